From an optimization exercise on the open Yosys and OpenROAD flow, aimed at small area; shortcuts taken in it are not production practice.
RTL that was checked went through simulation tests only; none was proved equivalent to the original.
Order is by start time. A run may have started before the one above it ended, and the first run may already hold edits.
Some runs may be left out. An edit can pass the tests and still lose a function that they never use.
No functional check of the RTL was part of run 2.
The clock port is modelled as an ideal driver; clocking choices that lean on that would not hold on a real chip.
Power figures rest on the tool's default switching activity, not on a simulated workload.

[design/flow/design.v]
module Decoder(
  input  [31:0] io_IF_Instr,
  output [2:0]  io_ID_ImmCtrl,
  output [3:0]  io_ID_JumpCtrl,
  output [3:0]  io_EX_A_ALUOP,
  output [2:0]  io_EX_A_ALUSrc1Ctrl,
  output [2:0]  io_EX_A_ALUSrc2Ctrl,
  output        io_EX_A_WordALUEn,
  output [2:0]  io_EX_A_WordALUOP,
  output        io_EX_B_MEMREn,
  output [2:0]  io_EX_B_MEMRCtrl,
  output        io_EX_B_MEMWEn,
  output [2:0]  io_EX_B_MEMWCtrl,
  output        io_EX_C_RegWEn,
  output [1:0]  io_EX_C_RegWSrc,
  output [4:0]  io_EX_C_Rd,
  output        io_EX_D_Rs1REn,
  output        io_EX_D_Rs2REn,
  output [4:0]  io_EX_D_Rs1,
  output [4:0]  io_EX_D_Rs2
);
  wire [6:0] Opcode = io_IF_Instr[6:0];  
  wire [2:0] Funct3 = io_IF_Instr[14:12];  
  wire [6:0] Funct7 = io_IF_Instr[31:25];  
  wire  _T_3 = 3'h0 == Funct3;  
  wire  _T_4 = 3'h1 == Funct3;  
  wire  _T_5 = 3'h4 == Funct3;  
  wire  _T_6 = 3'h5 == Funct3;  
  wire  _T_7 = 3'h6 == Funct3;  
  wire  _T_8 = 3'h7 == Funct3;  
  wire [3:0] _GEN_0 = 3'h7 == Funct3 ? 4'h6 : 4'h0;  
  wire [3:0] _GEN_1 = 3'h6 == Funct3 ? 4'h5 : _GEN_0;  
  wire [3:0] _GEN_2 = 3'h5 == Funct3 ? 4'h4 : _GEN_1;  
  wire [3:0] _GEN_3 = 3'h4 == Funct3 ? 4'h3 : _GEN_2;  
  wire [3:0] _GEN_4 = 3'h1 == Funct3 ? 4'h2 : _GEN_3;  
  wire [3:0] _GEN_5 = 3'h0 == Funct3 ? 4'h1 : _GEN_4;  
  wire  _T_12 = 3'h2 == Funct3;  
  wire  _T_13 = 3'h3 == Funct3;  
  wire [2:0] _GEN_6 = _T_7 ? 3'h6 : 3'h0;  
  wire [2:0] _GEN_7 = _T_6 ? 3'h5 : _GEN_6;  
  wire [2:0] _GEN_8 = _T_5 ? 3'h4 : _GEN_7;  
  wire [2:0] _GEN_9 = 3'h3 == Funct3 ? 3'h7 : _GEN_8;  
  wire [2:0] _GEN_10 = 3'h2 == Funct3 ? 3'h3 : _GEN_9;  
  wire [2:0] _GEN_11 = _T_4 ? 3'h2 : _GEN_10;  
  wire [2:0] _GEN_12 = _T_3 ? 3'h1 : _GEN_11;  
  wire [2:0] _GEN_13 = _T_13 ? 3'h4 : 3'h0;  
  wire [2:0] _GEN_14 = _T_12 ? 3'h3 : _GEN_13;  
  wire [2:0] _GEN_15 = _T_4 ? 3'h2 : _GEN_14;  
  wire [2:0] _GEN_16 = _T_3 ? 3'h1 : _GEN_15;  
  wire [6:0] _T_30 = Funct7 & 7'h7e;  
  wire  _T_31 = 7'h0 == _T_30;  
  wire [3:0] _GEN_17 = 7'h0 == _T_30 ? 4'h7 : 4'h0;  
  wire [3:0] _GEN_18 = 7'h20 == _T_30 ? 4'h9 : 4'h0;  
  wire [3:0] _GEN_19 = _T_31 ? 4'h8 : _GEN_18;  
  wire [3:0] _GEN_20 = _T_6 ? _GEN_19 : 4'h0;  
  wire [3:0] _GEN_21 = _T_4 ? _GEN_17 : _GEN_20;  
  wire [3:0] _GEN_22 = _T_8 ? 4'h6 : _GEN_21;  
  wire [3:0] _GEN_23 = _T_7 ? 4'h5 : _GEN_22;  
  wire [3:0] _GEN_24 = _T_5 ? 4'h4 : _GEN_23;  
  wire [3:0] _GEN_25 = _T_13 ? 4'h3 : _GEN_24;  
  wire [3:0] _GEN_26 = _T_12 ? 4'h2 : _GEN_25;  
  wire [3:0] _GEN_27 = _T_3 ? 4'h0 : _GEN_26;  
  wire [2:0] _GEN_28 = Funct7 == 7'h20 ? 3'h5 : 3'h0;  
  wire [2:0] _GEN_29 = Funct7 == 7'h0 ? 3'h4 : _GEN_28;  
  wire [2:0] _GEN_30 = _T_6 ? _GEN_29 : 3'h0;  
  wire [2:0] _GEN_31 = _T_4 ? 3'h3 : _GEN_30;  
  wire [2:0] _GEN_32 = _T_3 ? 3'h1 : _GEN_31;  
  wire  _T_44 = 7'h0 == Funct7;  
  wire [3:0] _GEN_35 = _T_6 ? 4'h8 : _GEN_1;  
  wire [3:0] _GEN_36 = _T_5 ? 4'h4 : _GEN_35;  
  wire [3:0] _GEN_37 = _T_13 ? 4'h3 : _GEN_36;  
  wire [3:0] _GEN_38 = _T_12 ? 4'h2 : _GEN_37;  
  wire [3:0] _GEN_39 = _T_4 ? 4'h7 : _GEN_38;  
  wire [3:0] _GEN_40 = _T_3 ? 4'h0 : _GEN_39;  
  wire  _T_53 = 7'h20 == Funct7;  
  wire [3:0] _GEN_41 = _T_6 ? 4'h9 : 4'h0;  
  wire [3:0] _GEN_42 = _T_3 ? 4'h1 : _GEN_41;  
  wire [3:0] _GEN_43 = 7'h20 == Funct7 ? _GEN_42 : 4'h0;  
  wire [3:0] _GEN_44 = 7'h0 == Funct7 ? _GEN_40 : _GEN_43;  
  wire [2:0] _GEN_45 = _T_53 ? 3'h2 : 3'h0;  
  wire [2:0] _GEN_46 = _T_44 ? 3'h1 : _GEN_45;  
  wire [2:0] _GEN_47 = _T_44 ? 3'h3 : 3'h0;  
  wire [2:0] _GEN_48 = _T_53 ? 3'h5 : 3'h0;  
  wire [2:0] _GEN_49 = _T_44 ? 3'h4 : _GEN_48;  
  wire [2:0] _GEN_50 = _T_6 ? _GEN_49 : 3'h0;  
  wire [2:0] _GEN_51 = _T_4 ? _GEN_47 : _GEN_50;  
  wire [2:0] _GEN_52 = _T_3 ? _GEN_46 : _GEN_51;  
  wire [2:0] _GEN_53 = 7'h67 == Opcode ? 3'h1 : 3'h0;  
  wire [3:0] _GEN_54 = 7'h67 == Opcode ? 4'h8 : 4'h0;  
  wire [1:0] _GEN_56 = 7'h67 == Opcode ? 2'h2 : 2'h0;  
  wire [2:0] _GEN_57 = 7'h67 == Opcode ? 3'h3 : 3'h0;  
  wire [1:0] _GEN_59 = 7'h67 == Opcode ? 2'h1 : 2'h0;  
  wire [2:0] _GEN_60 = 7'h6f == Opcode ? 3'h5 : _GEN_53;  
  wire [3:0] _GEN_61 = 7'h6f == Opcode ? 4'h7 : _GEN_54;  
  wire [1:0] _GEN_63 = 7'h6f == Opcode ? 2'h2 : _GEN_56;  
  wire [2:0] _GEN_64 = 7'h6f == Opcode ? 3'h3 : _GEN_57;  
  wire  _GEN_65 = 7'h6f == Opcode | 7'h67 == Opcode;  
  wire [1:0] _GEN_66 = 7'h6f == Opcode ? 2'h1 : _GEN_59;  
  wire  _GEN_67 = 7'h6f == Opcode ? 1'h0 : 7'h67 == Opcode;  
  wire [1:0] _GEN_68 = 7'h3b == Opcode ? 2'h3 : _GEN_63;  
  wire [2:0] _GEN_69 = 7'h3b == Opcode ? 3'h2 : _GEN_64;  
  wire  _GEN_70 = 7'h3b == Opcode | _GEN_65;  
  wire [1:0] _GEN_71 = 7'h3b == Opcode ? 2'h1 : _GEN_66;  
  wire  _GEN_72 = 7'h3b == Opcode | _GEN_67;  
  wire [2:0] _GEN_74 = 7'h3b == Opcode ? _GEN_52 : 3'h0;  
  wire [2:0] _GEN_75 = 7'h3b == Opcode ? 3'h0 : _GEN_60;  
  wire [3:0] _GEN_76 = 7'h3b == Opcode ? 4'h0 : _GEN_61;  
  wire [1:0] _GEN_78 = 7'h33 == Opcode ? 2'h3 : _GEN_68;  
  wire [2:0] _GEN_79 = 7'h33 == Opcode ? 3'h2 : _GEN_69;  
  wire  _GEN_80 = 7'h33 == Opcode | _GEN_70;  
  wire [1:0] _GEN_81 = 7'h33 == Opcode ? 2'h1 : _GEN_71;  
  wire  _GEN_82 = 7'h33 == Opcode | _GEN_72;  
  wire  _GEN_83 = 7'h33 == Opcode | 7'h3b == Opcode;  
  wire [3:0] _GEN_84 = 7'h33 == Opcode ? _GEN_44 : 4'h0;  
  wire  _GEN_85 = 7'h33 == Opcode ? 1'h0 : 7'h3b == Opcode;  
  wire [2:0] _GEN_86 = 7'h33 == Opcode ? 3'h0 : _GEN_74;  
  wire [2:0] _GEN_87 = 7'h33 == Opcode ? 3'h0 : _GEN_75;  
  wire [3:0] _GEN_88 = 7'h33 == Opcode ? 4'h0 : _GEN_76;  
  wire [2:0] _GEN_89 = 7'h1b == Opcode ? 3'h1 : _GEN_87;  
  wire [1:0] _GEN_90 = 7'h1b == Opcode ? 2'h3 : _GEN_78;  
  wire [2:0] _GEN_91 = 7'h1b == Opcode ? 3'h1 : _GEN_79;  
  wire  _GEN_92 = 7'h1b == Opcode | _GEN_80;  
  wire [1:0] _GEN_93 = 7'h1b == Opcode ? 2'h1 : _GEN_81;  
  wire  _GEN_94 = 7'h1b == Opcode | _GEN_82;  
  wire [2:0] _GEN_95 = 7'h1b == Opcode ? _GEN_32 : _GEN_86;  
  wire  _GEN_96 = 7'h1b == Opcode ? 1'h0 : _GEN_83;  
  wire [3:0] _GEN_97 = 7'h1b == Opcode ? 4'h0 : _GEN_84;  
  wire  _GEN_98 = 7'h1b == Opcode ? 1'h0 : _GEN_85;  
  wire [3:0] _GEN_99 = 7'h1b == Opcode ? 4'h0 : _GEN_88;  
  wire [2:0] _GEN_100 = 7'h13 == Opcode ? 3'h1 : _GEN_89;  
  wire [1:0] _GEN_101 = 7'h13 == Opcode ? 2'h3 : _GEN_90;  
  wire [2:0] _GEN_102 = 7'h13 == Opcode ? 3'h1 : _GEN_91;  
  wire  _GEN_103 = 7'h13 == Opcode | _GEN_92;  
  wire [1:0] _GEN_104 = 7'h13 == Opcode ? 2'h1 : _GEN_93;  
  wire  _GEN_105 = 7'h13 == Opcode | _GEN_94;  
  wire [3:0] _GEN_106 = 7'h13 == Opcode ? _GEN_27 : _GEN_97;  
  wire [2:0] _GEN_107 = 7'h13 == Opcode ? 3'h0 : _GEN_95;  
  wire  _GEN_108 = 7'h13 == Opcode ? 1'h0 : _GEN_96;  
  wire  _GEN_109 = 7'h13 == Opcode ? 1'h0 : _GEN_98;  
  wire [3:0] _GEN_110 = 7'h13 == Opcode ? 4'h0 : _GEN_99;  
  wire [2:0] _GEN_111 = 7'h23 == Opcode ? 3'h2 : _GEN_100;  
  wire [3:0] _GEN_112 = 7'h23 == Opcode ? 4'h0 : _GEN_106;  
  wire [1:0] _GEN_113 = 7'h23 == Opcode ? 2'h3 : _GEN_101;  
  wire [2:0] _GEN_114 = 7'h23 == Opcode ? 3'h1 : _GEN_102;  
  wire  _GEN_116 = 7'h23 == Opcode | _GEN_105;  
  wire [2:0] _GEN_117 = 7'h23 == Opcode ? _GEN_16 : 3'h0;  
  wire  _GEN_118 = 7'h23 == Opcode ? 1'h0 : _GEN_103;  
  wire [1:0] _GEN_119 = 7'h23 == Opcode ? 2'h0 : _GEN_104;  
  wire [2:0] _GEN_120 = 7'h23 == Opcode ? 3'h0 : _GEN_107;  
  wire  _GEN_121 = 7'h23 == Opcode ? 1'h0 : _GEN_108;  
  wire  _GEN_122 = 7'h23 == Opcode ? 1'h0 : _GEN_109;  
  wire [3:0] _GEN_123 = 7'h23 == Opcode ? 4'h0 : _GEN_110;  
  wire [2:0] _GEN_124 = 7'h3 == Opcode ? 3'h1 : _GEN_111;  
  wire [3:0] _GEN_125 = 7'h3 == Opcode ? 4'h0 : _GEN_112;  
  wire [1:0] _GEN_126 = 7'h3 == Opcode ? 2'h3 : _GEN_113;  
  wire [2:0] _GEN_127 = 7'h3 == Opcode ? 3'h1 : _GEN_114;  
  wire  _GEN_129 = 7'h3 == Opcode | _GEN_118;  
  wire [1:0] _GEN_130 = 7'h3 == Opcode ? 2'h2 : _GEN_119;  
  wire  _GEN_131 = 7'h3 == Opcode | _GEN_116;  
  wire [2:0] _GEN_132 = 7'h3 == Opcode ? _GEN_12 : 3'h0;  
  wire  _GEN_133 = 7'h3 == Opcode ? 1'h0 : 7'h23 == Opcode;  
  wire [2:0] _GEN_134 = 7'h3 == Opcode ? 3'h0 : _GEN_117;  
  wire [2:0] _GEN_135 = 7'h3 == Opcode ? 3'h0 : _GEN_120;  
  wire  _GEN_136 = 7'h3 == Opcode ? 1'h0 : _GEN_121;  
  wire  _GEN_137 = 7'h3 == Opcode ? 1'h0 : _GEN_122;  
  wire [3:0] _GEN_138 = 7'h3 == Opcode ? 4'h0 : _GEN_123;  
  wire [2:0] _GEN_139 = 7'h63 == Opcode ? 3'h3 : _GEN_124;  
  wire  _GEN_140 = 7'h63 == Opcode | _GEN_131;  
  wire  _GEN_141 = 7'h63 == Opcode | _GEN_136;  
  wire [3:0] _GEN_142 = 7'h63 == Opcode ? _GEN_5 : _GEN_138;  
  wire [3:0] _GEN_143 = 7'h63 == Opcode ? 4'h0 : _GEN_125;  
  wire [1:0] _GEN_144 = 7'h63 == Opcode ? 2'h0 : _GEN_126;  
  wire [2:0] _GEN_145 = 7'h63 == Opcode ? 3'h0 : _GEN_127;  
  wire  _GEN_146 = 7'h63 == Opcode ? 1'h0 : 7'h3 == Opcode;  
  wire  _GEN_147 = 7'h63 == Opcode ? 1'h0 : _GEN_129;  
  wire [1:0] _GEN_148 = 7'h63 == Opcode ? 2'h0 : _GEN_130;  
  wire [2:0] _GEN_149 = 7'h63 == Opcode ? 3'h0 : _GEN_132;  
  wire  _GEN_150 = 7'h63 == Opcode ? 1'h0 : _GEN_133;  
  wire [2:0] _GEN_151 = 7'h63 == Opcode ? 3'h0 : _GEN_134;  
  wire [2:0] _GEN_152 = 7'h63 == Opcode ? 3'h0 : _GEN_135;  
  wire  _GEN_153 = 7'h63 == Opcode ? 1'h0 : _GEN_137;  
  wire [2:0] _GEN_154 = 7'h17 == Opcode ? 3'h4 : _GEN_139;  
  wire [3:0] _GEN_155 = 7'h17 == Opcode ? 4'h0 : _GEN_143;  
  wire [1:0] _GEN_156 = 7'h17 == Opcode ? 2'h2 : _GEN_144;  
  wire [2:0] _GEN_157 = 7'h17 == Opcode ? 3'h1 : _GEN_145;  
  wire  _GEN_158 = 7'h17 == Opcode | _GEN_147;  
  wire [1:0] _GEN_159 = 7'h17 == Opcode ? 2'h1 : _GEN_148;  
  wire  _GEN_160 = 7'h17 == Opcode ? 1'h0 : _GEN_140;  
  wire  _GEN_161 = 7'h17 == Opcode ? 1'h0 : _GEN_141;  
  wire [3:0] _GEN_162 = 7'h17 == Opcode ? 4'h0 : _GEN_142;  
  wire  _GEN_163 = 7'h17 == Opcode ? 1'h0 : _GEN_146;  
  wire [2:0] _GEN_164 = 7'h17 == Opcode ? 3'h0 : _GEN_149;  
  wire  _GEN_165 = 7'h17 == Opcode ? 1'h0 : _GEN_150;  
  wire [2:0] _GEN_166 = 7'h17 == Opcode ? 3'h0 : _GEN_151;  
  wire [2:0] _GEN_167 = 7'h17 == Opcode ? 3'h0 : _GEN_152;  
  wire  _GEN_168 = 7'h17 == Opcode ? 1'h0 : _GEN_153;  
  wire [1:0] ALUSrc1Ctrl = 7'h37 == Opcode ? 2'h1 : _GEN_156;  
  assign io_ID_ImmCtrl = 7'h37 == Opcode ? 3'h4 : _GEN_154;  
  assign io_ID_JumpCtrl = 7'h37 == Opcode ? 4'h0 : _GEN_162;  
  assign io_EX_A_ALUOP = 7'h37 == Opcode ? 4'h0 : _GEN_155;  
  assign io_EX_A_ALUSrc1Ctrl = {{1'd0}, ALUSrc1Ctrl};  
  assign io_EX_A_ALUSrc2Ctrl = 7'h37 == Opcode ? 3'h1 : _GEN_157;  
  assign io_EX_A_WordALUEn = 7'h37 == Opcode ? 1'h0 : _GEN_168;  
  assign io_EX_A_WordALUOP = 7'h37 == Opcode ? 3'h0 : _GEN_167;  
  assign io_EX_B_MEMREn = 7'h37 == Opcode ? 1'h0 : _GEN_163;  
  assign io_EX_B_MEMRCtrl = 7'h37 == Opcode ? 3'h0 : _GEN_164;  
  assign io_EX_B_MEMWEn = 7'h37 == Opcode ? 1'h0 : _GEN_165;  
  assign io_EX_B_MEMWCtrl = 7'h37 == Opcode ? 3'h0 : _GEN_166;  
  assign io_EX_C_RegWEn = 7'h37 == Opcode | _GEN_158;  
  assign io_EX_C_RegWSrc = 7'h37 == Opcode ? 2'h1 : _GEN_159;  
  assign io_EX_C_Rd = io_IF_Instr[11:7];  
  assign io_EX_D_Rs1REn = 7'h37 == Opcode ? 1'h0 : _GEN_160;  
  assign io_EX_D_Rs2REn = 7'h37 == Opcode ? 1'h0 : _GEN_161;  
  assign io_EX_D_Rs1 = io_IF_Instr[19:15];  
  assign io_EX_D_Rs2 = io_IF_Instr[24:20];  
endmodule
module RegFile(
  input         clock,
  input         reset,
  input  [4:0]  io_ID_Rs1,
  input  [4:0]  io_ID_Rs2,
  input         io_WB_RegWEn,
  input  [63:0] io_WB_WData,
  input  [4:0]  io_WB_Rd,
  output [63:0] io_EX_RData1,
  output [63:0] io_EX_RData2
);
  reg [63:0] gprFile_1;  
  reg [63:0] gprFile_2;  
  reg [63:0] gprFile_3;  
  reg [63:0] gprFile_4;  
  reg [63:0] gprFile_5;  
  reg [63:0] gprFile_6;  
  reg [63:0] gprFile_7;  
  reg [63:0] gprFile_8;  
  reg [63:0] gprFile_9;  
  reg [63:0] gprFile_10;  
  reg [63:0] gprFile_11;  
  reg [63:0] gprFile_12;  
  reg [63:0] gprFile_13;  
  reg [63:0] gprFile_14;  
  reg [63:0] gprFile_15;  
  reg [63:0] gprFile_16;  
  reg [63:0] gprFile_17;  
  reg [63:0] gprFile_18;  
  reg [63:0] gprFile_19;  
  reg [63:0] gprFile_20;  
  reg [63:0] gprFile_21;  
  reg [63:0] gprFile_22;  
  reg [63:0] gprFile_23;  
  reg [63:0] gprFile_24;  
  reg [63:0] gprFile_25;  
  reg [63:0] gprFile_26;  
  reg [63:0] gprFile_27;  
  reg [63:0] gprFile_28;  
  reg [63:0] gprFile_29;  
  reg [63:0] gprFile_30;  
  reg [63:0] gprFile_31;  
  wire [63:0] _GEN_1 = 5'h1 == io_ID_Rs1 ? gprFile_1 : 64'h0;  
  wire [63:0] _GEN_2 = 5'h2 == io_ID_Rs1 ? gprFile_2 : _GEN_1;  
  wire [63:0] _GEN_3 = 5'h3 == io_ID_Rs1 ? gprFile_3 : _GEN_2;  
  wire [63:0] _GEN_4 = 5'h4 == io_ID_Rs1 ? gprFile_4 : _GEN_3;  
  wire [63:0] _GEN_5 = 5'h5 == io_ID_Rs1 ? gprFile_5 : _GEN_4;  
  wire [63:0] _GEN_6 = 5'h6 == io_ID_Rs1 ? gprFile_6 : _GEN_5;  
  wire [63:0] _GEN_7 = 5'h7 == io_ID_Rs1 ? gprFile_7 : _GEN_6;  
  wire [63:0] _GEN_8 = 5'h8 == io_ID_Rs1 ? gprFile_8 : _GEN_7;  
  wire [63:0] _GEN_9 = 5'h9 == io_ID_Rs1 ? gprFile_9 : _GEN_8;  
  wire [63:0] _GEN_10 = 5'ha == io_ID_Rs1 ? gprFile_10 : _GEN_9;  
  wire [63:0] _GEN_11 = 5'hb == io_ID_Rs1 ? gprFile_11 : _GEN_10;  
  wire [63:0] _GEN_12 = 5'hc == io_ID_Rs1 ? gprFile_12 : _GEN_11;  
  wire [63:0] _GEN_13 = 5'hd == io_ID_Rs1 ? gprFile_13 : _GEN_12;  
  wire [63:0] _GEN_14 = 5'he == io_ID_Rs1 ? gprFile_14 : _GEN_13;  
  wire [63:0] _GEN_15 = 5'hf == io_ID_Rs1 ? gprFile_15 : _GEN_14;  
  wire [63:0] _GEN_16 = 5'h10 == io_ID_Rs1 ? gprFile_16 : _GEN_15;  
  wire [63:0] _GEN_17 = 5'h11 == io_ID_Rs1 ? gprFile_17 : _GEN_16;  
  wire [63:0] _GEN_18 = 5'h12 == io_ID_Rs1 ? gprFile_18 : _GEN_17;  
  wire [63:0] _GEN_19 = 5'h13 == io_ID_Rs1 ? gprFile_19 : _GEN_18;  
  wire [63:0] _GEN_20 = 5'h14 == io_ID_Rs1 ? gprFile_20 : _GEN_19;  
  wire [63:0] _GEN_21 = 5'h15 == io_ID_Rs1 ? gprFile_21 : _GEN_20;  
  wire [63:0] _GEN_22 = 5'h16 == io_ID_Rs1 ? gprFile_22 : _GEN_21;  
  wire [63:0] _GEN_23 = 5'h17 == io_ID_Rs1 ? gprFile_23 : _GEN_22;  
  wire [63:0] _GEN_24 = 5'h18 == io_ID_Rs1 ? gprFile_24 : _GEN_23;  
  wire [63:0] _GEN_25 = 5'h19 == io_ID_Rs1 ? gprFile_25 : _GEN_24;  
  wire [63:0] _GEN_26 = 5'h1a == io_ID_Rs1 ? gprFile_26 : _GEN_25;  
  wire [63:0] _GEN_27 = 5'h1b == io_ID_Rs1 ? gprFile_27 : _GEN_26;  
  wire [63:0] _GEN_28 = 5'h1c == io_ID_Rs1 ? gprFile_28 : _GEN_27;  
  wire [63:0] _GEN_29 = 5'h1d == io_ID_Rs1 ? gprFile_29 : _GEN_28;  
  wire [63:0] _GEN_30 = 5'h1e == io_ID_Rs1 ? gprFile_30 : _GEN_29;  
  wire [63:0] _GEN_31 = 5'h1f == io_ID_Rs1 ? gprFile_31 : _GEN_30;  
  wire [63:0] _GEN_33 = 5'h1 == io_ID_Rs2 ? gprFile_1 : 64'h0;  
  wire [63:0] _GEN_34 = 5'h2 == io_ID_Rs2 ? gprFile_2 : _GEN_33;  
  wire [63:0] _GEN_35 = 5'h3 == io_ID_Rs2 ? gprFile_3 : _GEN_34;  
  wire [63:0] _GEN_36 = 5'h4 == io_ID_Rs2 ? gprFile_4 : _GEN_35;  
  wire [63:0] _GEN_37 = 5'h5 == io_ID_Rs2 ? gprFile_5 : _GEN_36;  
  wire [63:0] _GEN_38 = 5'h6 == io_ID_Rs2 ? gprFile_6 : _GEN_37;  
  wire [63:0] _GEN_39 = 5'h7 == io_ID_Rs2 ? gprFile_7 : _GEN_38;  
  wire [63:0] _GEN_40 = 5'h8 == io_ID_Rs2 ? gprFile_8 : _GEN_39;  
  wire [63:0] _GEN_41 = 5'h9 == io_ID_Rs2 ? gprFile_9 : _GEN_40;  
  wire [63:0] _GEN_42 = 5'ha == io_ID_Rs2 ? gprFile_10 : _GEN_41;  
  wire [63:0] _GEN_43 = 5'hb == io_ID_Rs2 ? gprFile_11 : _GEN_42;  
  wire [63:0] _GEN_44 = 5'hc == io_ID_Rs2 ? gprFile_12 : _GEN_43;  
  wire [63:0] _GEN_45 = 5'hd == io_ID_Rs2 ? gprFile_13 : _GEN_44;  
  wire [63:0] _GEN_46 = 5'he == io_ID_Rs2 ? gprFile_14 : _GEN_45;  
  wire [63:0] _GEN_47 = 5'hf == io_ID_Rs2 ? gprFile_15 : _GEN_46;  
  wire [63:0] _GEN_48 = 5'h10 == io_ID_Rs2 ? gprFile_16 : _GEN_47;  
  wire [63:0] _GEN_49 = 5'h11 == io_ID_Rs2 ? gprFile_17 : _GEN_48;  
  wire [63:0] _GEN_50 = 5'h12 == io_ID_Rs2 ? gprFile_18 : _GEN_49;  
  wire [63:0] _GEN_51 = 5'h13 == io_ID_Rs2 ? gprFile_19 : _GEN_50;  
  wire [63:0] _GEN_52 = 5'h14 == io_ID_Rs2 ? gprFile_20 : _GEN_51;  
  wire [63:0] _GEN_53 = 5'h15 == io_ID_Rs2 ? gprFile_21 : _GEN_52;  
  wire [63:0] _GEN_54 = 5'h16 == io_ID_Rs2 ? gprFile_22 : _GEN_53;  
  wire [63:0] _GEN_55 = 5'h17 == io_ID_Rs2 ? gprFile_23 : _GEN_54;  
  wire [63:0] _GEN_56 = 5'h18 == io_ID_Rs2 ? gprFile_24 : _GEN_55;  
  wire [63:0] _GEN_57 = 5'h19 == io_ID_Rs2 ? gprFile_25 : _GEN_56;  
  wire [63:0] _GEN_58 = 5'h1a == io_ID_Rs2 ? gprFile_26 : _GEN_57;  
  wire [63:0] _GEN_59 = 5'h1b == io_ID_Rs2 ? gprFile_27 : _GEN_58;  
  wire [63:0] _GEN_60 = 5'h1c == io_ID_Rs2 ? gprFile_28 : _GEN_59;  
  wire [63:0] _GEN_61 = 5'h1d == io_ID_Rs2 ? gprFile_29 : _GEN_60;  
  wire [63:0] _GEN_62 = 5'h1e == io_ID_Rs2 ? gprFile_30 : _GEN_61;  
  wire [63:0] _GEN_63 = 5'h1f == io_ID_Rs2 ? gprFile_31 : _GEN_62;  
  wire  _T_2 = io_WB_Rd != 5'h0;  
  assign io_EX_RData1 = io_ID_Rs1 == io_WB_Rd & io_WB_RegWEn & io_WB_Rd != 5'h0 ? io_WB_WData : _GEN_31;  
  assign io_EX_RData2 = io_ID_Rs2 == io_WB_Rd & io_WB_RegWEn & _T_2 ? io_WB_WData : _GEN_63;  
  always @(posedge clock) begin
    if (reset) begin  
      gprFile_1 <= 64'h0;  
    end else if (io_WB_RegWEn) begin  
      if (5'h1 == io_WB_Rd) begin  
        gprFile_1 <= io_WB_WData;  
      end
    end
    if (reset) begin  
      gprFile_2 <= 64'h0;  
    end else if (io_WB_RegWEn) begin  
      if (5'h2 == io_WB_Rd) begin  
        gprFile_2 <= io_WB_WData;  
      end
    end
    if (reset) begin  
      gprFile_3 <= 64'h0;  
    end else if (io_WB_RegWEn) begin  
      if (5'h3 == io_WB_Rd) begin  
        gprFile_3 <= io_WB_WData;  
      end
    end
    if (reset) begin  
      gprFile_4 <= 64'h0;  
    end else if (io_WB_RegWEn) begin  
      if (5'h4 == io_WB_Rd) begin  
        gprFile_4 <= io_WB_WData;  
      end
    end
    if (reset) begin  
      gprFile_5 <= 64'h0;  
    end else if (io_WB_RegWEn) begin  
      if (5'h5 == io_WB_Rd) begin  
        gprFile_5 <= io_WB_WData;  
      end
    end
    if (reset) begin  
      gprFile_6 <= 64'h0;  
    end else if (io_WB_RegWEn) begin  
      if (5'h6 == io_WB_Rd) begin  
        gprFile_6 <= io_WB_WData;  
      end
    end
    if (reset) begin  
      gprFile_7 <= 64'h0;  
    end else if (io_WB_RegWEn) begin  
      if (5'h7 == io_WB_Rd) begin  
        gprFile_7 <= io_WB_WData;  
      end
    end
    if (reset) begin  
      gprFile_8 <= 64'h0;  
    end else if (io_WB_RegWEn) begin  
      if (5'h8 == io_WB_Rd) begin  
        gprFile_8 <= io_WB_WData;  
      end
    end
    if (reset) begin  
      gprFile_9 <= 64'h0;  
    end else if (io_WB_RegWEn) begin  
      if (5'h9 == io_WB_Rd) begin  
        gprFile_9 <= io_WB_WData;  
      end
    end
    if (reset) begin  
      gprFile_10 <= 64'h0;  
    end else if (io_WB_RegWEn) begin  
      if (5'ha == io_WB_Rd) begin  
        gprFile_10 <= io_WB_WData;  
      end
    end
    if (reset) begin  
      gprFile_11 <= 64'h0;  
    end else if (io_WB_RegWEn) begin  
      if (5'hb == io_WB_Rd) begin  
        gprFile_11 <= io_WB_WData;  
      end
    end
    if (reset) begin  
      gprFile_12 <= 64'h0;  
    end else if (io_WB_RegWEn) begin  
      if (5'hc == io_WB_Rd) begin  
        gprFile_12 <= io_WB_WData;  
      end
    end
    if (reset) begin  
      gprFile_13 <= 64'h0;  
    end else if (io_WB_RegWEn) begin  
      if (5'hd == io_WB_Rd) begin  
        gprFile_13 <= io_WB_WData;  
      end
    end
    if (reset) begin  
      gprFile_14 <= 64'h0;  
    end else if (io_WB_RegWEn) begin  
      if (5'he == io_WB_Rd) begin  
        gprFile_14 <= io_WB_WData;  
      end
    end
    if (reset) begin  
      gprFile_15 <= 64'h0;  
    end else if (io_WB_RegWEn) begin  
      if (5'hf == io_WB_Rd) begin  
        gprFile_15 <= io_WB_WData;  
      end
    end
    if (reset) begin  
      gprFile_16 <= 64'h0;  
    end else if (io_WB_RegWEn) begin  
      if (5'h10 == io_WB_Rd) begin  
        gprFile_16 <= io_WB_WData;  
      end
    end
    if (reset) begin  
      gprFile_17 <= 64'h0;  
    end else if (io_WB_RegWEn) begin  
      if (5'h11 == io_WB_Rd) begin  
        gprFile_17 <= io_WB_WData;  
      end
    end
    if (reset) begin  
      gprFile_18 <= 64'h0;  
    end else if (io_WB_RegWEn) begin  
      if (5'h12 == io_WB_Rd) begin  
        gprFile_18 <= io_WB_WData;  
      end
    end
    if (reset) begin  
      gprFile_19 <= 64'h0;  
    end else if (io_WB_RegWEn) begin  
      if (5'h13 == io_WB_Rd) begin  
        gprFile_19 <= io_WB_WData;  
      end
    end
    if (reset) begin  
      gprFile_20 <= 64'h0;  
    end else if (io_WB_RegWEn) begin  
      if (5'h14 == io_WB_Rd) begin  
        gprFile_20 <= io_WB_WData;  
      end
    end
    if (reset) begin  
      gprFile_21 <= 64'h0;  
    end else if (io_WB_RegWEn) begin  
      if (5'h15 == io_WB_Rd) begin  
        gprFile_21 <= io_WB_WData;  
      end
    end
    if (reset) begin  
      gprFile_22 <= 64'h0;  
    end else if (io_WB_RegWEn) begin  
      if (5'h16 == io_WB_Rd) begin  
        gprFile_22 <= io_WB_WData;  
      end
    end
    if (reset) begin  
      gprFile_23 <= 64'h0;  
    end else if (io_WB_RegWEn) begin  
      if (5'h17 == io_WB_Rd) begin  
        gprFile_23 <= io_WB_WData;  
      end
    end
    if (reset) begin  
      gprFile_24 <= 64'h0;  
    end else if (io_WB_RegWEn) begin  
      if (5'h18 == io_WB_Rd) begin  
        gprFile_24 <= io_WB_WData;  
      end
    end
    if (reset) begin  
      gprFile_25 <= 64'h0;  
    end else if (io_WB_RegWEn) begin  
      if (5'h19 == io_WB_Rd) begin  
        gprFile_25 <= io_WB_WData;  
      end
    end
    if (reset) begin  
      gprFile_26 <= 64'h0;  
    end else if (io_WB_RegWEn) begin  
      if (5'h1a == io_WB_Rd) begin  
        gprFile_26 <= io_WB_WData;  
      end
    end
    if (reset) begin  
      gprFile_27 <= 64'h0;  
    end else if (io_WB_RegWEn) begin  
      if (5'h1b == io_WB_Rd) begin  
        gprFile_27 <= io_WB_WData;  
      end
    end
    if (reset) begin  
      gprFile_28 <= 64'h0;  
    end else if (io_WB_RegWEn) begin  
      if (5'h1c == io_WB_Rd) begin  
        gprFile_28 <= io_WB_WData;  
      end
    end
    if (reset) begin  
      gprFile_29 <= 64'h0;  
    end else if (io_WB_RegWEn) begin  
      if (5'h1d == io_WB_Rd) begin  
        gprFile_29 <= io_WB_WData;  
      end
    end
    if (reset) begin  
      gprFile_30 <= 64'h0;  
    end else if (io_WB_RegWEn) begin  
      if (5'h1e == io_WB_Rd) begin  
        gprFile_30 <= io_WB_WData;  
      end
    end
    if (reset) begin  
      gprFile_31 <= 64'h0;  
    end else if (io_WB_RegWEn) begin  
      if (5'h1f == io_WB_Rd) begin  
        gprFile_31 <= io_WB_WData;  
      end
    end
  end
endmodule
module ImmSext(
  input  [24:0] io_i31To7,
  input  [2:0]  io_immCtrl,
  output [63:0] io_imm64
);
  wire [51:0] _out_T_2 = io_i31To7[24] ? 52'hfffffffffffff : 52'h0;  
  wire [63:0] _out_T_4 = {_out_T_2,io_i31To7[24:13]};  
  wire [63:0] _out_T_10 = {_out_T_2,io_i31To7[24:18],io_i31To7[4:0]};  
  wire [50:0] _out_T_13 = io_i31To7[24] ? 51'h7ffffffffffff : 51'h0;  
  wire [63:0] _out_T_18 = {_out_T_13,io_i31To7[24],io_i31To7[0],io_i31To7[23:18],io_i31To7[4:1],1'h0};  
  wire [31:0] _out_T_21 = io_i31To7[24] ? 32'hffffffff : 32'h0;  
  wire [63:0] _out_T_23 = {_out_T_21,io_i31To7[24:5],12'h0};  
  wire [42:0] _out_T_26 = io_i31To7[24] ? 43'h7ffffffffff : 43'h0;  
  wire [63:0] _out_T_31 = {_out_T_26,io_i31To7[24],io_i31To7[12:5],io_i31To7[13],io_i31To7[23:14],1'h0};  
  wire [63:0] _out_T_34 = {59'h0,io_i31To7[12:8]};  
  wire [63:0] _GEN_0 = 3'h6 == io_immCtrl ? _out_T_34 : 64'h0;  
  wire [63:0] _GEN_1 = 3'h5 == io_immCtrl ? _out_T_31 : _GEN_0;  
  wire [63:0] _GEN_2 = 3'h4 == io_immCtrl ? _out_T_23 : _GEN_1;  
  wire [63:0] _GEN_3 = 3'h3 == io_immCtrl ? _out_T_18 : _GEN_2;  
  wire [63:0] _GEN_4 = 3'h2 == io_immCtrl ? _out_T_10 : _GEN_3;  
  assign io_imm64 = 3'h1 == io_immCtrl ? _out_T_4 : _GEN_4;  
endmodule
module Transfer(
  input  [3:0]  io_ID_A_JumpCtrl,
  input  [31:0] io_ID_B_PC,
  input  [63:0] io_ID_B_Imm,
  input  [63:0] io_ID_B_Rs1Data,
  input  [63:0] io_ID_B_Rs2Data,
  output        io_PC_JumpEn,
  output [31:0] io_PC_PC
);
  wire [31:0] Rs1Data32 = io_ID_B_Rs1Data[31:0];  
  wire [63:0] _GEN_28 = {{32'd0}, io_ID_B_PC};  
  wire [63:0] _PCADDImm_T_1 = _GEN_28 + io_ID_B_Imm;  
  wire [63:0] _GEN_29 = {{32'd0}, Rs1Data32};  
  wire [63:0] _Rs1ADDImm_T_1 = _GEN_29 + io_ID_B_Imm;  
  wire [63:0] _Rs1ADDImm_T_2 = _Rs1ADDImm_T_1 & 64'hfffffffe;  
  wire [31:0] PCADD4 = io_ID_B_PC + 32'h4;  
  wire  _T_1 = io_ID_B_Rs1Data == io_ID_B_Rs2Data;  
  wire [31:0] PCADDImm = _PCADDImm_T_1[31:0];
  wire [31:0] _GEN_1 = io_ID_B_Rs1Data == io_ID_B_Rs2Data ? PCADDImm : PCADD4;  
  wire  _T_3 = io_ID_B_Rs1Data != io_ID_B_Rs2Data;  
  wire [31:0] _GEN_3 = io_ID_B_Rs1Data != io_ID_B_Rs2Data ? PCADDImm : PCADD4;  
  wire  _T_7 = $signed(io_ID_B_Rs1Data) < $signed(io_ID_B_Rs2Data);  
  wire [31:0] _GEN_5 = $signed(io_ID_B_Rs1Data) < $signed(io_ID_B_Rs2Data) ? PCADDImm : PCADD4;  
  wire  _T_11 = $signed(io_ID_B_Rs1Data) >= $signed(io_ID_B_Rs2Data);  
  wire [31:0] _GEN_7 = $signed(io_ID_B_Rs1Data) >= $signed(io_ID_B_Rs2Data) ? PCADDImm : PCADD4;  
  wire  _T_13 = io_ID_B_Rs1Data < io_ID_B_Rs2Data;  
  wire [31:0] _GEN_9 = io_ID_B_Rs1Data < io_ID_B_Rs2Data ? PCADDImm : PCADD4;  
  wire  _T_15 = io_ID_B_Rs1Data >= io_ID_B_Rs2Data;  
  wire [31:0] _GEN_11 = io_ID_B_Rs1Data >= io_ID_B_Rs2Data ? PCADDImm : PCADD4;  
  wire [31:0] Rs1ADDImm = _Rs1ADDImm_T_2[31:0];
  wire [31:0] _GEN_13 = 4'h8 == io_ID_A_JumpCtrl ? Rs1ADDImm : PCADD4;  
  wire  _GEN_14 = 4'h7 == io_ID_A_JumpCtrl | 4'h8 == io_ID_A_JumpCtrl;  
  wire [31:0] _GEN_15 = 4'h7 == io_ID_A_JumpCtrl ? PCADDImm : _GEN_13;  
  wire  _GEN_16 = 4'h6 == io_ID_A_JumpCtrl ? _T_15 : _GEN_14;  
  wire [31:0] _GEN_17 = 4'h6 == io_ID_A_JumpCtrl ? _GEN_11 : _GEN_15;  
  wire  _GEN_18 = 4'h5 == io_ID_A_JumpCtrl ? _T_13 : _GEN_16;  
  wire [31:0] _GEN_19 = 4'h5 == io_ID_A_JumpCtrl ? _GEN_9 : _GEN_17;  
  wire  _GEN_20 = 4'h4 == io_ID_A_JumpCtrl ? _T_11 : _GEN_18;  
  wire [31:0] _GEN_21 = 4'h4 == io_ID_A_JumpCtrl ? _GEN_7 : _GEN_19;  
  wire  _GEN_22 = 4'h3 == io_ID_A_JumpCtrl ? _T_7 : _GEN_20;  
  wire [31:0] _GEN_23 = 4'h3 == io_ID_A_JumpCtrl ? _GEN_5 : _GEN_21;  
  wire  _GEN_24 = 4'h2 == io_ID_A_JumpCtrl ? _T_3 : _GEN_22;  
  wire [31:0] _GEN_25 = 4'h2 == io_ID_A_JumpCtrl ? _GEN_3 : _GEN_23;  
  assign io_PC_JumpEn = 4'h1 == io_ID_A_JumpCtrl ? _T_1 : _GEN_24;  
  assign io_PC_PC = 4'h1 == io_ID_A_JumpCtrl ? _GEN_1 : _GEN_25;  
endmodule
module IDStage(
  input         clock,
  input         reset,
  input  [31:0] io_IF_Instr,
  input  [31:0] io_IF_PC,
  output [3:0]  io_EX_A_ALUOP,
  output [2:0]  io_EX_A_ALUSrc1Ctrl,
  output [2:0]  io_EX_A_ALUSrc2Ctrl,
  output        io_EX_A_WordALUEn,
  output [2:0]  io_EX_A_WordALUOP,
  output        io_EX_B_MEMREn,
  output [2:0]  io_EX_B_MEMRCtrl,
  output        io_EX_B_MEMWEn,
  output [2:0]  io_EX_B_MEMWCtrl,
  output        io_EX_C_RegWEn,
  output [1:0]  io_EX_C_RegWSrc,
  output [4:0]  io_EX_C_Rd,
  output        io_EX_D_Rs1REn,
  output        io_EX_D_Rs2REn,
  output [4:0]  io_EX_D_Rs1,
  output [4:0]  io_EX_D_Rs2,
  output [31:0] io_EX_E_PC,
  output [63:0] io_EX_E_Imm,
  output [63:0] io_EX_E_RData1,
  output [63:0] io_EX_E_RData2,
  input         io_WB_RegWEn,
  input  [63:0] io_WB_WData,
  input  [4:0]  io_WB_Rd,
  output [31:0] io_PC_PC,
  output        io_HAZARD_JumpEn,
  input  [1:0]  io_DATAPATH_Rs1Ctrl,
  input  [1:0]  io_DATAPATH_Rs2Ctrl,
  input  [63:0] io_DATAPATH_MEMData,
  input  [63:0] io_DATAPATH_WBData
);
  wire [31:0] Decoder_io_IF_Instr;  
  wire [2:0] Decoder_io_ID_ImmCtrl;  
  wire [3:0] Decoder_io_ID_JumpCtrl;  
  wire [3:0] Decoder_io_EX_A_ALUOP;  
  wire [2:0] Decoder_io_EX_A_ALUSrc1Ctrl;  
  wire [2:0] Decoder_io_EX_A_ALUSrc2Ctrl;  
  wire  Decoder_io_EX_A_WordALUEn;  
  wire [2:0] Decoder_io_EX_A_WordALUOP;  
  wire  Decoder_io_EX_B_MEMREn;  
  wire [2:0] Decoder_io_EX_B_MEMRCtrl;  
  wire  Decoder_io_EX_B_MEMWEn;  
  wire [2:0] Decoder_io_EX_B_MEMWCtrl;  
  wire  Decoder_io_EX_C_RegWEn;  
  wire [1:0] Decoder_io_EX_C_RegWSrc;  
  wire [4:0] Decoder_io_EX_C_Rd;  
  wire  Decoder_io_EX_D_Rs1REn;  
  wire  Decoder_io_EX_D_Rs2REn;  
  wire [4:0] Decoder_io_EX_D_Rs1;  
  wire [4:0] Decoder_io_EX_D_Rs2;  
  wire  RegFile_clock;  
  wire  RegFile_reset;  
  wire [4:0] RegFile_io_ID_Rs1;  
  wire [4:0] RegFile_io_ID_Rs2;  
  wire  RegFile_io_WB_RegWEn;  
  wire [63:0] RegFile_io_WB_WData;  
  wire [4:0] RegFile_io_WB_Rd;  
  wire [63:0] RegFile_io_EX_RData1;  
  wire [63:0] RegFile_io_EX_RData2;  
  wire [24:0] ImmSext_io_i31To7;  
  wire [2:0] ImmSext_io_immCtrl;  
  wire [63:0] ImmSext_io_imm64;  
  wire [3:0] Transfer_io_ID_A_JumpCtrl;  
  wire [31:0] Transfer_io_ID_B_PC;  
  wire [63:0] Transfer_io_ID_B_Imm;  
  wire [63:0] Transfer_io_ID_B_Rs1Data;  
  wire [63:0] Transfer_io_ID_B_Rs2Data;  
  wire  Transfer_io_PC_JumpEn;  
  wire [31:0] Transfer_io_PC_PC;  
  wire [63:0] _GEN_0 = io_DATAPATH_Rs1Ctrl == 2'h2 ? io_DATAPATH_WBData : RegFile_io_EX_RData1;  
  wire [63:0] _GEN_2 = io_DATAPATH_Rs2Ctrl == 2'h2 ? io_DATAPATH_WBData : RegFile_io_EX_RData2;  
  Decoder Decoder (  
    .io_IF_Instr(Decoder_io_IF_Instr),
    .io_ID_ImmCtrl(Decoder_io_ID_ImmCtrl),
    .io_ID_JumpCtrl(Decoder_io_ID_JumpCtrl),
    .io_EX_A_ALUOP(Decoder_io_EX_A_ALUOP),
    .io_EX_A_ALUSrc1Ctrl(Decoder_io_EX_A_ALUSrc1Ctrl),
    .io_EX_A_ALUSrc2Ctrl(Decoder_io_EX_A_ALUSrc2Ctrl),
    .io_EX_A_WordALUEn(Decoder_io_EX_A_WordALUEn),
    .io_EX_A_WordALUOP(Decoder_io_EX_A_WordALUOP),
    .io_EX_B_MEMREn(Decoder_io_EX_B_MEMREn),
    .io_EX_B_MEMRCtrl(Decoder_io_EX_B_MEMRCtrl),
    .io_EX_B_MEMWEn(Decoder_io_EX_B_MEMWEn),
    .io_EX_B_MEMWCtrl(Decoder_io_EX_B_MEMWCtrl),
    .io_EX_C_RegWEn(Decoder_io_EX_C_RegWEn),
    .io_EX_C_RegWSrc(Decoder_io_EX_C_RegWSrc),
    .io_EX_C_Rd(Decoder_io_EX_C_Rd),
    .io_EX_D_Rs1REn(Decoder_io_EX_D_Rs1REn),
    .io_EX_D_Rs2REn(Decoder_io_EX_D_Rs2REn),
    .io_EX_D_Rs1(Decoder_io_EX_D_Rs1),
    .io_EX_D_Rs2(Decoder_io_EX_D_Rs2)
  );
  RegFile RegFile (  
    .clock(RegFile_clock),
    .reset(RegFile_reset),
    .io_ID_Rs1(RegFile_io_ID_Rs1),
    .io_ID_Rs2(RegFile_io_ID_Rs2),
    .io_WB_RegWEn(RegFile_io_WB_RegWEn),
    .io_WB_WData(RegFile_io_WB_WData),
    .io_WB_Rd(RegFile_io_WB_Rd),
    .io_EX_RData1(RegFile_io_EX_RData1),
    .io_EX_RData2(RegFile_io_EX_RData2)
  );
  ImmSext ImmSext (  
    .io_i31To7(ImmSext_io_i31To7),
    .io_immCtrl(ImmSext_io_immCtrl),
    .io_imm64(ImmSext_io_imm64)
  );
  Transfer Transfer (  
    .io_ID_A_JumpCtrl(Transfer_io_ID_A_JumpCtrl),
    .io_ID_B_PC(Transfer_io_ID_B_PC),
    .io_ID_B_Imm(Transfer_io_ID_B_Imm),
    .io_ID_B_Rs1Data(Transfer_io_ID_B_Rs1Data),
    .io_ID_B_Rs2Data(Transfer_io_ID_B_Rs2Data),
    .io_PC_JumpEn(Transfer_io_PC_JumpEn),
    .io_PC_PC(Transfer_io_PC_PC)
  );
  assign io_EX_A_ALUOP = Decoder_io_EX_A_ALUOP;  
  assign io_EX_A_ALUSrc1Ctrl = Decoder_io_EX_A_ALUSrc1Ctrl;  
  assign io_EX_A_ALUSrc2Ctrl = Decoder_io_EX_A_ALUSrc2Ctrl;  
  assign io_EX_A_WordALUEn = Decoder_io_EX_A_WordALUEn;  
  assign io_EX_A_WordALUOP = Decoder_io_EX_A_WordALUOP;  
  assign io_EX_B_MEMREn = Decoder_io_EX_B_MEMREn;  
  assign io_EX_B_MEMRCtrl = Decoder_io_EX_B_MEMRCtrl;  
  assign io_EX_B_MEMWEn = Decoder_io_EX_B_MEMWEn;  
  assign io_EX_B_MEMWCtrl = Decoder_io_EX_B_MEMWCtrl;  
  assign io_EX_C_RegWEn = Decoder_io_EX_C_RegWEn;  
  assign io_EX_C_RegWSrc = Decoder_io_EX_C_RegWSrc;  
  assign io_EX_C_Rd = Decoder_io_EX_C_Rd;  
  assign io_EX_D_Rs1REn = Decoder_io_EX_D_Rs1REn;  
  assign io_EX_D_Rs2REn = Decoder_io_EX_D_Rs2REn;  
  assign io_EX_D_Rs1 = Decoder_io_EX_D_Rs1;  
  assign io_EX_D_Rs2 = Decoder_io_EX_D_Rs2;  
  assign io_EX_E_PC = io_IF_PC;  
  assign io_EX_E_Imm = ImmSext_io_imm64;  
  assign io_EX_E_RData1 = io_DATAPATH_Rs1Ctrl == 2'h1 ? io_DATAPATH_MEMData : _GEN_0;  
  assign io_EX_E_RData2 = io_DATAPATH_Rs2Ctrl == 2'h1 ? io_DATAPATH_MEMData : _GEN_2;  
  assign io_PC_PC = Transfer_io_PC_PC;  
  assign io_HAZARD_JumpEn = Transfer_io_PC_JumpEn;  
  assign Decoder_io_IF_Instr = io_IF_Instr;  
  assign RegFile_clock = clock;
  assign RegFile_reset = reset;
  assign RegFile_io_ID_Rs1 = io_IF_Instr[19:15];  
  assign RegFile_io_ID_Rs2 = io_IF_Instr[24:20];  
  assign RegFile_io_WB_RegWEn = io_WB_RegWEn;  
  assign RegFile_io_WB_WData = io_WB_WData;  
  assign RegFile_io_WB_Rd = io_WB_Rd;  
  assign ImmSext_io_i31To7 = io_IF_Instr[31:7];  
  assign ImmSext_io_immCtrl = Decoder_io_ID_ImmCtrl;  
  assign Transfer_io_ID_A_JumpCtrl = Decoder_io_ID_JumpCtrl;  
  assign Transfer_io_ID_B_PC = io_IF_PC;  
  assign Transfer_io_ID_B_Imm = ImmSext_io_imm64;  
  assign Transfer_io_ID_B_Rs1Data = io_DATAPATH_Rs1Ctrl == 2'h1 ? io_DATAPATH_MEMData : _GEN_0;  
  assign Transfer_io_ID_B_Rs2Data = io_DATAPATH_Rs2Ctrl == 2'h1 ? io_DATAPATH_MEMData : _GEN_2;  
endmodule
[design/flow/run.sh]
#!/bin/bash
# synth_recipe.tcl (not shown) runs the flow's synth.tcl, then flattens the netlist and writes it again
# the make line also repeats each setting of config.mk as NAME=value (left out here)
make -C /OpenROAD-flow-scripts/flow DESIGN_CONFIG=/design/flow/config.mk WORK_HOME=/design/flow/orfs CLKGATE_MAP_FILE= SYNTH_SCRIPT=/design/flow/synth_recipe.tcl finish
[design/flow/config.mk]
export PLATFORM = sky130hd
export DESIGN_NAME = IDStage
export DESIGN_NICKNAME = IDStage
export VERILOG_FILES = /design/flow/design.v
export SDC_FILE = /design/flow/constraint.sdc
export NUM_CORES = 8
export LEC_CHECK = 0
export CAP_MARGIN = 20
export CORE_MARGIN = 2
export CORE_UTILIZATION = 30
export SETUP_SLACK_MARGIN = 1.0
export SLEW_MARGIN = 20
[design/flow/constraint.sdc]
create_clock -name core_clock -period 12.5 [get_ports {clock}]
set_input_delay 2.5000 -clock core_clock [delete_from_list [all_inputs] [get_ports {clock}]]
set_output_delay 2.5000 -clock core_clock [all_outputs]
set_load 0.01 [all_outputs]
==> results of run 1 <==
-- worst max-delay path: cells and delay by family --
| family | cells | cell delay [ps] |
|---|---|---|
| AOI/OAI and AO/OA | 9 | 2060 |
| adders and majority gates | 1 | 350 |
| buffers and inverters | 15 | 2450 |
| muxes | 1 | 160 |
| and+or+nand+nor | 10 | 1650 |
-- cell usage in the layout (no fill, tap or decap), types with 42 or more instances in the layout --
| master | synthesis | layout |
|---|---|---|
| inv_1 | 79 | 76 |
| clkdlybuf4s50_1 | 0 | 511 |
| a21oi_1 | 2390 | 2342 |
| a211oi_1 | 111 | 91 |
| clkbuf_8 | 0 | 55 |
| nor3_1 | 150 | 119 |
| dfxtp_1 | 1984 | 1984 |
| nand2_1 | 4599 | 4557 |
| a21oi_2 | 2 | 46 |
| nor2_1 | 491 | 403 |
| a221oi_1 | 121 | 106 |
| a22oi_1 | 1338 | 1308 |
| mux2i_1 | 203 | 193 |
| nand3_1 | 202 | 192 |
| nor2_4 | 0 | 82 |
| a21o_1 | 50 | 50 |
| clkbuf_1 | 1263 | 42 |
| clkbuf_16 | 0 | 232 |
| a22o_1 | 96 | 96 |
| and2_1 | 57 | 53 |
| o22ai_1 | 89 | 80 |
| and3_1 | 54 | 53 |
| o21ai_0 | 281 | 226 |
| xnor2_1 | 59 | 53 |
| a31oi_1 | 99 | 83 |
| buf_6 | 1 | 129 |
| buf_4 | 82 | 1287 |
| diode_2 | 0 | 117 |
| a222oi_1 | 120 | 120 |
| buf_12 | 0 | 237 |
| ha_1 | 126 | 114 |
| nand4_1 | 176 | 176 |
-- layer usage --
layer,track usage,vias up
li1,-,55100
met1,0.548,67500
met2,0.636,15100
met3,0.220,5000
met4,0.428,60
met5,0.000661,-
-- where the power goes --
part	leakage (nW)	switching (W)	internal, W
Clock	3.73	0.00308	0.00410
Sequential	16.0	0.0000516	0.00637
Combinational	29.5	0.00175	0.000901
-- worst paths after layout --
| kind | from | to | slack (ps) | cells after the start |
|---|---|---|---|---|
| worst max-delay path | io_IF_Instr[16] | io_PC_PC[12] | 720 | 36 |
| worst min-delay path | RegFile.gprFile_12[50] | RegFile.gprFile_12[50] | 470 | 2 |
| worst max register to register | RegFile.gprFile_22[8] | RegFile.gprFile_22[8] | 11440 | 2 |
| worst min register to register | RegFile.gprFile_12[50] | RegFile.gprFile_12[50] | 470 | 2 |
-- cell type report --
class	instances	area (sq um)
Inverter	80	303
Sequential cell	1984	39700
Multi-Input combinational cell	11400	63800
Tap cell	4751	5940
Clock buffer	320	6490
Fill cell	37000	215000
Antenna cell	117	293
Clock inverter	73	1070
Timing Repair Buffer	2246	22500
-- kinds of logic (layout without fill, tap and decap cells) --
logic type,Yosys count,in the layout,synth area share
buf+inv,1628,2719,0.0613
fa+ha+maj,128,128,0.0151
simple gates,5966,5966,0.228
compound gates,4976,4976,0.293
xor+xnor,97,97,0.00795
flops,1984,1984,0.372
other cells,1,119,0.0000351
mux,242,242,0.0233
-- timing repair --
item	4_1_cts	5_1_grt
setup endpoints to repair	33	33
cloned	13	7
gates resized for setup	433	355
pin swaps	111	155
buffers inserted	145	101
-- stage by stage --
step	power, W	setup WS (ps)	cells
finish	0.0163	721	21000
global route	0.0164	703	20900
detailed placement	0.00882	-1260	20200
floorplan	0.00746	1640	15000
CTS	0.0159	789	20800
global placement	0.00883	-1850	20200
==> reports/qor.csv, run 1 <==
metric,value,unit
power_leakage,49.3,nW
synth_area_leaders,"dfxtp_1 37%, nand2_1 16%, a21oi_1 11%",
setup_tns,0,ps
setup_viol,0,
die_h,601,um
power.density,116,mW/mm^2
row_count,219,
ant_nets,0,
min_path_type,reg -> reg,
clk_latency,920,ps
numPortBuffers,564,
tightestPinTransition,1410,ps
via_per_inst,6.81,
synth_seq_cells,1984,
yosysTopAreaCell,dfxtp_1,
grt_pass1_wl,1170000,um
max_stage_delay,660,ps
seq_area_frac_synth,0.372,
cap_violations,0,
drt_iter0_markers,30700,
dr_total_vias,143000,
coreArea,0.355,sq mm
drive_above_1_share,0.163,
rsz0062_at_grt,true,
status,finished clean,
synth_top_area_share,0.372,
drt-total-wl,903000,um
clockRootBuffer,clkbuf_16,
numCtsBuffers,220,
cts.sinks,1984,
ys.flop_type,dfxtp_1,
postSynthAreaPerCell,7.11,sq um
cp.arrival,9280,ps
start_util,0.301,
die-area,0.361,sq mm
peakVddDrop,0.129,mV
finalHoldViolCount,0,
netlist_instances,15000,
cts-hold-fix-buffers,0,
grt_max_degree,205,
gp_congestion,1.11,
route.detailed.drc,0,
dp_hpwl,584000,um
drt-pass1-iter-count,13,
antenna_found_initial,130,
final_core_util,0.395,
cts_tree,done,
crit_required,10000,ps
cts_max_level,4,
drv_slew,0,
fmax,0.0849,GHz
areaGrowthSynthToFinish,31.2,%
synth_most_common_cell,nand2_1,
synth_edf_count,0,
end_kind,output port,
cp-start-kind,input port,
async_flop_share,0,
wire_per_inst,43.0,um
critical_path_class,in -> out,
grt_pass1_vias,125000,
yosysWarningCount,1,
syn_area,0.107,sq mm
layout.nets,16300,
gr-total-overflow,0,
fin_crit_sh,0.942,
synthTopCellsByCount,"4599 x nand2_1, 2390 x a21oi_1, 1984 x dfxtp_1, 1338 x a22oi_1, 1263 x clkbuf_1",
highest_layer,met5,
dpl-instance-area,0.126,sq mm
wl_met2,341000,um
io_pins,567,
cp_slowest_cell,o211ai_1,
wl_met3,151000,um
holdWs,470,ps
track_usage,0.472,
finClkSkew,0,ps
clk_path_buf_depth,4,
wl_met1,304000,um
clk_pin_slew_worst_paths,60,ps
path_max_fanout,8,
fin_area,0.140,sq mm
min_period,11780,ps
crit_top_cell,buf_4,
fp.dieW,601,um
ys_types,93,
max_slew_margin,0.0624,
==> run 2, diff against run 1 <==
==> design/flow/design.v (replaced) <==
module IDStage(
  input         clock,
  input         reset,
  input  [31:0] io_IF_Instr,
  input  [31:0] io_IF_PC,
  output [3:0]  io_EX_A_ALUOP,
  output [2:0]  io_EX_A_ALUSrc1Ctrl,
  output [2:0]  io_EX_A_ALUSrc2Ctrl,
  output        io_EX_A_WordALUEn,
  output [2:0]  io_EX_A_WordALUOP,
  output        io_EX_B_MEMREn,
  output [2:0]  io_EX_B_MEMRCtrl,
  output        io_EX_B_MEMWEn,
  output [2:0]  io_EX_B_MEMWCtrl,
  output        io_EX_C_RegWEn,
  output [1:0]  io_EX_C_RegWSrc,
  output [4:0]  io_EX_C_Rd,
  output        io_EX_D_Rs1REn,
  output        io_EX_D_Rs2REn,
  output [4:0]  io_EX_D_Rs1,
  output [4:0]  io_EX_D_Rs2,
  output [31:0] io_EX_E_PC,
  output [63:0] io_EX_E_Imm,
  output [63:0] io_EX_E_RData1,
  output [63:0] io_EX_E_RData2,
  input         io_WB_RegWEn,
  input  [63:0] io_WB_WData,
  input  [4:0]  io_WB_Rd,
  output [31:0] io_PC_PC,
  output        io_HAZARD_JumpEn,
  input  [1:0]  io_DATAPATH_Rs1Ctrl,
  input  [1:0]  io_DATAPATH_Rs2Ctrl,
  input  [63:0] io_DATAPATH_MEMData,
  input  [63:0] io_DATAPATH_WBData
);
  wire [31:0] ins = io_IF_Instr;
  wire [6:0] op = ins[6:0];
  wire [2:0] f3 = ins[14:12];
  wire [6:0] f7 = ins[31:25];
  wire [4:0] rs1 = ins[19:15];
  wire [4:0] rs2 = ins[24:20];
  wire isLUI   = op == 7'h37;
  wire isAUIPC = op == 7'h17;
  wire isBR    = op == 7'h63;
  wire isLD    = op == 7'h03;
  wire isST    = op == 7'h23;
  wire isOPI   = op == 7'h13;
  wire isOPIW  = op == 7'h1b;
  wire isOP    = op == 7'h33;
  wire isOPW   = op == 7'h3b;
  wire isJAL   = op == 7'h6f;
  wire isJALR  = op == 7'h67;
  reg [3:0] aluop;
  reg [2:0] wop;
  reg [2:0] mrctl;
  reg [2:0] mwctl;
  wire f7z  = f7 == 7'h00;
  wire f7s  = f7 == 7'h20;
  wire f7hz = f7[6:1] == 6'h00;
  wire f7hs = f7[6:1] == 6'h10;
  always @* begin
    aluop = 4'h0;
    if (isOPI) begin
      case (f3)
        3'd1: aluop = f7hz ? 4'h7 : 4'h0;
        3'd2: aluop = 4'h2;
        3'd3: aluop = 4'h3;
        3'd4: aluop = 4'h4;
        3'd5: aluop = f7hz ? 4'h8 : (f7hs ? 4'h9 : 4'h0);
        3'd6: aluop = 4'h5;
        3'd7: aluop = 4'h6;
        default: aluop = 4'h0;
      endcase
    end else if (isOP) begin
      if (f7z) begin
        case (f3)
          3'd1: aluop = 4'h7;
          3'd2: aluop = 4'h2;
          3'd3: aluop = 4'h3;
          3'd4: aluop = 4'h4;
          3'd5: aluop = 4'h8;
          3'd6: aluop = 4'h5;
          3'd7: aluop = 4'h6;
          default: aluop = 4'h0;
        endcase
      end else if (f7s) begin
        case (f3)
          3'd0: aluop = 4'h1;
          3'd5: aluop = 4'h9;
          default: aluop = 4'h0;
        endcase
      end
    end
  end
  always @* begin
    wop = 3'h0;
    if (isOPIW) begin
      case (f3)
        3'd0: wop = 3'h1;
        3'd1: wop = 3'h3;
        3'd5: wop = f7z ? 3'h4 : (f7s ? 3'h5 : 3'h0);
        default: wop = 3'h0;
      endcase
    end else if (isOPW) begin
      case (f3)
        3'd0: wop = f7z ? 3'h1 : (f7s ? 3'h2 : 3'h0);
        3'd1: wop = f7z ? 3'h3 : 3'h0;
        3'd5: wop = f7z ? 3'h4 : (f7s ? 3'h5 : 3'h0);
        default: wop = 3'h0;
      endcase
    end
  end
  always @* begin
    case (f3)
      3'd0: mrctl = 3'h1;
      3'd1: mrctl = 3'h2;
      3'd2: mrctl = 3'h3;
      3'd3: mrctl = 3'h7;
      3'd4: mrctl = 3'h4;
      3'd5: mrctl = 3'h5;
      3'd6: mrctl = 3'h6;
      default: mrctl = 3'h0;
    endcase
    if (!isLD) mrctl = 3'h0;
  end
  always @* begin
    case (f3)
      3'd0: mwctl = 3'h1;
      3'd1: mwctl = 3'h2;
      3'd2: mwctl = 3'h3;
      3'd3: mwctl = 3'h4;
      default: mwctl = 3'h0;
    endcase
    if (!isST) mwctl = 3'h0;
  end
  wire isALUI = isLD | isST | isOPI | isOPIW;        
  wire isALUR = isOP | isOPW;                        
  wire isJ    = isJAL | isJALR;
  assign io_EX_A_ALUOP       = aluop;
  assign io_EX_A_ALUSrc1Ctrl = {1'b0, isALUI | isALUR | isAUIPC | isJ, isALUI | isALUR | isLUI};
  assign io_EX_A_ALUSrc2Ctrl = {1'b0, isALUR | isJ, isALUI | isLUI | isAUIPC | isJ};
  assign io_EX_A_WordALUEn   = isOPW;
  assign io_EX_A_WordALUOP   = wop;
  assign io_EX_B_MEMREn      = isLD;
  assign io_EX_B_MEMRCtrl    = mrctl;
  assign io_EX_B_MEMWEn      = isST;
  assign io_EX_B_MEMWCtrl    = mwctl;
  assign io_EX_C_RegWEn      = isLUI | isAUIPC | isLD | isOPI | isOPIW | isALUR | isJ;
  assign io_EX_C_RegWSrc     = {isLD, isLUI | isAUIPC | isOPI | isOPIW | isALUR | isJ};
  assign io_EX_C_Rd          = ins[11:7];
  assign io_EX_D_Rs1REn      = isBR | isLD | isST | isOPI | isOPIW | isALUR | isJALR;
  assign io_EX_D_Rs2REn      = isBR | isALUR;
  assign io_EX_D_Rs1         = rs1;
  assign io_EX_D_Rs2         = rs2;
  assign io_EX_E_PC          = io_IF_PC;
  wire isI = isLD | isOPI | isOPIW | isJALR;
  wire isU = isLUI | isAUIPC;
  wire immv = isI | isST | isBR | isU | isJAL;
  wire sgn = ins[31] & immv;
  wire [63:0] imm;
  assign imm[63:32] = {32{sgn}};
  assign imm[31:20] = isU ? ins[31:20] : {12{sgn}};
  assign imm[19:12] = (isU | isJAL) ? ins[19:12] : {8{sgn}};
  assign imm[11]    = isBR ? ins[7] : (isJAL ? ins[20] : ((isI | isST) & ins[31]));
  assign imm[10:5]  = (isI | isST | isBR | isJAL) ? ins[30:25] : 6'h0;
  assign imm[4:1]   = (isI | isJAL) ? ins[24:21] : ((isST | isBR) ? ins[11:8] : 4'h0);
  assign imm[0]     = isI ? ins[20] : (isST ? ins[7] : 1'b0);
  assign io_EX_E_Imm = imm;
  wire [4:0] wrd = io_WB_Rd;
  reg [31:1] valid;
  wire [31:1] we;
  wire [63:0] rq [0:31];
  assign rq[0] = 64'h0;
  genvar i;
  generate
    for (i = 1; i < 32; i = i + 1) begin : gr
      reg [63:0] q;
      assign we[i] = io_WB_RegWEn & (wrd == i);
      always @(posedge clock)
        if (we[i]) q <= io_WB_WData;
      always @(posedge clock)
        if (reset) valid[i] <= 1'b0;
        else if (we[i]) valid[i] <= 1'b1;
      assign rq[i] = q;
    end
  endgenerate
  wire wnz = io_WB_RegWEn & (wrd != 5'h0);
  wire byp1 = wnz & (wrd == rs1);
  wire byp2 = wnz & (wrd == rs2);
  wire rf1 = io_DATAPATH_Rs1Ctrl[0] == io_DATAPATH_Rs1Ctrl[1];
  wire rf2 = io_DATAPATH_Rs2Ctrl[0] == io_DATAPATH_Rs2Ctrl[1];
  wire s1m = io_DATAPATH_Rs1Ctrl == 2'd1;
  wire s1w = io_DATAPATH_Rs1Ctrl == 2'd2;
  wire s2m = io_DATAPATH_Rs2Ctrl == 2'd1;
  wire s2w = io_DATAPATH_Rs2Ctrl == 2'd2;
  wire s1b = rf1 & byp1;
  wire s2b = rf2 & byp2;
  wire rr1 = rf1 & ~byp1;
  wire rr2 = rf2 & ~byp2;
  reg [63:0] rd1, rd2;
  integer k;
  always @* begin
    rd1 = ({64{s1m}} & io_DATAPATH_MEMData) | ({64{s1w}} & io_DATAPATH_WBData) |
          ({64{s1b}} & io_WB_WData);
    rd2 = ({64{s2m}} & io_DATAPATH_MEMData) | ({64{s2w}} & io_DATAPATH_WBData) |
          ({64{s2b}} & io_WB_WData);
    for (k = 1; k < 32; k = k + 1) begin
      rd1 = rd1 | ({64{rr1 & valid[k] & (rs1 == k)}} & rq[k]);
      rd2 = rd2 | ({64{rr2 & valid[k] & (rs2 == k)}} & rq[k]);
    end
  end
  assign io_EX_E_RData1 = rd1;
  assign io_EX_E_RData2 = rd2;
  wire eq  = rd1 == rd2;
  wire ltu = rd1 < rd2;
  wire lt  = ltu ^ rd1[63] ^ rd2[63];
  reg cond;
  always @* begin
    case (f3)
      3'd0: cond = eq;
      3'd1: cond = ~eq;
      3'd4: cond = lt;
      3'd5: cond = ~lt;
      3'd6: cond = ltu;
      3'd7: cond = ~ltu;
      default: cond = 1'b0;
    endcase
  end
  wire taken = isJ | (isBR & cond);
  wire [31:0] base = isJALR ? rd1[31:0] : io_IF_PC;
  wire [31:0] tgt = base + imm[31:0];
  wire [31:0] pc4 = io_IF_PC + 32'd4;
  assign io_HAZARD_JumpEn = taken;
  assign io_PC_PC = taken ? {tgt[31:1], tgt[0] & ~isJALR} : pc4;
endmodule
==> run 2 against run 1 <==
Net effect:
- still clean
- non-clock buffer count is 572 lower
- register-to-register slack worse by 40 ps
- sequential share of layout area is 22 points higher
- clock power is 7.1% lower
- flip-flop and latch count is 31 higher
- highest routed layer unchanged
==> reports/qor.csv, run 2 <==
metric,value,unit,change
status,finished clean,,unchanged
grt_max_degree,66,,was 205
ant_nets,0,,unchanged
die-area,0.310,sq mm,was 0.361 sq mm
grt_pass1_vias,80500,,was 125000
r2r-start,valid[22],,was RegFile.gprFile_22[8]
path_max_fanout,7,,was 8
fmax,0.0856,GHz,was 0.0849 GHz
synth_edf_count,1984,,was 0
cp_slowest_cell,a222oi_1,,was o211ai_1
yosysWarningCount,1,,unchanged
grt_pass1_wl,766000,um,was 1170000 um
max_stage_delay,990,ps,was 660 ps
layout.nets,8244,,was 16300
largest_reg_flops,1984,,
clk_pin_slew_worst_paths,60,ps,about the same
holdWs,568,ps,was 470 ps
gr-total-overflow,0,,unchanged
postSynthAreaPerCell,14.0,sq um,was 7.11 sq um
fin_crit_sh,0.935,,was 0.942
synth_seq_cells,2015,,was 1984
cts.sinks,2015,,was 1984
min_path_type,reg -> reg,,unchanged
dp_slack,-1090,ps,was -1260 ps
drive_above_1_share,0.224,,was 0.163
final_core_util,0.394,,was 0.395
gr-usage-met2,0.521,,was 0.636
seq_area_frac_synth,0.656,,was 0.372
end_kind,output port,,unchanged
layout_commonest_cell,edfxtp_1,,was nand2_1
async_flop_share,0,,unchanged
dp_hpwl,365000,um,was 584000 um
crit_top_cell,buf_6,,was buf_4
finClkSkew,0,ps,unchanged
clk_path_buf_depth,3,,was 4
cp.arrival,9190,ps,was 9280 ps
grt_use_met3,0.159,,was 0.220
clk_latency,870,ps,was 920 ps
nFillCells,28500,,was 37000
tightestPinTransition,1370,ps,was 1410 ps
synth_most_common_cell,edfxtp_1,,was nand2_1
busiest_layer,met2,,unchanged
synth_top_area_share,0.649,,was 0.372
totalPowerFinal,0.0154,W,was 0.0163 W
ys_types,87,,was 93
min_period,11690,ps,was 11780 ps
finalHoldViolCount,0,,unchanged
numCtsBuffers,212,,was 220
start_util,0.301,,about the same
setup_ws,813,ps,was 721 ps
drt-pass1-iter-count,15,,was 13
hp-start,valid[29],,was RegFile.gprFile_12[50]
power_leakage,40.2,nW,was 49.3 nW
syn_area,0.0918,sq mm,was 0.107 sq mm
placedCellCount,11500,,was 20200
numPortBuffers,564,,unchanged
cts_tree,done,,unchanged
areaGrowthSynthToFinish,31.0,%,was 31.2%
setup_viol,0,,unchanged
multiInputGateArea,0.0302,sq mm,was 0.0638 sq mm
yosysTopAreaCell,edfxtp_1,,was dfxtp_1
dr_total_vias,87100,,was 143000
io_pins,567,,unchanged
route.detailed.drc,0,,unchanged
setup.worst_path.start,io_WB_Rd[3],,was io_IF_Instr[16]
antenna_found_initial,68,,was 130
wire_per_inst,49.4,um,was 43.0 um
power.density,128,mW/mm^2,was 116 mW/mm^2
drt_iter0_markers,21700,,was 30700
coreArea,0.305,sq mm,was 0.355 sq mm
row_count,203,,was 219
regMostFlops,gr.q,,
reg_top3,"gr.q: 1984 flops, valid: 31 flops",,
gp_congestion,1.00,,was 1.11
fp.dieW,557,um,was 601 um
final_cell_mix,"1984 x edfxtp_1, 809 x buf_4, 755 x a22oi_1, 507 x a22o_1, 504 x clkdlybuf4s50_1",,"was 4557 x nand2_1, 2342 x a21oi_1, 1984 x dfxtp_1, 1308 x a22oi_1, 1287 x buf_4"
synth_area_leaders,"edfxtp_1 65%, a22oi_1 6.2%, a22o_1 4.8%",,"was dfxtp_1 37%, nand2_1 16%, a21oi_1 11%"
cap_violations,0,,unchanged
max_slew_margin,0.0880,,was 0.0624
register_area,0.0602,sq mm,was 0.0397 sq mm
die_h,557,um,was 601 um
track_usage,0.369,,was 0.472
ys.flop_type,edfxtp_1,,was dfxtp_1
layout.cells.non_filler,12200,,was 21000
drt-total-wl,602000,um,was 903000 um
cp-start-kind,input port,,unchanged
drv_slew,0,,unchanged
cts_max_level,4,,unchanged
crit_required,10000,ps,about the same
rsz0062_at_grt,false,,was true
critical_path_class,in -> out,,unchanged
synthTopCellsByCount,"1984 x edfxtp_1, 757 x a22oi_1, 507 x a22o_1, 476 x a221oi_1, 299 x nand2_1",,"was 4599 x nand2_1, 2390 x a21oi_1, 1984 x dfxtp_1, 1338 x a22oi_1, 1263 x clkbuf_1"
peakVddDrop,0.170,mV,was 0.129 mV
netlist_instances,6572,,was 15000
clockRootBuffer,clkbuf_16,,unchanged
grtUsageMet1,0.448,,was 0.548
via_per_inst,7.14,,was 6.81
==> run 2: cell count changes in the layout (fill, tap and decap cells not counted), sizes merged, moves of 236 or more <==
| cell | change |
|---|---|
| dfxtp | -1953 |
| a22o | +411 |
| o21ai | -236 |
| a22oi | -581 |
| buf | -561 |
| a221oi | +357 |
| edfxtp | +1984 |
| a21oi | -2320 |
| nand2 | -4300 |
==> run 2: cell families after synthesis <==
| group | Yosys count | synth area share |
|---|---|---|
| AO/OA/AOI/OAI | 2225 | 0.199 |
| XOR/XNOR | 67 | 0.00639 |
| adder cells (fa/ha/maj) | 101 | 0.0138 |
| buffers and inverters | 632 | 0.0337 |
| flip-flops | 2015 | 0.656 |
| multiplexers | 66 | 0.00811 |
| other | 1 | 0.0000408 |
| AND/OR/NAND/NOR | 1465 | 0.0835 |
==> run 2: layout make-up <==
type / instances / area share
Sequential cell: 2015 / 0.500
Multi-Input combinational cell: 3932 / 0.251
Timing Repair Buffer: 1674 / 0.144
Clock buffer: 244 / 0.0453
Tap cell: 4100 / 0.0427
Clock inverter: 154 / 0.0143
Inverter: 40 / 0.00132
Antenna cell: 46 / 0.000957
==> run 2: power by group <==
part / switching, W / total [W] / internal [W]
Combinational: 0.000767 / 0.00120 / 0.000434
Clock: 0.00297 / 0.00668 / 0.00371
Sequential: 0.0000528 / 0.00756 / 0.00750
Total: 0.00379 / 0.0154 / 0.0116
==> run 2: metal layers <==
metal	wire length, um	vias up
met5	466	-
met4	56400	48
met3	105000	2872
met2	240000	10600
met1	201000	42900
li1	-	30700
==> run 2: final timing paths <==
kind	to	slack, ps	cells past startpoint
worst max register to register	valid[22]	11400	2
worst min-delay path	valid[29]	570	2
worst max-delay path	io_PC_PC[24]	810	29
worst min register to register	valid[29]	570	2
==> run 2: timing repair <==
action | 4_1_cts | 5_1_grt
resized for setup | 257 | 203
pin swaps | 102 | 113
endpoints found under the setup margin | 33 | 33
hold buffers | 0 | 0
buffers inserted | 158 | 109
gates cloned | 10 | 12
==> run 2: per-stage QoR <==
stage	setup TNS (ps)	instance area [sq um]
2_1_floorplan	0	91800
3_3_place_gp	-35340	109000
3_5_place_dp	-33370	109000
4_1_cts	0	118000
5_1_grt	0	120000
6_report	0	120000
==> run 2: worst max-delay path, delay by kind of cell <==
family | cells | cell delay (ps)
buf+inv | 13 | 2350
simple gates | 8 | 2260
compound gates | 5 | 1450
mux | 2 | 450
fa+ha+maj | 1 | 140
==> run 3, diff against run 2 <==
--- a/design/flow/design.v
+++ b/design/flow/design.v
@@ -168,6 +168,5 @@
   assign io_EX_E_Imm = imm;
   wire [4:0] wrd = io_WB_Rd;
-  reg [31:1] valid;
-  wire [31:1] we;
+  wire [63:0] wdz = io_WB_WData & {64{~reset}};
   wire [63:0] rq [0:31];
   assign rq[0] = 64'h0;
@@ -176,10 +175,6 @@
     for (i = 1; i < 32; i = i + 1) begin : gr
       reg [63:0] q;
-      assign we[i] = io_WB_RegWEn & (wrd == i);
       always @(posedge clock)
-        if (we[i]) q <= io_WB_WData;
-      always @(posedge clock)
-        if (reset) valid[i] <= 1'b0;
-        else if (we[i]) valid[i] <= 1'b1;
+        if (reset | (io_WB_RegWEn & (wrd == i))) q <= wdz;
       assign rq[i] = q;
     end
@@ -206,25 +201,41 @@
           ({64{s2b}} & io_WB_WData);
     for (k = 1; k < 32; k = k + 1) begin
-      rd1 = rd1 | ({64{rr1 & valid[k] & (rs1 == k)}} & rq[k]);
-      rd2 = rd2 | ({64{rr2 & valid[k] & (rs2 == k)}} & rq[k]);
+      rd1 = rd1 | ({64{rr1 & (rs1 == k)}} & rq[k]);
+      rd2 = rd2 | ({64{rr2 & (rs2 == k)}} & rq[k]);
     end
   end
   assign io_EX_E_RData1 = rd1;
   assign io_EX_E_RData2 = rd2;
-  wire eq  = rd1 == rd2;
-  wire ltu = rd1 < rd2;
-  wire lt  = ltu ^ rd1[63] ^ rd2[63];
-  reg cond;
-  always @* begin
-    case (f3)
-      3'd0: cond = eq;
-      3'd1: cond = ~eq;
-      3'd4: cond = lt;
-      3'd5: cond = ~lt;
-      3'd6: cond = ltu;
-      3'd7: cond = ~ltu;
-      default: cond = 1'b0;
-    endcase
-  end
+  wire [63:0] ce = ~(rd1 ^ rd2);
+  wire [63:0] cl = ~rd1 & rd2;
+  wire [15:0] e1, l1;
+  generate
+    for (i = 0; i < 16; i = i + 1) begin : cmp1
+      if (i < 15) begin : full
+        assign e1[i] = &ce[4*i+3:4*i];
+        assign l1[i] = cl[4*i+3] | (ce[4*i+3] & cl[4*i+2]) | (ce[4*i+3] & ce[4*i+2] & cl[4*i+1]) |
+                       (ce[4*i+3] & ce[4*i+2] & ce[4*i+1] & cl[4*i]);
+      end else begin : top
+        assign e1[i] = &ce[62:60];
+        assign l1[i] = cl[62] | (ce[62] & cl[61]) | (ce[62] & ce[61] & cl[60]);
+      end
+    end
+  endgenerate
+  wire [3:0] e2, l2;
+  generate
+    for (i = 0; i < 4; i = i + 1) begin : cmp2
+      assign e2[i] = &e1[4*i+3:4*i];
+      assign l2[i] = l1[4*i+3] | (e1[4*i+3] & l1[4*i+2]) | (e1[4*i+3] & e1[4*i+2] & l1[4*i+1]) |
+                     (e1[4*i+3] & e1[4*i+2] & e1[4*i+1] & l1[4*i]);
+    end
+  endgenerate
+  wire e3 = &e2;
+  wire l3 = l2[3] | (e2[3] & l2[2]) | (e2[3] & e2[2] & l2[1]) | (e2[3] & e2[2] & e2[1] & l2[0]);
+  wire eq  = ce[63] & e3;
+  wire ltu = cl[63] | (ce[63] & l3);
+  wire lt  = (rd1[63] & ~rd2[63]) | (ce[63] & l3);
+  wire f3ok = f3[2] | ~f3[1];
+  wire cmp = f3[2] ? (f3[1] ? ltu : lt) : eq;
+  wire cond = f3ok & (cmp ^ f3[0]);
   wire taken = isJ | (isBR & cond);
   wire [31:0] base = isJALR ? rd1[31:0] : io_IF_PC;
==> design/flow/flow/run.sh (new file) <==
#!/bin/bash
# Standard ORFS layout, except that the port buffers are the smallest buffer cell.
set -euo pipefail
bash standard.sh BUFFER_PORTS_ARGS="-buffer_cell sky130_fd_sc_hd__buf_1" finish > standard_flow.log 2>&1
==> design/flow/standard.sh (new file) <==
#!/bin/bash
# synth_recipe.tcl (not shown) runs the flow's synth.tcl, then flattens the netlist and writes it again
# the make line also repeats each setting of config.mk as NAME=value (left out here)
make -C /OpenROAD-flow-scripts/flow DESIGN_CONFIG=/design/flow/config.mk WORK_HOME=/design/flow/orfs CLKGATE_MAP_FILE= SYNTH_SCRIPT=/design/flow/synth_recipe.tcl "${@:-finish}"
--- a/design/flow/config.mk
+++ b/design/flow/config.mk
@@ -8,5 +8,8 @@
 export CAP_MARGIN = 20
 export CORE_MARGIN = 2
-export CORE_UTILIZATION = 30
-export SETUP_SLACK_MARGIN = 1.0
+export CORE_UTILIZATION = 40
+export CTS_CLUSTER_DIAMETER = 100
+export CTS_CLUSTER_SIZE = 20
+export PLACE_DENSITY = 0.8
+export SETUP_SLACK_MARGIN = 0.5
 export SLEW_MARGIN = 20
removed: design/flow/run.sh
==> run 3 against run 2 <==
Net effect:
- hold slack improved by 1600 ps
- largest cell class unchanged
- clock power fell by 43%
- global-route usage rose by 6.7 points
- setup slack got worse by 510 ps
- design area fell by 14%
- non-clock buffer count fell by 523
- synthesized area fell by 1.0%
- still clean on timing, DRC and antenna
- critical endpoint is now io_PC_PC[7]
- power fell by 7.7%
- routed wire length fell by 12%
- synthesized cell count fell by 0.26%
==> reports/qor.csv, run 3 <==
metric,value,unit,change
status,finished clean,,unchanged
synthMuxAreaShare,0.00940,,was 0.00811
ys_types,82,,was 87
die_h,481,um,was 557 um
synth_top_family_by_area,compound AO/OA/AOI/OAI gates,,unchanged
final_cell_mix,"1984 x edfxtp_1, 1012 x a22oi_1, 556 x buf_1, 493 x buf_4, 397 x a22o_1",,"was 1984 x edfxtp_1, 809 x buf_4, 755 x a22oi_1, 507 x a22o_1, 504 x clkdlybuf4s50_1"
synth_compound_area_frac,0.206,,was 0.199
syn_area,0.0909,sq mm,was 0.0918 sq mm
ant_nets,0,,unchanged
synth_fa_ha_area_frac,0.0141,,was 0.0138
regMostFlops,gr.q,,unchanged
clk_path_buf_depth,3,,unchanged
yosys.area_share.simple,0.0757,,was 0.0835
cts_max_level,3,,was 4
dpl-instance-area,0.100,sq mm,was 0.109 sq mm
yosysWarningCount,1,,unchanged
power.density,137,mW/mm^2,was 128 mW/mm^2
yosysTopAreaCell,edfxtp_1,,unchanged
grt_max_degree,65,,was 66
crit_required,10000,ps,about the same
cp-start-kind,input port,,unchanged
clk_pin_slew_worst_paths,90,ps,was 60 ps
critical_path_class,in -> out,,unchanged
start_util,0.403,,was 0.301
path_max_fanout,14,,was 7
track_usage,0.436,,was 0.369
synth_area_leaders,"edfxtp_1 66%, a22oi_1 8.4%, a22o_1 3.8%",,"was edfxtp_1 65%, a22oi_1 6.2%, a22o_1 4.8%"
peakVddDrop,0.122,mV,was 0.170 mV
reg_top3,gr.q: 1984 flops,,"was gr.q: 1984 flops, valid: 31 flops"
dr_total_vias,84600,,was 87100
layout.nets,7606,,was 8244
fin_area,0.104,sq mm,was 0.120 sq mm
netlist_instances,6555,,was 6572
busiest_layer,met2,,unchanged
postSynthAreaPerCell,13.9,sq um,was 14.0 sq um
numCtsBuffers,110,,was 212
drt-pass1-iter-count,15,,unchanged
grt_pass1_wl,683000,um,was 766000 um
cts_tree,done,,unchanged
end_kind,output port,,unchanged
power_leakage,34.2,nW,was 40.2 nW
cts.sinks,1984,,was 2015
async_flop_share,0,,unchanged
synth_top_area_share,0.656,,was 0.649
max_slew_margin,0.129,,was 0.0880
rsz0062_at_grt,false,,unchanged
fmax,0.0820,GHz,was 0.0856 GHz
drive_above_1_share,0.129,,was 0.224
dp_hpwl,320000,um,was 365000 um
register_area,0.0596,sq mm,was 0.0602 sq mm
ys.flop_type,edfxtp_1,,unchanged
cap_violations,0,,unchanged
grt_pass1_vias,77600,,was 80500
setup_viol,0,,unchanged
cts-hold-fix-buffers,0,,unchanged
min_path_type,in -> reg,,was reg -> reg
nFillCells,19800,,was 28500
numPortBuffers,564,,unchanged
synth_xor_area_frac,0.00598,,was 0.00639
gr-total-overflow,0,,unchanged
synth_edf_count,1984,,unchanged
fp.dieW,481,um,was 557 um
holdWs,2200,ps,was 568 ps
drt_iter0_markers,22500,,was 21700
route.detailed.drc,0,,unchanged
gp_congestion,1.03,,was 1.00
synthTopCellsByCount,"1984 x edfxtp_1, 1012 x a22oi_1, 397 x a22o_1, 376 x a221oi_1, 325 x nand2_1",,"was 1984 x edfxtp_1, 757 x a22oi_1, 507 x a22o_1, 476 x a221oi_1, 299 x nand2_1"
finalHoldViolCount,0,,unchanged
tightestPinTransition,1310,ps,was 1370 ps
fin_crit_sh,0.976,,was 0.935
via_per_inst,8.22,,was 7.14
antenna_found_initial,55,,was 68
areaGrowthSynthToFinish,14.2,%,was 31.0%
synth_most_common_cell,edfxtp_1,,unchanged
final_core_util,0.461,,was 0.394
multiInputGateArea,0.0294,sq mm,was 0.0302 sq mm
clockRootBuffer,clkbuf_16,,unchanged
row_count,174,,was 203
grt_use_met3,0.249,,was 0.159
gr-usage-met2,0.592,,was 0.521
synth_seq_cells,1984,,was 2015
largest_reg_flops,1984,,unchanged
cp.arrival,9700,ps,was 9190 ps
io_pins,567,,unchanged
seq_area_frac_synth,0.656,,about the same
wire_per_inst,51.3,um,was 49.4 um
layout_commonest_cell,edfxtp_1,,unchanged
die-area,0.231,sq mm,was 0.310 sq mm
min_period,12200,ps,was 11690 ps
coreArea,0.225,sq mm,was 0.305 sq mm
grtUsageMet1,0.495,,was 0.448
drt-total-wl,528000,um,was 602000 um
drv_slew,0,,unchanged
## run 3: worst max-delay path, stage by stage
cell and delay, ps:
clkbuf_2 270, buf_4 340, nor2_1 540, nand2_1 290, a211oi_4 910, buf_4 580
nand2_1 130, nand3_1 120, a221o_1 140, nor4_1 60, nand3_1 290, inv_1 90
ha_1 310, nand4_1 140, nor4_1 80, buf_4 190, a221oi_4 450, a21oi_2 150
o31ai_4 600, buf_4 220, mux2_2 360, nor2_4 140, buf_12 160, inv_2 130
o21ai_0 250, buf_1 190
## run 3: kinds of logic (layout without fill, tap and decap cells)
family          after synthesis  in the layout
other cells                   1             55
xor+xnor                     62             62
fa+ha+maj                   102            102
buf+inv                     678           1364
flops                      1984           1984
mux                          80             80
compound gates             2337           2337
simple gates               1311           1315
## run 3: per-layer routing
layer | wire length (um) | share of wire
met1 | 158000 | 0.30
met5 | 657 | 0.0012
met3 | 107000 | 0.20
met4 | 59500 | 0.11
met2 | 203000 | 0.38
## run 3: timing repair
item,CTS,global route
setup endpoints to repair,33,33
cloned,0,4
hold endpoints to repair,0,0
pin swaps,3,27
buffers inserted,2,43
resized for setup,12,36
## run 3: path summary, 6_finish.rpt
| check | startpoint | end | slack, ps | cells after the start |
|---|---|---|---|---|
| worst max-delay path | io_IF_Instr[17] | io_PC_PC[7] | 300 | 26 |
| worst min-delay path | io_WB_WData[15] | gr[19].q[15] | 2200 | 2 |
## run 3: final cells by class
cell class,count,area share
flip-flops and latches,1984,0.574
multi-input cells,3898,0.283
repair buffers,1151,0.0739
well taps,2992,0.0361
clock buffers,113,0.0270
inverters,91,0.00329
diodes,53,0.00128
clock inverters,9,0.000856
## run 3: power by group
part           switching [W]  internal [W]
Clock                0.00224       0.00160
Combinational        0.00159      0.000496
Sequential          0.000359       0.00797
## run 3: through the flow
step           total power [W]  instances  setup TNS, ps  setup slack (ps)
2_1_floorplan          0.00912       6556              0              1700
3_3_place_gp            0.0103      10100         -19830              -895
3_5_place_dp            0.0103      10100          -4170              -440
4_1_cts                 0.0139      10200              0               522
5_1_grt                 0.0143      10200              0               496
6_report                0.0142      10300              0               300
==> run 4, diff against run 3 <==
--- a/design/flow/design.v
+++ b/design/flow/design.v
@@ -193,16 +193,35 @@
   wire rr1 = rf1 & ~byp1;
   wire rr2 = rf2 & ~byp2;
-  reg [63:0] rd1, rd2;
-  integer k;
-  always @* begin
-    rd1 = ({64{s1m}} & io_DATAPATH_MEMData) | ({64{s1w}} & io_DATAPATH_WBData) |
-          ({64{s1b}} & io_WB_WData);
-    rd2 = ({64{s2m}} & io_DATAPATH_MEMData) | ({64{s2w}} & io_DATAPATH_WBData) |
-          ({64{s2b}} & io_WB_WData);
-    for (k = 1; k < 32; k = k + 1) begin
-      rd1 = rd1 | ({64{rr1 & (rs1 == k)}} & rq[k]);
-      rd2 = rd2 | ({64{rr2 & (rs2 == k)}} & rq[k]);
-    end
-  end
+  wire [33:0] sel1, sel2;
+  wire [63:0] src [0:33];
+  generate
+    for (i = 1; i < 32; i = i + 1) begin : gs
+      assign sel1[i-1] = rr1 & (rs1 == i);
+      assign sel2[i-1] = rr2 & (rs2 == i);
+      assign src[i-1] = rq[i];
+    end
+  endgenerate
+  assign sel1[33:31] = {s1b, s1w, s1m};
+  assign sel2[33:31] = {s2b, s2w, s2m};
+  assign src[31] = io_DATAPATH_MEMData;
+  assign src[32] = io_DATAPATH_WBData;
+  assign src[33] = io_WB_WData;
+  wire [63:0] rd1, rd2;
+  genvar b, g;
+  generate
+    for (b = 0; b < 64; b = b + 1) begin : gb
+      wire [11:0] n1, n2;
+      for (g = 0; g < 11; g = g + 1) begin : gg
+        IDStage_aoi222 u1 (.a1(sel1[3*g]), .a2(src[3*g][b]), .b1(sel1[3*g+1]), .b2(src[3*g+1][b]),
+                           .c1(sel1[3*g+2]), .c2(src[3*g+2][b]), .y(n1[g]));
+        IDStage_aoi222 u2 (.a1(sel2[3*g]), .a2(src[3*g][b]), .b1(sel2[3*g+1]), .b2(src[3*g+1][b]),
+                           .c1(sel2[3*g+2]), .c2(src[3*g+2][b]), .y(n2[g]));
+      end
+      assign n1[11] = ~(sel1[33] & src[33][b]);
+      assign n2[11] = ~(sel2[33] & src[33][b]);
+      assign rd1[b] = ~&n1;
+      assign rd2[b] = ~&n2;
+    end
+  endgenerate
   assign io_EX_E_RData1 = rd1;
   assign io_EX_E_RData2 = rd2;
@@ -245,2 +264,8 @@
   assign io_PC_PC = taken ? {tgt[31:1], tgt[0] & ~isJALR} : pc4;
 endmodule
+module IDStage_aoi222(
+  input  a1, a2, b1, b2, c1, c2,
+  output y
+);
+  assign y = ~((a1 & a2) | (b1 & b2) | (c1 & c2));
+endmodule
--- a/design/flow/config.mk
+++ b/design/flow/config.mk
@@ -11,5 +11,6 @@
 export CTS_CLUSTER_DIAMETER = 100
 export CTS_CLUSTER_SIZE = 20
-export PLACE_DENSITY = 0.8
+export PLACE_DENSITY = 0.65
 export SETUP_SLACK_MARGIN = 0.5
 export SLEW_MARGIN = 20
+export SYNTH_HIERARCHICAL = 1
==> run 4 against run 3 <==
Net effect:
- count of clock-buffer cells in the layout fell by 1
- cell count fell by 13%
- die area fell by 6.7%
- flip-flop and latch count did not move
- first-iteration DRC count fell by 1.8%
- maximum frequency barely moved
- largest power group unchanged
- largest cell class unchanged
- clock power fell by 2%
- critical path type unchanged
- synthesized area fell by 6.7%
- combinational power fell by 14%
- via count fell by 16%
- routed wire length fell by 23%
- hold slack got worse by 53 ps
==> reports/qor.csv, run 4 <==
metric,value,unit,change
cts_tree,done,,unchanged
status,finished clean,,unchanged
numPortBuffers,564,,unchanged
power_leakage,31.9,nW,was 34.2 nW
synthTopCellsByCount,"1984 x edfxtp_1, 1408 x a222oi_1, 267 x nand4_1, 181 x nand3_1, 158 x nor2_1",,"was 1984 x edfxtp_1, 1012 x a22oi_1, 397 x a22o_1, 376 x a221oi_1, 325 x nand2_1"
setup_tns,0,ps,unchanged
largest_reg_flops,1984,,unchanged
track_usage,0.356,,was 0.436
drt-total-wl,405000,um,was 528000 um
die-area,0.216,sq mm,was 0.231 sq mm
end_kind,output port,,unchanged
layout.nets,6485,,was 7606
switching_share,0.273,,was 0.294
cap_violations,0,,unchanged
cp_slowest_cell,a222oi_1,,was a211oi_4
synth_compound_area_frac,0.202,,was 0.206
cts-hold-fix-buffers,0,,unchanged
areaGrowthSynthToFinish,15.9,%,was 14.2%
p_seq_frac,0.598,,was 0.584
regMostFlops,gr.q,,unchanged
setup_ws,296,ps,was 300 ps
synth_edf_count,1984,,unchanged
fp.dieW,464,um,was 481 um
row_count,168,,was 174
cts_max_level,3,,unchanged
synth_top_family_by_area,compound AO/OA/AOI/OAI gates,,unchanged
postSynthAreaPerCell,16.7,sq um,was 13.9 sq um
synth_seq_cells,1984,,unchanged
clkPwrFrac,0.272,,was 0.269
power.density,141,mW/mm^2,was 137 mW/mm^2
wire_per_inst,45.3,um,was 51.3 um
grt_pass1_vias,65100,,was 77600
fin_crit_sh,0.976,,about the same
async_flop_share,0,,unchanged
synth_area_leaders,"edfxtp_1 70%, a222oi_1 17%, nand4_1 2.0%",,"was edfxtp_1 66%, a22oi_1 8.4%, a22o_1 3.8%"
path_max_fanout,10,,was 14
netlist_instances,5062,,was 6555
gr-total-overflow,0,,unchanged
rsz0062_at_grt,false,,unchanged
clk_path_buf_depth,3,,unchanged
grt_pass1_wl,538000,um,was 683000 um
gp_congestion,1.04,,was 1.03
layout_commonest_cell,edfxtp_1,,unchanged
setup_viol,0,,unchanged
dp_hpwl,258000,um,was 320000 um
layout.cells.non_filler,8955,,was 10300
seq_area_frac_synth,0.703,,was 0.656
drt-pass1-iter-count,17,,was 15
cts.sinks,1984,,unchanged
reg_top3,gr.q: 1984 flops,,unchanged
fmax,0.0819,GHz,was 0.0820 GHz
synth_most_common_cell,edfxtp_1,,unchanged
synthMuxAreaShare,0.00406,,was 0.00940
crit_top_cell,buf_4,,unchanged
placedCellCount,8628,,was 10100
antenna_found_initial,51,,was 55
ys_types,67,,was 82
final_cell_mix,"1984 x edfxtp_1, 1408 x a222oi_1, 554 x buf_1, 414 x buf_4, 267 x nand4_1",,"was 1984 x edfxtp_1, 1012 x a22oi_1, 556 x buf_1, 493 x buf_4, 397 x a22o_1"
clockRootBuffer,clkbuf_16,,unchanged
io_pins,567,,unchanged
crit_required,10000,ps,about the same
drive_above_1_share,0.138,,was 0.129
ys.flop_type,edfxtp_1,,unchanged
synth_fa_ha_area_frac,0.0151,,was 0.0141
clk_pin_slew_worst_paths,80,ps,was 90 ps
coreArea,0.210,sq mm,was 0.225 sq mm
dp_slack,-542,ps,was -440 ps
peakVddDrop,0.125,mV,was 0.122 mV
combPwrFrac,0.130,,was 0.146
totalPowerFinal,0.0138,W,was 0.0142 W
cp-start-kind,input port,,unchanged
drt_iter0_markers,22100,,was 22500
synth_top_area_share,0.703,,was 0.656
min_period,12200,ps,about the same
syn_area,0.0848,sq mm,was 0.0909 sq mm
finalHoldViolCount,0,,unchanged
min_path_type,in -> reg,,unchanged
tightestPinTransition,1270,ps,was 1310 ps
drv_slew,0,,unchanged
grt_max_degree,65,,unchanged
ant_nets,0,,unchanged
die_h,464,um,was 481 um
p_sw,0.00377,W,was 0.00419 W
max_stage_delay,830,ps,was 910 ps
critical_path_class,in -> out,,unchanged
yosysWarningCount,7,,was 1
yosys.area_share.simple,0.0546,,was 0.0757
yosysTopAreaCell,edfxtp_1,,unchanged
start_util,0.403,,about the same
numCtsBuffers,110,,unchanged
max_slew_margin,0.156,,was 0.129
via_per_inst,7.91,,was 8.22
synth_xor_area_frac,0.00703,,was 0.00598
cp.arrival,9700,ps,about the same
p_int,0.0100,W,was 0.0101 W
route.detailed.drc,0,,unchanged
dr_total_vias,70900,,was 84600
==> run 4: final timing paths <==
kind	startpoint	to	cells past startpoint
hold / removal	io_WB_WData[55]	gr[31].q[55]	2
setup / recovery	io_WB_Rd[4]	io_PC_PC[1]	30
==> run 4: power groups by stage <==
stage	registers [W]	clock network (W)	logic, W
after global routing	0.00831	0.00396	0.00182
after detailed placement	0.00838	0	0.00164
after floorplan	0.00833	0	0.000747
after CTS	0.00824	0.00373	0.00168
final	0.00826	0.00376	0.00179
after global placement	0.00835	0	0.00163
==> run 4: critical path: cells and delay by family <==
family / cells / cell delay [ps]
and+or+nand+nor: 11 / 2580
AOI/OAI and AO/OA: 5 / 1850
buffers and inverters: 10 / 1760
muxes: 1 / 340
adders and majority gates: 1 / 310
xor gates and xnor gates: 2 / 280
==> run 4: metrics by stage <==
step	hold WS, ps	util	cell area [sq um]
global placement	2950	0.443	93200
global route	2160	0.467	98200
finish	2150	0.467	98300
CTS	2110	0.462	97200
detailed placement	2960	0.444	93200
floorplan	3040	-	84800
==> run 4: cell type report <==
cell class,instances,area [sq um]
repair buffers,1050,6460
inverters,88,330
well taps,2805,3510
clock inverters,9,129
flip-flops and latches,1984,59600
multi-input cells,2881,25400
fillers,18100,112000
diodes,26,65.1
clock buffers,112,2800
==> run 4: cell families (layout without fill, tap and decap cells) <==
kind of cell / Yosys count / after routing
mux: 33 / 33
buf+inv: 236 / 1259
other cells: 1 / 28
xor+xnor: 68 / 68
compound gates: 1770 / 1770
fa+ha+maj: 102 / 102
simple gates: 868 / 906
flops: 1984 / 1984
==> run 4: what timing repair did <==
item                       4_1_cts  5_1_grt
cloned                          33       10
pin swaps                       66       77
buffers inserted                70       66
gates resized for setup         38       81
setup endpoints to repair       33       33
==> run 4: per-module statistics from Yosys (local to each module, per instance) <==
module / flip-flops and latches / copies in the design / cells / area (sq um)
IDStage: 1984 / 1 / 3654 / 70700
IDStage_aoi222: 0 / 1408 / 1 / 10.0
==> run 4: layer usage <==
layer  vias to the layer above  track usage  routed length [um]
met5                         -      0.00423                 805
met2                      7938        0.529              173000
met3                      1454        0.161               75300
met1                     34900        0.437              130000
li1                      26500            -                   -
met4                        56        0.179               26100
==> run 5, diff against run 4 <==
--- a/design/flow/design.v
+++ b/design/flow/design.v
@@ -171,10 +171,12 @@
   wire [63:0] rq [0:31];
   assign rq[0] = 64'h0;
+  wire [31:1] we;                
   genvar i;
   generate
     for (i = 1; i < 32; i = i + 1) begin : gr
       reg [63:0] q;
+      assign we[i] = io_WB_RegWEn & (wrd == i);
       always @(posedge clock)
-        if (reset | (io_WB_RegWEn & (wrd == i))) q <= wdz;
+        if (reset | we[i]) q <= wdz;
       assign rq[i] = q;
     end
@@ -191,12 +193,10 @@
   wire s1b = rf1 & byp1;
   wire s2b = rf2 & byp2;
-  wire rr1 = rf1 & ~byp1;
-  wire rr2 = rf2 & ~byp2;
   wire [33:0] sel1, sel2;
   wire [63:0] src [0:33];
   generate
     for (i = 1; i < 32; i = i + 1) begin : gs
-      assign sel1[i-1] = rr1 & (rs1 == i);
-      assign sel2[i-1] = rr2 & (rs2 == i);
+      assign sel1[i-1] = rf1 & ~we[i] & (rs1 == i);
+      assign sel2[i-1] = rf2 & ~we[i] & (rs2 == i);
       assign src[i-1] = rq[i];
     end
==> run 5 against run 4 <==
Net effect:
- critical path type unchanged
- non-clock buffer count decreased by 56
- still clean on timing, DRC and antenna
- via count fell by 1.2%
- power fell by 0.20%
- sequential power about the same
==> reports/qor.csv, run 5 <==
metric,value,unit,change
status,finished clean,,unchanged
power_leakage,31.7,nW,was 31.9 nW
largest_reg_flops,1984,,unchanged
finalHoldViolCount,0,,unchanged
synthTopCellsByCount,"1984 x edfxtp_1, 1408 x a222oi_1, 280 x nand4_1, 166 x nand3_1, 110 x nor2_1",,"was 1984 x edfxtp_1, 1408 x a222oi_1, 267 x nand4_1, 181 x nand3_1, 158 x nor2_1"
synth_top_area_share,0.702,,was 0.703
row_count,169,,was 168
min_period,12100,ps,was 12200 ps
setup_viol,0,,unchanged
layout.cells.non_filler,8895,,was 8955
clk_pin_slew_worst_paths,80,ps,about the same
holdPathStages,2,,unchanged
cp_slowest_cell,a221oi_1,,was a222oi_1
ys_types,74,,was 67
io_pins,567,,unchanged
layout.nets,6425,,was 6485
numCtsBuffers,111,,was 110
rsz0062_at_grt,true,,was false
tightestPinTransition,1230,ps,was 1270 ps
die-area,0.216,sq mm,about the same
synth_seq_cells,1984,,unchanged
cap_violations,0,,unchanged
drt_iter0_markers,19900,,was 22100
seq_area_frac_synth,0.702,,was 0.703
yosysWarningCount,7,,unchanged
antenna_found_initial,54,,was 51
gp_congestion,1.03,,was 1.04
dp_hpwl,257000,um,was 258000 um
min_path_type,in -> reg,,unchanged
dpl-instance-area,0.0942,sq mm,was 0.0932 sq mm
cts.sinks,1984,,unchanged
grt_pass1_wl,531000,um,was 538000 um
placedCellCount,8734,,was 8628
synth_most_common_cell,edfxtp_1,,unchanged
setup_ws,400,ps,was 296 ps
cts_tree,done,,unchanged
path_cells,buf_1 -> buf_4 -> nand4b_1 -> nor3_4 -> buf_4 -> buf_4 -> a222oi_1 -> nand3_1 -> a2111o_1 -> ha_1 -> a21oi_1 -> o21ai_1 -> a221oi_1 -> nor2_1 -> nor4_4 -> a2111oi_1 -> a41o_2 -> nor2_8 -> buf_12 -> mux2i_1 -> buf_1,,
dp_slack,-700,ps,was -542 ps
fp.dieW,465,um,was 464 um
synth_edf_count,1984,,unchanged
start_util,0.402,,was 0.403
layout_commonest_cell,edfxtp_1,,unchanged
max_stage_delay,620,ps,was 830 ps
reg_top3,gr.q: 1984 flops,,unchanged
crit_required,10000,ps,about the same
synth_area_leaders,"edfxtp_1 70%, a222oi_1 17%, nand4_1 2.1%",,"was edfxtp_1 70%, a222oi_1 17%, nand4_1 2.0%"
final_cell_mix,"1984 x edfxtp_1, 1408 x a222oi_1, 559 x buf_1, 385 x buf_4, 280 x nand4_1",,"was 1984 x edfxtp_1, 1408 x a222oi_1, 554 x buf_1, 414 x buf_4, 267 x nand4_1"
grt_max_degree,65,,unchanged
cts_max_level,3,,unchanged
yosysTopAreaCell,edfxtp_1,,unchanged
critical_path_class,in -> out,,unchanged
coreArea,0.211,sq mm,was 0.210 sq mm
fin_area,0.0977,sq mm,was 0.0983 sq mm
end_kind,output port,,unchanged
gr-total-overflow,0,,unchanged
via_per_inst,7.87,,was 7.91
crit_top_cell,buf_4,,unchanged
fin_crit_sh,0.968,,was 0.976
clockRootBuffer,clkbuf_16,,unchanged
track_usage,0.349,,was 0.356
drv_slew,0,,unchanged
cp.arrival,9600,ps,was 9700 ps
regMostFlops,gr.q,,unchanged
ant_nets,0,,unchanged
totalPowerFinal,0.0138,W,about the same
route.detailed.drc,0,,unchanged
holdWs,2160,ps,was 2150 ps
clk_path_buf_depth,3,,unchanged
cp-start-kind,input port,,unchanged
drive_above_1_share,0.119,,was 0.138
postSynthAreaPerCell,16.7,sq um,about the same
areaGrowthSynthToFinish,15.0,%,was 15.9%
crit_buf_inv,6,,was 10
wire_per_inst,44.3,um,was 45.3 um
grt_pass1_vias,65900,,was 65100
power.density,141,mW/mm^2,about the same
max_slew_margin,0.180,,was 0.156
hp-start,io_WB_WData[8],,was io_WB_WData[55]
async_flop_share,0,,unchanged
numPortBuffers,564,,unchanged
netlist_instances,5094,,was 5062
path_max_fanout,18,,was 10
peakVddDrop,0.125,mV,about the same
dr_total_vias,70000,,was 70900
hold_path_end,gr[26].q[8],,was gr[31].q[55]
ys.flop_type,edfxtp_1,,unchanged
drt-pass1-iter-count,17,,unchanged
die_h,465,um,was 464 um
drt-total-wl,394000,um,was 405000 um
cts-hold-fix-buffers,0,,unchanged
crit_cells,21,,was 30
fmax,0.0826,GHz,was 0.0819 GHz
syn_area,0.0849,sq mm,was 0.0848 sq mm
critical_path.top_delay_family,compound AO/OA/AOI/OAI gates,,was simple AND/OR/NAND/NOR gates
run 5: worst max path at each step:
| stage | from | endpoint | slack [ps] |
|---|---|---|---|
| 5_1_grt | io_DATAPATH_Rs1Ctrl[0] | io_PC_PC[20] | 500 |
| 3_3_place_gp | io_IF_Instr[16] | io_PC_PC[0] | -970 |
| 6_report | io_IF_Instr[23] | io_PC_PC[28] | 400 |
| 4_1_cts | io_WB_Rd[0] | io_PC_PC[31] | 510 |
| 2_1_floorplan | io_WB_Rd[2] | io_PC_PC[15] | 510 |
| 3_5_place_dp | io_IF_Instr[16] | io_PC_PC[0] | -700 |
run 5: cells by family (layout without fill, tap and decap cells):
family | Yosys count | after routing | share of synthesized area
buffers and inverters | 233 | 1204 | 0.0142
AO/OA/AOI/OAI | 1783 | 1783 | 0.201
other | 1 | 10 | 0.0000442
flip-flops | 1984 | 1984 | 0.702
adder cells (fa/ha/maj) | 102 | 102 | 0.0151
multiplexers | 26 | 26 | 0.00311
XOR/XNOR | 68 | 68 | 0.00701
AND/OR/NAND/NOR | 897 | 897 | 0.0582
run 5: where the power goes:
part / internal (W) / switching, W
clock: 0.00164 / 0.00216
sequential: 0.00796 / 0.000289
combinational: 0.000452 / 0.00128
run 5: stage by stage:
stage / setup TNS (ps) / util
final: 0 / 0.462
after floorplan: 0 / -
after CTS: 0 / 0.461
after global placement: -23390 / 0.445
after global routing: 0 / 0.462
after detailed placement: -15340 / 0.445
run 5: cell type report:
type	instances	area [sq um]
fill	18400	114000
sequential	1984	59600
multi-input combinational	2878	25400
timing repair buffer	994	5830
tap	2821	3530
clock buffer	112	2800
inverter	86	325
clock inverter	12	220
antenna	8	20.0
run 5: per-layer routing:
metal / vias up / share of wire / global-route usage
li1: 26500 / - / -
met2: 7543 / 0.43 / 0.532
met3: 1417 / 0.18 / 0.129
met5: - / 0.00082 / 0.000668
met1: 34500 / 0.32 / 0.430
met4: 50 / 0.069 / 0.190
run 5: per-module statistics from Yosys, one instance, submodules excluded:
module	cells	cell area, sq um
IDStage	3686	70800
IDStage_aoi222	1	10.0
run 5: repair_timing:
item	in CTS	in global routing
setup endpoints to repair	33	32
gates resized for setup	29	32
gates cloned	0	0
setup buffers	20	9
pin swaps	17	8
==> run 6, diff against run 5 <==
--- a/design/flow/design.v
+++ b/design/flow/design.v
@@ -226,32 +226,7 @@
   assign io_EX_E_RData1 = rd1;
   assign io_EX_E_RData2 = rd2;
-  wire [63:0] ce = ~(rd1 ^ rd2);
-  wire [63:0] cl = ~rd1 & rd2;
-  wire [15:0] e1, l1;
-  generate
-    for (i = 0; i < 16; i = i + 1) begin : cmp1
-      if (i < 15) begin : full
-        assign e1[i] = &ce[4*i+3:4*i];
-        assign l1[i] = cl[4*i+3] | (ce[4*i+3] & cl[4*i+2]) | (ce[4*i+3] & ce[4*i+2] & cl[4*i+1]) |
-                       (ce[4*i+3] & ce[4*i+2] & ce[4*i+1] & cl[4*i]);
-      end else begin : top
-        assign e1[i] = &ce[62:60];
-        assign l1[i] = cl[62] | (ce[62] & cl[61]) | (ce[62] & ce[61] & cl[60]);
-      end
-    end
-  endgenerate
-  wire [3:0] e2, l2;
-  generate
-    for (i = 0; i < 4; i = i + 1) begin : cmp2
-      assign e2[i] = &e1[4*i+3:4*i];
-      assign l2[i] = l1[4*i+3] | (e1[4*i+3] & l1[4*i+2]) | (e1[4*i+3] & e1[4*i+2] & l1[4*i+1]) |
-                     (e1[4*i+3] & e1[4*i+2] & e1[4*i+1] & l1[4*i]);
-    end
-  endgenerate
-  wire e3 = &e2;
-  wire l3 = l2[3] | (e2[3] & l2[2]) | (e2[3] & e2[2] & l2[1]) | (e2[3] & e2[2] & e2[1] & l2[0]);
-  wire eq  = ce[63] & e3;
-  wire ltu = cl[63] | (ce[63] & l3);
-  wire lt  = (rd1[63] & ~rd2[63]) | (ce[63] & l3);
+  wire eq  = rd1 == rd2;
+  wire ltu = rd1 < rd2;
+  wire lt  = ltu ^ rd1[63] ^ rd2[63];
   wire f3ok = f3[2] | ~f3[1];
   wire cmp = f3[2] ? (f3[1] ? ltu : lt) : eq;
@@ -259,5 +234,24 @@
   wire taken = isJ | (isBR & cond);
   wire [31:0] base = isJALR ? rd1[31:0] : io_IF_PC;
-  wire [31:0] tgt = base + imm[31:0];
+  reg [31:0] cg, cp, tgt;
+  integer l, n, d;
+  always @* begin
+    cg = base & imm[31:0];
+    cp = base ^ imm[31:0];
+    for (l = 1; l <= 5; l = l + 1)
+      for (n = 0; n < 32; n = n + 1)
+        if ((n + 1) % (1 << l) == 0) begin
+          d = n - (1 << (l - 1));
+          cg[n] = cg[n] | (cp[n] & cg[d]);
+          cp[n] = cp[n] & cp[d];
+        end
+    for (l = 4; l >= 1; l = l - 1)
+      for (n = 0; n < 32; n = n + 1)
+        if ((n + 1) % (1 << l) == (1 << (l - 1)) && n >= (1 << l)) begin
+          d = n - (1 << (l - 1));
+          cg[n] = cg[n] | (cp[n] & cg[d]);
+        end
+    tgt = (base ^ imm[31:0]) ^ {cg[30:0], 1'b0};
+  end
   wire [31:0] pc4 = io_IF_PC + 32'd4;
   assign io_HAZARD_JumpEn = taken;
--- a/design/flow/config.mk
+++ b/design/flow/config.mk
@@ -10,6 +10,6 @@
 export CORE_UTILIZATION = 40
 export CTS_CLUSTER_DIAMETER = 100
-export CTS_CLUSTER_SIZE = 20
-export PLACE_DENSITY = 0.65
+export CTS_CLUSTER_SIZE = 24
+export PLACE_DENSITY = 0.72
 export SETUP_SLACK_MARGIN = 0.5
 export SLEW_MARGIN = 20
==> run 6 against run 5 <==
Net effect:
- still clean on timing, DRC and antenna
- die area fell by 0.40%
- routed wire length down 3.9%
- first-iteration DRC count is 6.0% higher
- utilization fell by 0.27 points
- hold slack worse by 15 ps
- count of clock-buffer cells in the layout down 17
- synthesized area decreased by 0.40%
- combinational power decreased by 2%
- via count is 0.25% lower
- design area is 1.4% lower
- sequential power is essentially flat
- largest power group unchanged
- highest routed layer unchanged
==> reports/qor.csv, run 6 <==
metric,value,unit,change
status,finished clean,,unchanged
layout_commonest_cell,edfxtp_1,,unchanged
drive_above_1_share,0.109,,was 0.119
clockRootBuffer,clkbuf_16,,unchanged
critical_path_class,in -> out,,unchanged
route.detailed.drc,0,,unchanged
gr-usage-met2,0.504,,was 0.532
grtUsageMet1,0.404,,was 0.430
min_period,12120,ps,was 12100 ps
drt-total-wl,379000,um,was 394000 um
row_count,168,,was 169
power_leakage,31.0,nW,was 31.7 nW
reg_top3,gr.q: 1984 flops,,unchanged
dpl-instance-area,0.0935,sq mm,was 0.0942 sq mm
totalPowerFinal,0.0134,W,was 0.0138 W
numCtsBuffers,94,,was 111
max_stage_delay,1030,ps,was 620 ps
drt_iter0_markers,21100,,was 19900
start_util,0.403,,was 0.402
gr-total-overflow,0,,unchanged
die_h,464,um,was 465 um
path_cells,buf_1 -> nand2_1 -> nor3_4 -> buf_4 -> buf_4 -> a222oi_1 -> nand3_1 -> a2111oi_1 -> buf_4 -> ha_1 -> nand4_1 -> nor2_1 -> buf_4 -> nand2_1 -> o2bb2ai_2 -> buf_4 -> and4b_1 -> a32o_1 -> o21a_1 -> o31a_2 -> inv_4 -> mux2_1 -> buf_1,,was buf_1 -> buf_4 -> nand4b_1 -> nor3_4 -> buf_4 -> buf_4 -> a222oi_1 -> nand3_1 -> a2111o_1 -> ha_1 -> a21oi_1 -> o21ai_1 -> a221oi_1 -> nor2_1 -> nor4_4 -> a2111oi_1 -> a41o_2 -> nor2_8 -> buf_12 -> mux2i_1 -> buf_1
path_max_fanout,15,,was 18
cts_tree,done,,unchanged
synth_edf_count,1984,,unchanged
netlist_instances,4994,,was 5094
coreArea,0.210,sq mm,was 0.211 sq mm
synth_most_common_cell,edfxtp_1,,unchanged
layout.nets,6259,,was 6425
rsz0062_at_grt,true,,unchanged
crit_top_cell,buf_4,,unchanged
largest_reg_flops,1984,,unchanged
dp_hpwl,243000,um,was 257000 um
via_per_inst,8.01,,was 7.87
busiest_layer,met2,,unchanged
grt_use_met3,0.125,,was 0.129
register_area,0.0596,sq mm,unchanged
cp-start-kind,input port,,unchanged
antenna_found_initial,33,,was 54
wire_per_inst,43.5,um,was 44.3 um
track_usage,0.336,,was 0.349
cp_slowest_cell,nor3_4,,was a221oi_1
io_pins,567,,unchanged
seq_area_frac_synth,0.705,,was 0.702
nFillCells,18200,,was 18400
yosysWarningCount,7,,unchanged
syn_area,0.0846,sq mm,was 0.0849 sq mm
min_path_type,in -> reg,,unchanged
cap_violations,0,,unchanged
clk_path_buf_depth,3,,unchanged
postSynthAreaPerCell,16.9,sq um,was 16.7 sq um
max_slew_margin,0.0804,,was 0.180
cts_max_level,3,,unchanged
async_flop_share,0,,unchanged
critical_path.top_delay_family,simple AND/OR/NAND/NOR gates,,was compound AO/OA/AOI/OAI gates
setup_viol,0,,unchanged
drt-pass1-iter-count,17,,unchanged
dr_total_vias,69800,,was 70000
numPortBuffers,564,,unchanged
synth_area_leaders,"edfxtp_1 70%, a222oi_1 17%, nand4_1 2.0%",,"was edfxtp_1 70%, a222oi_1 17%, nand4_1 2.1%"
gp_congestion,0.994,,was 1.03
synth_seq_cells,1984,,unchanged
fin_crit_sh,0.970,,was 0.968
grt_max_degree,65,,unchanged
final_cell_mix,"1984 x edfxtp_1, 1408 x a222oi_1, 563 x buf_1, 309 x buf_4, 275 x nand4_1",,"was 1984 x edfxtp_1, 1408 x a222oi_1, 559 x buf_1, 385 x buf_4, 280 x nand4_1"
fmax,0.0825,GHz,was 0.0826 GHz
synthTopCellsByCount,"1984 x edfxtp_1, 1408 x a222oi_1, 275 x nand4_1, 165 x nand3_1, 103 x inv_1",,"was 1984 x edfxtp_1, 1408 x a222oi_1, 280 x nand4_1, 166 x nand3_1, 110 x nor2_1"
fin_area,0.0963,sq mm,was 0.0977 sq mm
die-area,0.215,sq mm,was 0.216 sq mm
power.density,139,mW/mm^2,was 141 mW/mm^2
ant_nets,0,,unchanged
areaGrowthSynthToFinish,13.9,%,was 15.0%
synth_top_area_share,0.705,,was 0.702
crit_buf_inv,8,,was 6
yosysTopAreaCell,edfxtp_1,,unchanged
grt_pass1_wl,514000,um,was 531000 um
finalHoldViolCount,0,,unchanged
ys_types,70,,was 74
regMostFlops,gr.q,,unchanged
peakVddDrop,0.119,mV,was 0.125 mV
fp.dieW,464,um,was 465 um
grt_pass1_vias,65300,,was 65900
multiInputGateArea,0.0248,sq mm,was 0.0254 sq mm
end_kind,output port,,unchanged
ys.flop_type,edfxtp_1,,unchanged
drv_slew,0,,unchanged
cp.arrival,9620,ps,was 9600 ps
cts.sinks,1984,,unchanged
tightestPinTransition,1380,ps,was 1230 ps
crit_required,10000,ps,about the same
clk_pin_slew_worst_paths,100,ps,was 80 ps
## run 6: area by class of cell
type | instances | share of cell area
diodes | 27 | 0.000701
inverters | 105 | 0.00412
clock inverters | 9 | 0.00165
flip-flops and latches | 1984 | 0.619
clock buffers | 95 | 0.0247
multi-input cells | 2767 | 0.257
repair buffers | 925 | 0.0566
well taps | 2805 | 0.0364
## run 6: per-module statistics from Yosys (local to each module, per instance)
module          flops+latches  cell area, sq um
IDStage_aoi222              0              10.0
IDStage                  1984             70500
## run 6: per-layer routing
metal | vias to the layer above | part of all wire
met5 | - | 0.00065
met4 | 21 | 0.086
met3 | 1660 | 0.18
met2 | 8211 | 0.43
met1 | 34000 | 0.31
li1 | 25900 | -
## run 6: path summary, 6_finish.rpt
check | startpoint | to | slack [ps] | cells past startpoint
min | io_WB_WData[5] | gr[31].q[5] | 2140 | 2
max | io_IF_Instr[22] | io_PC_PC[0] | 380 | 23
## run 6: repair_timing
| item | CTS | global route |
|---|---|---|
| hold endpoints to repair | 0 | 0 |
| setup endpoints to repair | 32 | 33 |
| hold buffers | 0 | 0 |
| buffers inserted | 3 | 7 |
| resized for setup | 4 | 17 |
| pin swaps | 2 | 6 |
## run 6: where the power goes
group | internal, W | switching (W) | total (W)
sequential | 0.00796 | 0.000291 | 0.00825
clock | 0.00139 | 0.00211 | 0.00350
combinational | 0.000432 | 0.00126 | 0.00169
## run 6: per-stage QoR
stage / cells / hold WS, ps / setup TNS [ps] / utilization / worst slack (ps)
after floorplan: 4995 / 3040 / 0 / - / 1380
after global placement: 8572 / 2920 / -7690 / 0.445 / -318
after detailed placement: 8575 / 2920 / 0 / 0.446 / 343
after CTS: 8682 / 2120 / 0 / 0.458 / 528
after global routing: 8695 / 2140 / 0 / 0.459 / 420
final: 8717 / 2140 / 0 / 0.459 / 380
## run 6: cells by family after synthesis
logic type,after synthesis,synth area share
AO/OA/AOI/OAI,1696,0.195
XOR/XNOR,54,0.00559
adder cells (fa/ha/maj),114,0.0183
buffers and inverters,244,0.0149
flip-flops,1984,0.705
multiplexers,59,0.00784
other,1,0.0000443
AND/OR/NAND/NOR,842,0.0543
==> run 7, diff against run 6 <==
==> design/flow/flow/run.sh (replaced) <==
#!/bin/bash
# Standard ORFS layout with two changes: the port buffers are the smallest buffer cell, and
# before clock tree synthesis each large buffer tree left by placement is replaced by a single
# buffer (flow/rebuf_hook.tcl).
set -euo pipefail
export RB_MINBUFS=2 RB_MINSINKS=40 RB_BUF=buf_8
bash standard.sh BUFFER_PORTS_ARGS="-buffer_cell sky130_fd_sc_hd__buf_1" \
  PRE_CTS_TCL="$PWD/flow/rebuf_hook.tcl" finish > standard_flow.log 2>&1
==> design/flow/flow/rebuf_hook.tcl (new file) <==
# Re-buffer large fanout nets: a buffer tree rooted at a logic gate that reaches many sinks is
# replaced by one buffer placed at the sinks' centroid, and the root gate is set to its
# smallest drive strength. Later stages legalize the placement and repair timing.
proc rb_isbuf {inst} { return [regexp {__buf_[0-9]+$} [[$inst getMaster] getName]] }
set rb_block [ord::get_db_block]
set rb_trees {}
foreach net [$rb_block getNets] {
  set drv ""; set dpin ""
  foreach it [$net getITerms] { if {[$it isOutputSignal]} { set drv [$it getInst]; set dpin [[$it getMTerm] getName] } }
  if {$drv == "" || [rb_isbuf $drv]} continue
  set bufs {}; set sinks 0; set frontier [list $net]
  while {[llength $frontier]} {
    set n [lindex $frontier 0]; set frontier [lrange $frontier 1 end]
    foreach it [$n getITerms] {
      if {[$it isOutputSignal]} continue
      set inst [$it getInst]
      if {[rb_isbuf $inst] && ![regexp {^(input|output)} [$inst getName]]} {
        lappend bufs [$inst getName]
        foreach o [$inst getITerms] { if {[$o isOutputSignal]} { lappend frontier [$o getNet] } }
      } else { incr sinks }
    }
  }
  if {[llength $bufs] >= $::env(RB_MINBUFS) && $sinks >= $::env(RB_MINSINKS)} { lappend rb_trees [list $dpin [$drv getName] $bufs $sinks] }
}
set rb_all {}
foreach t $rb_trees { lappend rb_all {*}[lindex $t 2] }
puts "rebuffer: [llength $rb_trees] trees, [llength $rb_all] buffers"
if {[llength $rb_all]} {
  set rb_keep {}
  foreach inst [$rb_block getInsts] { if {[rb_isbuf $inst] && [lsearch -exact $rb_all [$inst getName]] < 0} { lappend rb_keep [$inst getName] } }
  if {[llength $rb_keep]} { set_dont_touch [get_cells $rb_keep] }
  remove_buffers [get_cells $rb_all]
  if {[llength $rb_keep]} { unset_dont_touch [get_cells $rb_keep] }
  foreach t $rb_trees {
    set drv [$rb_block findInst [lindex $t 1]]
    set net [[$drv findITerm [lindex $t 0]] getNet]
    set xs 0; set ys 0; set k 0
    foreach it [$net getITerms] { if {[$it isInputSignal]} { set b [[$it getInst] getBBox]; set xs [expr {$xs + [$b xMin]}]; set ys [expr {$ys + [$b yMin]}]; incr k } }
    insert_buffer -net [get_nets [$net getName]] -buffer_cell sky130_fd_sc_hd__$::env(RB_BUF) -location [list [expr {$xs/$k/1000.0}] [expr {$ys/$k/1000.0}]]
    set m [[$drv getMaster] getName]
    if {[regsub {_[0-9]+$} $m {_1} m1] && $m1 ne $m && [llength [get_lib_cells -quiet $m1]]} { replace_cell [get_cells [lindex $t 1]] [get_lib_cells $m1] }
  }
}
==> run 7 against run 6 <==
Net effect:
- still clean
- sequential power barely moved
- hold slack worse by 9.7 ps
- synthesized cell count stayed put
- sequential share of layout area is 1.0 points higher
- critical path depth decreased by 1
- setup slack got worse by 120 ps
- die area did not move
- power is 0.14% higher
- critical path type unchanged
- largest cell class unchanged
- largest power group unchanged
==> reports/qor.csv, run 7 <==
metric,value,unit,change
status,finished clean,,unchanged
final_core_util,0.452,,was 0.459
numPortBuffers,564,,unchanged
gp_congestion,0.994,,unchanged
crit_required,10000,ps,about the same
antenna_found_initial,33,,unchanged
layout.cells.non_filler,8553,,was 8717
crit_buf_inv,7,,was 8
async_flop_share,0,,unchanged
holdWs,2130,ps,was 2140 ps
reg_top3,gr.q: 1984 flops,,unchanged
grt_max_degree,69,,was 65
max_stage_delay,670,ps,was 1030 ps
power_leakage,30.2,nW,was 31.0 nW
track_usage,0.341,,was 0.336
largest_reg_flops,1984,,unchanged
drt-pass1-iter-count,32,,was 17
cts_tree,done,,unchanged
start_util,0.403,,unchanged
cts.sinks,1984,,unchanged
power.density,142,mW/mm^2,was 139 mW/mm^2
fmax,0.0817,GHz,was 0.0825 GHz
drive_above_1_share,0.0849,,was 0.109
drv_slew,0,,unchanged
grt_pass1_wl,520000,um,was 514000 um
die-area,0.215,sq mm,unchanged
coreArea,0.210,sq mm,unchanged
setup_viol,0,,unchanged
grt_pass1_vias,65200,,was 65300
netlist_instances,4994,,unchanged
ys.flop_type,edfxtp_1,,unchanged
gr-total-overflow,0,,unchanged
synth_seq_cells,1984,,unchanged
postSynthAreaPerCell,16.9,sq um,unchanged
layout_commonest_cell,edfxtp_1,,unchanged
dp_slack,343,ps,unchanged
path_cells,buf_1 -> nand2b_1 -> buf_4 -> nor3_2 -> buf_8 -> a222oi_1 -> nand4_1 -> a2111o_1 -> inv_1 -> ha_1 -> nand4_1 -> nor2_2 -> nand2_1 -> o2bb2ai_2 -> buf_4 -> and4b_1 -> a32o_1 -> o21a_1 -> o31a_2 -> inv_4 -> mux2_1 -> buf_1,,was buf_1 -> nand2_1 -> nor3_4 -> buf_4 -> buf_4 -> a222oi_1 -> nand3_1 -> a2111oi_1 -> buf_4 -> ha_1 -> nand4_1 -> nor2_1 -> buf_4 -> nand2_1 -> o2bb2ai_2 -> buf_4 -> and4b_1 -> a32o_1 -> o21a_1 -> o31a_2 -> inv_4 -> mux2_1 -> buf_1
synthMuxAreaShare,0.00784,,unchanged
yosys.area_share.simple,0.0543,,unchanged
route.detailed.drc,0,,unchanged
cp_slowest_cell,buf_8,,was nor3_4
synth_area_leaders,"edfxtp_1 70%, a222oi_1 17%, nand4_1 2.0%",,unchanged
critical_path_class,in -> out,,unchanged
peakVddDrop,0.114,mV,was 0.119 mV
max_slew_margin,0.137,,was 0.0804
synth_fa_ha_area_frac,0.0183,,unchanged
clk_pin_slew_worst_paths,100,ps,about the same
drt-total-wl,384000,um,was 379000 um
setup_ws,262,ps,was 380 ps
min_period,12240,ps,was 12120 ps
final_cell_mix,"1984 x edfxtp_1, 1408 x a222oi_1, 562 x buf_1, 275 x nand4_1, 164 x nand3_1",,"was 1984 x edfxtp_1, 1408 x a222oi_1, 563 x buf_1, 309 x buf_4, 275 x nand4_1"
io_pins,567,,unchanged
min_path_type,in -> reg,,unchanged
drt_iter0_markers,23400,,was 21100
row_count,168,,unchanged
synth_compound_area_frac,0.195,,unchanged
multiInputGateArea,0.0244,sq mm,was 0.0248 sq mm
finalHoldViolCount,0,,unchanged
wire_per_inst,44.9,um,was 43.5 um
tightestPinTransition,1290,ps,was 1380 ps
post_cts_buffers,0,,was 3
synth_top_family_by_area,compound AO/OA/AOI/OAI gates,,unchanged
yosysWarningCount,7,,unchanged
cp.arrival,9740,ps,was 9620 ps
critical_path.top_delay_family,simple AND/OR/NAND/NOR gates,,unchanged
fp.dieW,464,um,unchanged
via_per_inst,8.11,,was 8.01
yosysTopAreaCell,edfxtp_1,,unchanged
syn_area,0.0846,sq mm,unchanged
areaGrowthSynthToFinish,12.1,%,was 13.9%
path_max_fanout,64,,was 15
setup_tns,0,ps,unchanged
register_area,0.0596,sq mm,unchanged
dr_total_vias,69300,,was 69800
regMostFlops,gr.q,,unchanged
nFillCells,18200,,about the same
ant_nets,0,,unchanged
placedCellCount,8575,,unchanged
rsz0062_at_grt,true,,unchanged
synth_edf_count,1984,,unchanged
synthTopCellsByCount,"1984 x edfxtp_1, 1408 x a222oi_1, 275 x nand4_1, 165 x nand3_1, 103 x inv_1",,unchanged
layout.nets,6113,,was 6259
numCtsBuffers,94,,unchanged
die_h,464,um,unchanged
synth_most_common_cell,edfxtp_1,,unchanged
end_kind,output port,,unchanged
ys_types,70,,unchanged
synth_top_area_share,0.705,,unchanged
cap_violations,0,,unchanged
seq_area_frac_synth,0.705,,unchanged
fin_crit_sh,0.979,,was 0.970
cp-start-kind,input port,,unchanged
dp_hpwl,243000,um,unchanged
synth_xor_area_frac,0.00559,,unchanged
[run 7: cell count changes in the layout (fill, tap and decap cells not counted), sizes merged]
cell	change
diode	-18
buf	-147
clkbuf	+1
[run 7: power breakdown]
group	total (W)	switching [W]	internal [W]
combinational	0.00168	0.00126	0.000422
clock	0.00352	0.00213	0.00139
sequential	0.00825	0.000296	0.00796
[run 7: kinds of logic after synthesis]
logic type | Yosys count
flip-flops | 1984
other | 1
buffers and inverters | 244
adder cells (fa/ha/maj) | 114
AND/OR/NAND/NOR | 842
AO/OA/AOI/OAI | 1696
XOR/XNOR | 54
multiplexers | 59
[run 7: routing by layer]
| layer | vias up | global-route usage | wire, um |
|---|---|---|---|
| li1 | 25600 | - | - |
| met1 | 33700 | 0.398 | 116000 |
| met2 | 8202 | 0.506 | 162000 |
| met3 | 1789 | 0.154 | 71800 |
| met4 | 34 | 0.217 | 33800 |
| met5 | - | 0.0267 | 703 |
[run 7: final timing paths]
check	from	to	cells after the start
worst max-delay path	io_IF_Instr[22]	io_PC_PC[0]	22
worst min-delay path	io_WB_WData[5]	gr[31].q[5]	2
[run 7: metrics by stage]
step	total power (W)	cell area [sq um]
6_report	0.0135	94800
5_1_grt	0.0137	94800
4_1_cts	0.0133	94500
3_5_place_dp	0.00997	93500
3_3_place_gp	0.00989	93400
2_1_floorplan	0.00901	84900
[run 7: Yosys stat by module (local to each module, per instance)]
| module | times used | cells inside | flip-flops and latches |
|---|---|---|---|
| IDStage_aoi222 | 1408 | 1 | 0 |
| IDStage | 1 | 3586 | 1984 |
[run 7: repair_timing]
item	4_1_cts	5_1_grt
hold buffers	0	0
resized for setup	48	46
pin swaps	0	13
setup endpoints to repair	33	33
[run 7: area by class of cell, without the clock buffers]
class,instances,share of cell area
flip-flops and latches,1984,0.629
repair buffers,779,0.0457
well taps,2805,0.0370
inverters,105,0.00418
diodes,9,0.000238
multi-input cells,2767,0.258
clock inverters,9,0.00168

separate check: timing with driven ports:
Ports are ideal in the flow. The routed layouts listed here were re-timed in OpenROAD.
Step 1 sets driving cells, clkbuf_16 on the clock port and buf_2 on the other inputs (assumed; they add their load-dependent delay and slew).
Step 2 moves the port delays by t, midway between the first and last clock arrival at a register: inputs arrive t later, outputs are due t later. That takes back most of the time a late clock gives input paths.
a / b / c = no drivers / after step 1 / after step 2; a / b = the first two.
| run | shift t [ns] | setup WS [ns] | cell pins on the clock port's net |
|---|---|---|---|
| run 1 | 1.059 | 0.721 / 0.300 / 0.300 | 1 |
| run 2 | 0.994 | 0.813 / 0.770 / 0.770 | 1 |
| run 3 | 0.923 | 0.300 / 0.269 / 0.269 | 1 |
| run 4 | 0.859 | 0.296 / 0.253 / 0.253 | 1 |
| run 5 | 0.866 | 0.400 / 0.277 / 0.277 | 1 |
| run 6 | 0.861 | 0.380 / 0.338 / 0.338 | 1 |
| run 7 | 0.881 | 0.262 / 0.236 / 0.236 | 1 |
After both steps setup and hold are still met in every run listed. For run 1, which loses most, drivers alone change the setup slack by -0.421 ns; drivers and shift together by -0.421 ns.
